What follows belongs to an exercise in optimizing a design on an open flow for small area; a production flow would make more cautious choices.
In this exercise RTL edits were held to simulation tests only and were not proved equivalent to the original.
Order is by start time. A run may have started before the one above it ended, and the first run may already hold edits.
The series may have gaps, and a smaller design here may also do less where the tests do not look.
The clock cells of runs 4 to 12 come from the design's own scripts or RTL, not from TritonCTS.
The clock input has no modelled driver; a real chip could not lean on it and would need a root buffer or a full tree.

==> constraint.sdc <==
create_clock -name core_clock -period 10.0 [get_ports {clk}]
set_input_delay 2.0000 -clock core_clock [delete_from_list [all_inputs] [get_ports {clk}]]
set_output_delay 2.0000 -clock core_clock [all_outputs]
set_load 0.01 [all_outputs]
==> design.v <==
module button (
    input  logic clk,
    input  logic rst,
    input  logic b_i,
    output logic en_o
);
    logic[1:0] state, next_state;
    always_ff @(posedge clk or posedge rst) begin
        if(rst) begin
            state <= 0;
        end
        else begin
            state <= next_state;
        end
    end
    always_comb begin
        unique case (state)
            0:    if(b_i) next_state = 1;
                    else    next_state = 0;
            1:   if(!b_i)    next_state = 2;
                    else        next_state = 1;
            2:  next_state = 3;
            3:  next_state = 0;
        endcase
    end
    assign en_o = (state == 3);
endmodule
module clk_gen #(
    parameter logic[31:0] TIME_V = 32'd50_000
)
(
    input  logic clk,
    input  logic rst,
    output logic clk_o,
    output logic tick_o
);
    logic[31:0] clk_counter;
    logic       clk_reg;
    always_ff @(posedge clk or posedge rst) begin
        if(rst) begin
            clk_counter <= '0;
            clk_reg <= 1'b0;
        end
        else begin
            if(clk_counter != TIME_V)
                clk_counter <= clk_counter + 32'd1;
            else begin
                clk_reg <= !clk_reg;
                clk_counter <= '0;
            end
        end
    end
    assign clk_o = clk_reg;
    assign tick_o = (clk_counter == TIME_V) && !clk_reg;
endmodule
module counter (
    input  logic clk,
    input  logic rst,
    input  logic tick_i,
    input  logic en_i,
    output logic carry_o
);
    logic       carry_reg;
    logic[4:0]  time_reg;
    always_ff @(posedge clk or posedge rst) begin
        if(rst) begin
            carry_reg <= 1'b0;
            time_reg  <= 4'd0;
        end 
        else begin
            if(tick_i && en_i) begin
                if(time_reg < 4'd9) begin
                    time_reg  <= time_reg + 4'd1;
                    carry_reg <= 1'b0;
                end else begin
                    time_reg  <= 4'd0;
                    carry_reg <= 1'b1;
                end
            end
        end
    end
    assign carry_o = carry_reg;
endmodule
module debouncer ( 
    input  logic clk, 
    input  logic rst, 
    input  logic noisy,
    output logic clean 
);
    logic[19:0] count;
    logic       new_input;
    always_ff @(posedge clk)
    begin
        if (rst) begin 
            new_input <= noisy; 
            clean     <= noisy; 
            count     <= 20'd0;
        end
        else  
        begin 
            if (noisy != new_input) begin
                new_input <= noisy; 
                count <= 0;
            end
            else if (count == 20'd15)  
                clean <= new_input;
            else 
                count <= count + 20'd1;
        end
    end
endmodule
module display_counter (
    input logic       clk,
    input logic       rst,
    input logic       tick_i,
    input logic       carry_i,
    output logic[3:0] CSEG0_o,
    output logic[3:0] CSEG1_o,
    output logic[3:0] SEG0_o,
    output logic[3:0] SEG1_o,
    output logic[3:0] MIN0_o,
    output logic[3:0] MIN1_o,
    output logic[3:0] HOUR0_o,
    output logic[3:0] HOUR1_o
);
    logic[3:0] CSEG0, CSEG1, SEG0, SEG1, MIN0, MIN1, HOUR0, HOUR1;
    logic   en0, en1, en2, en3, en4, en5, en6, en7;
    assign  en0 = tick_i && carry_i;
    assign  en1 = (en0 && CSEG0 == 4'd9);
    assign  en2 = (en1 && CSEG1 == 4'd9);
    assign  en3 = (en2 && SEG0  == 4'd9);
    assign  en4 = (en3 && SEG1  == 4'd5);
    assign  en5 = (en4 && MIN0  == 4'd9);
    assign  en6 = (en5 && MIN1  == 4'd5);
    assign  en7 = (en6 && HOUR0    == 4'd9);
    always_ff @(posedge clk or posedge rst) begin
        if(rst) begin
            CSEG0       <= '0;
            CSEG1       <= '0;
            SEG0        <= '0;
            SEG1        <= '0;
            MIN0        <= '0;
            MIN1        <= '0;
            HOUR0       <= '0;
            HOUR1       <= '0;
        end
        else begin
            if(en0) begin
                if(CSEG0 == 4'd9)
                    CSEG0 <= '0;
                else
                    CSEG0 <= CSEG0 + 4'd1;
            end
            if(en1) begin
                if(CSEG1 == 4'd9)
                    CSEG1 <= '0;
                else
                    CSEG1 <= CSEG1 + 4'd1;
            end
            if(en2) begin
                if(SEG0 == 4'd9)
                    SEG0 <= '0;
                else
                    SEG0 <= SEG0 + 4'd1;
            end
            if(en3) begin
                if(SEG1 == 4'd5)
                    SEG1 <= '0;
                else
                    SEG1 <= SEG1 + 4'd1;
            end
            if(en4) begin
                if(MIN0 == 4'd9)
                    MIN0 <= '0;
                else
                    MIN0 <= MIN0 + 4'd1;
            end
            if(en5) begin
                if(MIN1 == 4'd5)
                    MIN1 <= '0;
                else
                    MIN1 <= MIN1 + 4'd1;
            end
            if(en6) begin
                if(HOUR0 == 4'd9)
                    HOUR0 <= '0;
                else
                    HOUR0 <= HOUR0 + 4'd1;
            end
            if(en7) begin
                if(HOUR1 == 4'd9)
                    HOUR1 <= '0;
                else
                    HOUR1 <= HOUR1 + 4'd1;
            end
        end
    end
    assign CSEG0_o      = CSEG0;
    assign CSEG1_o      = CSEG1;
    assign SEG0_o       = SEG0;
    assign SEG1_o       = SEG1;
    assign MIN0_o       = MIN0;
    assign MIN1_o       = MIN1;
    assign HOUR0_o      = HOUR0;
    assign HOUR1_o      = HOUR1;
endmodule
module display_manager (
    input  logic       clk,
    input  logic       tick_1,
    input  logic       tick_2,
    input  logic       rst,
    input  logic       update_i,
    input  logic[3:0]  CSEG0_i,
    input  logic[3:0]  CSEG1_i,
    input  logic[3:0]  SEG0_i,
    input  logic[3:0]  SEG1_i,
    input  logic[3:0]  MIN0_i,
    input  logic[3:0]  MIN1_i,
    input  logic[3:0]  HOUR0_i,
    input  logic[3:0]  HOUR1_i,
    output logic       display_en_o,
    output logic[3:0]  CSEG0_o,
    output logic[3:0]  CSEG1_o,
    output logic[3:0]  SEG0_o,
    output logic[3:0]  SEG1_o,
    output logic[3:0]  MIN0_o,
    output logic[3:0]  MIN1_o,
    output logic[3:0]  HOUR0_o,
    output logic[3:0]  HOUR1_o
);
    logic[3:0] CSEG0;
    logic[3:0] CSEG1;
    logic[3:0] SEG0;
    logic[3:0] SEG1;
    logic[3:0] MIN0;
    logic[3:0] MIN1;
    logic[3:0] HOUR0;
    logic[3:0] HOUR1;
    logic display_en;
    always_ff @(posedge clk or posedge rst) begin
        if(rst)
            display_en <= 1'b0;
        else if(tick_2)
            display_en <= !display_en; 
    end
    assign display_en_o = display_en;
    always_ff @(posedge clk or posedge rst) begin
        if(rst) begin
            CSEG0   <= '0;
            CSEG1   <= '0;
            SEG0    <= '0;
            SEG1    <= '0;
            MIN0    <= '0;
            MIN1    <= '0;
            HOUR0   <= '0;
            HOUR1   <= '0;            
        end
        else begin
            if(tick_1 && update_i) begin
                CSEG0   <= CSEG0_i;
                CSEG1   <= CSEG1_i;
                SEG0    <= SEG0_i;
                SEG1    <= SEG1_i;
                MIN0    <= MIN0_i;
                MIN1    <= MIN1_i;
                HOUR0   <= HOUR0_i;
                HOUR1   <= HOUR1_i; 
            end
        end
    end
    always_comb begin
        CSEG0_o      = CSEG0;
        CSEG1_o      = CSEG1;
        SEG0_o       = SEG0;
        SEG1_o       = SEG1;
        MIN0_o       = MIN0;
        MIN1_o       = MIN1;
        HOUR0_o      = HOUR0;
        HOUR1_o      = HOUR1;
    end
endmodule
module fsm (
    input  logic clk,
    input  logic rst,
    input  logic start_i,
    input  logic stop_i,
    input  logic split_i,
    output logic en_o,
    output logic update_o
);
    logic[1:0]  state, next_state;
    logic       start_b, stop_b, split_b;
    always_ff @(posedge clk or posedge rst) begin
        if(rst) begin
            state <= 0;
        end 
        else begin
            state <= next_state;
        end
    end    
    button START_B (
        .clk    (clk),
        .rst    (rst),
        .b_i    (start_i),
        .en_o   (start_b)
    ); 
    button STOP_B (
        .clk    (clk),
        .rst    (rst),
        .b_i    (stop_i),
        .en_o   (stop_b)
    ); 
    button SPLIT_B (
        .clk    (clk),
        .rst    (rst),
        .b_i    (split_i),
        .en_o   (split_b)
    ); 
    always_comb begin
        unique case (state)
            0:      if(start_b)      next_state = 1;
                         else             next_state = 0;
            1:      if(split_b)      next_state = 3;
                         else if(stop_b)  next_state = 2;
                         else             next_state = 1;
            3:      if(split_b)      next_state = 1;
                         else             next_state = 3;
            2:       if(start_b)      next_state = 1;
                         else             next_state = 2;
        endcase
    end
    assign en_o     = (state == 1 || state == 3);
    assign update_o = (state != 3);
endmodule 
module display (
    input clock,
    input reset,
    input [5:0] d1,
    input [5:0] d2,
    input [5:0] d3,
    input [5:0] d4,
    input [5:0] d5,
    input [5:0] d6,
    input [5:0] d7,
    input [5:0] d8,
    output [7:0] dec_cat,
    output [7:0] an
    );    
    reg [2:0] selected;
    always @(posedge clock, posedge reset) begin
        if(reset) begin
            selected <= 3'd0;
        end
        else begin
            if(timer1ms) begin
                selected <= selected + 3'd1;
            end
        end
    end
    reg [7:0] cathode;
    always @* begin
        case(selected)
            3'b000:  cathode = {segments[d1[4:1]], ~d1[0]};
            3'b001:  cathode = {segments[d2[4:1]], ~d2[0]};
            3'b010:  cathode = {segments[d3[4:1]], ~d3[0]};
            3'b011:  cathode = {segments[d4[4:1]], ~d4[0]};
            3'b100:  cathode = {segments[d5[4:1]], ~d5[0]};
            3'b101:  cathode = {segments[d6[4:1]], ~d6[0]};
            3'b110:  cathode = {segments[d7[4:1]], ~d7[0]};
            default: cathode = {segments[d8[4:1]], ~d8[0]};  
        endcase
    end
    reg [7:0] anode;
    always @* begin
        case(selected)
            3'b000:  anode = (d1[5] == 1'b1) ? 8'b0111_1111 : 8'b1111_1111; 
            3'b001:  anode = (d2[5] == 1'b1) ? 8'b1011_1111 : 8'b1111_1111;
            3'b010:  anode = (d3[5] == 1'b1) ? 8'b1101_1111 : 8'b1111_1111;
            3'b011:  anode = (d4[5] == 1'b1) ? 8'b1110_1111 : 8'b1111_1111;
            3'b100:  anode = (d5[5] == 1'b1) ? 8'b1111_0111 : 8'b1111_1111;
            3'b101:  anode = (d6[5] == 1'b1) ? 8'b1111_1011 : 8'b1111_1111;
            3'b110:  anode = (d7[5] == 1'b1) ? 8'b1111_1101 : 8'b1111_1111;
            default: anode = (d8[5] == 1'b1) ? 8'b1111_1110 : 8'b1111_1111;  
        endcase
    end
    wire [6:0] segments [15:0];
    assign segments[0] = 7'b1000000;
    assign segments[1] = 7'b1111001;
    assign segments[2] = 7'b0100100;
    assign segments[3] = 7'b0110000;
    assign segments[4] = 7'b0011001;
    assign segments[5] = 7'b0010010;
    assign segments[6] = 7'b0000010;
    assign segments[7] = 7'b1111000;
    assign segments[8] = 7'b0000000;
    assign segments[9] = 7'b0010000;
    assign segments[10] = 7'b0001000;
    assign segments[11] = 7'b0000011;
    assign segments[12] = 7'b1000110;
    assign segments[13] = 7'b0100001;
    assign segments[14] = 7'b0000110;
    assign segments[15] = 7'b0001110;
    reg timer1ms;
    reg [16:0] counter;
    always @(posedge clock, posedge reset) begin
        if(reset) begin
            timer1ms <=  1'b0;
            counter  <= 17'd0;
        end
        else begin
            if(counter == 17'd3) begin
                timer1ms <= 1'b1;
                counter <= 17'd0;
            end
            else begin
                timer1ms <= 1'b0;
                counter <= counter + 17'd1;
            end
        end
    end
    assign an = anode;
    assign dec_cat = cathode;
endmodule
module top (
    input  logic clk,
    input  logic rst,
    input  logic start_i,
    input  logic stop_i,
    input  logic split_i,
    output logic[7:0] dec_cat,
    output logic[7:0] an
);
    logic start_c, stop_c, split_c;
    logic en_timer, carry, update, display_en250ms, display_en;
    logic[3:0]  CSEG0, CSEG1, SEG0, SEG1, MIN0, MIN1, HOUR0, HOUR1;
    logic[3:0]  CSEG0_D, CSEG1_D, SEG0_D, SEG1_D, 
                MIN0_D, MIN1_D, HOUR0_D, HOUR1_D;
    logic   clk_100hz, clk_250ms, clk_split;
    logic   tick_100hz, tick_250ms;
    assign display_en = (update) ? 1'b1 : display_en250ms;
    debouncer DEB_START (
        .clk    (clk),
        .rst    (rst),
        .noisy  (start_i),
        .clean  (start_c)
    ); 
    debouncer DEB_STOP (
        .clk    (clk),
        .rst    (rst),
        .noisy  (stop_i),
        .clean  (stop_c)
    ); 
    debouncer DEB_SPLIT (
        .clk    (clk),
        .rst    (rst),
        .noisy  (split_i),
        .clean  (split_c)
    ); 
    fsm MAIN_FSM (
        .clk        (clk),
        .rst        (rst),
        .start_i    (start_c),
        .stop_i     (stop_c),
        .split_i    (split_c),
        .en_o       (en_timer),
        .update_o   (update)
    );
    clk_gen #(
        .TIME_V     (32'd0)
    ) CLOCK100HZ (
        .clk        (clk),
        .rst        (rst),
        .clk_o      (clk_100hz),
        .tick_o     (tick_100hz)
    );
    clk_gen #(
        .TIME_V     (32'd60)
    ) CLOCK250MS (
        .clk        (clk),
        .rst        (rst),
        .clk_o      (clk_250ms),
        .tick_o     (tick_250ms)
    );
    counter TIMER (
        .clk        (clk),
        .rst        (rst),
        .tick_i     (tick_100hz),
        .en_i       (en_timer),
        .carry_o    (carry)
    );
    display_counter DISPLAY_COUNTER (
        .clk            (clk),
        .rst            (rst),
        .tick_i         (tick_100hz),
        .carry_i        (carry),
        .CSEG0_o        (CSEG0),
        .CSEG1_o        (CSEG1),
        .SEG0_o         (SEG0),
        .SEG1_o         (SEG1),
        .MIN0_o         (MIN0),
        .MIN1_o         (MIN1),
        .HOUR0_o        (HOUR0),
        .HOUR1_o        (HOUR1) 
    );
    display_manager DISPLAY_MANAGER (
        .clk            (clk),
        .tick_1         (tick_100hz),
        .tick_2         (tick_250ms),
        .rst            (rst), 
        .update_i       (update),
        .CSEG0_i        (CSEG0),
        .CSEG1_i        (CSEG1),
        .SEG0_i         (SEG0),
        .SEG1_i         (SEG1),
        .MIN0_i         (MIN0),
        .MIN1_i         (MIN1),
        .HOUR0_i        (HOUR0),
        .HOUR1_i        (HOUR1),
        .display_en_o   (display_en250ms),
        .CSEG0_o        (CSEG0_D),
        .CSEG1_o        (CSEG1_D),
        .SEG0_o         (SEG0_D),
        .SEG1_o         (SEG1_D),
        .MIN0_o         (MIN0_D),
        .MIN1_o         (MIN1_D),
        .HOUR0_o        (HOUR0_D),
        .HOUR1_o        (HOUR1_D)         
    );
    display DISPLAY_7_SEG (
        .clock      (clk),
        .reset      (rst),
        .d1         ({display_en, HOUR1_D,  1'b0}),
        .d2         ({display_en, HOUR0_D,  display_en}),
        .d3         ({display_en, MIN1_D,   1'b0}),
        .d4         ({display_en, MIN0_D,   display_en}),
        .d5         ({display_en, SEG1_D,   1'b0}),
        .d6         ({display_en, SEG0_D,   display_en}),
        .d7         ({display_en, CSEG1_D,  1'b0}),
        .d8         ({display_en, CSEG0_D,  1'b0}),
        .dec_cat    (dec_cat),
        .an         (an)
    );
endmodule
==> config.mk <==
export PLATFORM = sky130hd
export DESIGN_NAME = top
export DESIGN_NICKNAME = top
export VERILOG_FILES = /design/flow/design.v
export SDC_FILE = /design/flow/constraint.sdc
export NUM_CORES = 4
export LEC_CHECK = 0
export CAP_MARGIN = 20
export CORE_MARGIN = 2
export CORE_UTILIZATION = 40
export SLEW_MARGIN = 20
==> run.sh <==
#!/bin/bash
# synth_recipe.tcl (not shown) runs the flow's synth.tcl, then flattens the netlist and writes it again
# the make line also repeats each setting of config.mk as NAME=value (left out here)
make -C /OpenROAD-flow-scripts/flow DESIGN_CONFIG=/design/flow/config.mk WORK_HOME=/design/flow/orfs CLKGATE_MAP_FILE= SYNTH_SCRIPT=/design/flow/synth_recipe.tcl finish
==> results of run 1 <==
[worst register-to-register path: cells and delay by family, from the launching register on]
kind,cells,cell delay (ns)
buffers and inverters,1,0.37
and+or+nand+nor,4,1.36
muxes,1,0.39
DFF,1,0.44
[path summary, 6_finish.rpt]
check,start,endpoint,slack [ns]
worst min register to register,CLOCK250MS.clk_reg$_DFFE_PP0N_,CLOCK250MS.clk_reg$_DFFE_PP0N_,0.46
worst max register to register,CLOCK100HZ.clk_counter[19]$_DFF_PP0_,DISPLAY_MANAGER.HOUR0[3]$_DFFE_PP0P_,7.32
worst min-delay path,CLOCK250MS.clk_reg$_DFFE_PP0N_,CLOCK250MS.clk_reg$_DFFE_PP0N_,0.46
max in group asynchronous,rst,CLOCK250MS.clk_counter[3]$_DFF_PP0_,6.41
worst max-delay path,DISPLAY_7_SEG.selected[2]$_DFFE_PP0P_,dec_cat[4],4.81
min in group asynchronous,rst,CLOCK250MS.clk_counter[13]$_DFF_PP0_,2.22
[logic make-up after synthesis]
group	count (synthesis)
buffers and inverters	101
xor gates and xnor gates	147
adders and majority gates	15
and+or+nand+nor	558
muxes	49
AOI/OAI and AO/OA	209
DFF	232
[routing by layer]
metal | GRT usage (%) | wire length, um
met4 | 4.52 | 656
met3 | 2.04 | 787
met5 | 0 | 0
met1 | 21.0 | 12000
met2 | 24.1 | 11100
[final cells by class]
| cell class | instances | share of cell area (%) |
|---|---|---|
| multi-input combinational | 978 | 47.3 |
| sequential | 232 | 40.1 |
| clock buffer | 40 | 5.66 |
| tap | 396 | 3.59 |
| timing repair buffer | 22 | 1.56 |
| inverter | 46 | 1.29 |
| clock inverter | 6 | 0.453 |
[placed cells by master (no fill, tap or decap), drive strengths merged, types with 5 or more instances in the layout]
| cell type | netlist | final |
|---|---|---|
| a21oi | 64 | 64 |
| o32ai | 7 | 7 |
| and4 | 15 | 15 |
| nor2 | 110 | 110 |
| inv | 45 | 47 |
| xnor2 | 92 | 92 |
| nand3 | 66 | 66 |
| a31oi | 12 | 12 |
| o21a | 5 | 5 |
| nor4 | 36 | 36 |
| edfxtp | 6 | 6 |
| nor3 | 27 | 27 |
| or4 | 10 | 10 |
| nand4b | 10 | 10 |
| clkdlybuf4s50 | 0 | 20 |
| clkbuf | 48 | 40 |
| and3 | 24 | 24 |
| a211oi | 12 | 12 |
| or3 | 16 | 16 |
| nand2b | 17 | 17 |
| mux2i | 5 | 5 |
| nor3b | 22 | 22 |
| nor2b | 23 | 23 |
| o22ai | 11 | 11 |
| ha | 14 | 14 |
| or3b | 6 | 6 |
| a22oi | 6 | 6 |
| mux2 | 44 | 44 |
| nand2 | 112 | 112 |
| o21ai | 56 | 56 |
| dfrtp | 166 | 166 |
| dfxtp | 60 | 60 |
| xor2 | 55 | 55 |
| nand4 | 43 | 43 |
[through the flow]
stage	hold WS, ns	instance area, um2	util (%)	cells	worst slack, ns
final	0.460	13800	45.0	1720	4.81
after global placement	0.447	13000	42.3	1674	5.24
after CTS	0.461	13800	45.0	1720	4.83
after floorplan	0.433	12500	-	1311	2.32
after detailed placement	0.449	13000	42.3	1674	5.21
after global routing	0.473	13800	45.0	1720	4.69
==> results.cfg, run 1 <==
[global_routing]
grt_pass1_vias = 8668
gr-total-overflow = 0
track_usage_pct = 15.0
grt_start_max_net_pins = 111
antenna_found_initial = 0
grt_pass1_wl_um = 42200

[synthesis]
synthMostInstantiatedCell = dfrtp_1
synth_compound_area_share_pct = 10.4
synthDistinctLibCells = 76
synth_cells = 1311
synth-adder-area-share_pct = 1.48
yosysTopAreaCell = dfrtp_1
synth_top_family_by_area = simple AND/OR/NAND/NOR gates
avgSynthCellArea_um2 = 9.53
synth_mux_area_share_pct = 4.37
synthXorXnorAreaFrac_pct = 10.3
yosys-top-cells-count = 166 x dfrtp_1, 112 x nand2_1, 110 x nor2_1
ys.flop_type = dfrtp_1
yosysWarnings = 9
netlist.area_leader.share_pct = 33.3
syn_nets = 1330
synth_edf_count = 6
ys_top_cells_by_area = dfrtp_1 33%, dfxtp_1 9.6%, xnor2_1 6.5%
synth_simple_gate_area_share_pct = 25.7
async_flop_share_pct = 71.6
netlist_area_um2 = 12500
yosysSeqAreaShare_pct = 44.3
ys_ff_latch = 232

[worst_setup_path]
end_kind = primary output
path_buf_inv = 2
critPathTopFamily = simple AND/OR/NAND/NOR gates
path_max_fanout = 11
reg2reg_depth = 6
crit_required_ns = 8.00
crit_type = register to primary output
slowest_delay_ns = 0.64
startpoint_type = register
cp_slowest_cell = or4_1
crit_chain = inv_1, ha_1, or4_1, a211oi_1, a2111oi_0, nand4_1, clkdlybuf4s50_1
path_depth = 7
cp_data_arrival_time_ns = 3.19

[hold_path]
hold_class = register to register
holdPathStages = 1

[die]
rows = 64
die_h_um = 181
ioPinCount = 21
die_x_um = 181
dieArea_um2 = 32700
coreArea_um2 = 30700
initial_utilization_pct = 40.7

[final_layout]
regArea_um2 = 5540
area_growth_pct = 10.5
n_antenna_cell = 0
fill_cells = 2912
fin_nets = 1324
reg_top3 = CLOCK100HZ.clk_counter (32), CLOCK250MS.clk_counter (32)
drive_gt1_share_pct = 6.95
multiInputGateArea_um2 = 6540

[clocking]
cts_setup_buffers = 0
clk_pin_slew_worst_paths_ns = 0.06
clk_latency_ns = 0.52
cts_tree = built
cts-root-buf = clkbuf_16
cts_made_buffers = 25
cts_htree_levels = 1
cts_hold_buf = 0
clockBufferDepth = 3
ctsResizeCount = 0
cts_sinks = 232

[sta]
maxSlewHeadroom_pct = 35.7
finClkSkew_ns = 0.0109
slew_violations = 0
clock.fmax_mhz = 193
setup_tns_ns = 0
finalCriticalPeriod_ns = 5.19
fin_crit_sh_pct = 51.9
hold_viol = 0
worstMarginPinSlew_ns = 0.964
setup_viol = 0
rsz0062_at_grt = no

[drt]
vias = 9298
drt_drc_violations_left = 0
wl_per_cell_um = 14.3
routed_via_density = 5.41
dr.pass1.iters = 4
drt_iter0_drc = 552
wirelength_um = 24600
ant_nets = 0

[job]
maxCapViolCount = 0

[placed_design]
hpwl_um = 17000
routabilityCongestion = 0.882
numPortBuffers = 20

[run_status]
outcome = finished clean
Power of run 1 is not shown: the default activity estimate is doubtful for this run.
==> run 2: changes to the inputs <==
==> design.v (replaced) <==
module top (
    input  logic clk,
    input  logic rst,
    input  logic start_i,
    input  logic stop_i,
    input  logic split_i,
    output logic[7:0] dec_cat,
    output logic[7:0] an
);
    logic [2:0] noisy;
    logic [2:0] smp, clean;
    logic [3:0] cnt [3];
    assign noisy = {split_i, stop_i, start_i};
    genvar g;
    generate
        for (g = 0; g < 3; g++) begin : deb
            always_ff @(posedge clk) begin
                if (rst) begin
                    smp[g]   <= noisy[g];
                    clean[g] <= noisy[g];
                    cnt[g]   <= 4'd0;
                end else if (noisy[g] != smp[g]) begin
                    smp[g] <= noisy[g];
                    cnt[g] <= 4'd0;
                end else if (cnt[g] == 4'd15)
                    clean[g] <= smp[g];
                else
                    cnt[g] <= cnt[g] + 4'd1;
            end
        end
    endgenerate
    logic [1:0] bst [3];
    logic [2:0] press;
    generate
        for (g = 0; g < 3; g++) begin : btn
            always_ff @(posedge clk or posedge rst) begin
                if (rst)
                    bst[g] <= 2'd0;
                else case (bst[g])
                    2'd0:    if (clean[g])  bst[g] <= 2'd1;
                    2'd1:    if (!clean[g]) bst[g] <= 2'd2;
                    default: bst[g] <= bst[g] + 2'd1;
                endcase
            end
            assign press[g] = (bst[g] == 2'd3);
        end
    endgenerate
    logic run, split;
    always_ff @(posedge clk or posedge rst) begin
        if (rst) begin
            run   <= 1'b0;
            split <= 1'b0;
        end else if (!run) begin
            if (press[0]) run <= 1'b1;
        end else if (split) begin
            if (press[2]) split <= 1'b0;
        end else if (press[2])
            split <= 1'b1;
        else if (press[1])
            run <= 1'b0;
    end
    logic [1:0] ph;
    logic       scan_go;
    logic [5:0] c61;
    logic       blink;
    logic       tick;
    assign tick = !ph[0];
    always_ff @(posedge clk or posedge rst) begin
        if (rst) begin
            ph      <= 2'd0;
            scan_go <= 1'b0;
            c61     <= 6'd0;
            blink   <= 1'b0;
        end else begin
            ph      <= ph + 2'd1;
            scan_go <= (ph == 2'd3);
            c61     <= (c61 == 6'd60) ? 6'd0 : c61 + 6'd1;
            if (c61 == 6'd60 && !ph[0])
                blink <= !blink;
        end
    end
    logic [3:0] pre;
    logic       carry;
    always_ff @(posedge clk or posedge rst) begin
        if (rst) begin
            pre   <= 4'd0;
            carry <= 1'b0;
        end else if (tick && run) begin
            if (pre == 4'd9) begin
                pre   <= 4'd0;
                carry <= 1'b1;
            end else begin
                pre   <= pre + 4'd1;
                carry <= 1'b0;
            end
        end
    end
    logic [3:0] cs0, cs1, s0, m0, h0, h1;
    logic [2:0] s1, m1;
    logic e0, e1, e2, e3, e4, e5, e6, e7;
    assign e0 = tick && carry;
    assign e1 = e0 && (cs0 == 4'd9);
    assign e2 = e1 && (cs1 == 4'd9);
    assign e3 = e2 && (s0  == 4'd9);
    assign e4 = e3 && (s1  == 3'd5);
    assign e5 = e4 && (m0  == 4'd9);
    assign e6 = e5 && (m1  == 3'd5);
    assign e7 = e6 && (h0  == 4'd9);
    always_ff @(posedge clk or posedge rst) begin
        if (rst) begin
            cs0 <= '0; cs1 <= '0; s0 <= '0; s1 <= '0;
            m0  <= '0; m1  <= '0; h0 <= '0; h1 <= '0;
        end else begin
            if (e0) cs0 <= (cs0 == 4'd9) ? 4'd0 : cs0 + 4'd1;
            if (e1) cs1 <= (cs1 == 4'd9) ? 4'd0 : cs1 + 4'd1;
            if (e2) s0  <= (s0  == 4'd9) ? 4'd0 : s0  + 4'd1;
            if (e3) s1  <= (s1  == 3'd5) ? 3'd0 : s1  + 3'd1;
            if (e4) m0  <= (m0  == 4'd9) ? 4'd0 : m0  + 4'd1;
            if (e5) m1  <= (m1  == 3'd5) ? 3'd0 : m1  + 3'd1;
            if (e6) h0  <= (h0  == 4'd9) ? 4'd0 : h0  + 4'd1;
            if (e7) h1  <= (h1  == 4'd9) ? 4'd0 : h1  + 4'd1;
        end
    end
    logic [3:0] dcs0, dcs1, ds0, dm0, dh0, dh1;
    logic [2:0] ds1, dm1;
    always_ff @(posedge clk or posedge rst) begin
        if (rst) begin
            dcs0 <= '0; dcs1 <= '0; ds0 <= '0; ds1 <= '0;
            dm0  <= '0; dm1  <= '0; dh0 <= '0; dh1 <= '0;
        end else if (tick && !split) begin
            dcs0 <= cs0; dcs1 <= cs1; ds0 <= s0; ds1 <= s1;
            dm0  <= m0;  dm1  <= m1;  dh0 <= h0; dh1 <= h1;
        end
    end
    logic [2:0] sel;
    always_ff @(posedge clk or posedge rst) begin
        if (rst)
            sel <= 3'd0;
        else if (scan_go)
            sel <= sel + 3'd1;
    end
    logic       lit;
    logic [3:0] digit;
    logic [6:0] seg;
    assign lit = !split || blink;
    always_comb begin
        case (sel)
            3'd0:    digit = dh1;
            3'd1:    digit = dh0;
            3'd2:    digit = {1'b0, dm1};
            3'd3:    digit = dm0;
            3'd4:    digit = {1'b0, ds1};
            3'd5:    digit = ds0;
            3'd6:    digit = dcs1;
            default: digit = dcs0;
        endcase
    end
    always_comb begin
        case (digit)
            4'd0:    seg = 7'b1000000;
            4'd1:    seg = 7'b1111001;
            4'd2:    seg = 7'b0100100;
            4'd3:    seg = 7'b0110000;
            4'd4:    seg = 7'b0011001;
            4'd5:    seg = 7'b0010010;
            4'd6:    seg = 7'b0000010;
            4'd7:    seg = 7'b1111000;
            4'd8:    seg = 7'b0000000;
            4'd9:    seg = 7'b0010000;
            default: seg = 7'bxxxxxxx;
        endcase
    end
    assign dec_cat = {seg, !(lit && sel[0] && sel != 3'd7)};
    assign an      = lit ? ~(8'b1000_0000 >> sel) : 8'hFF;
endmodule
==> run 2 against run 1 <==
Compared with the run above: maximum frequency down 8.3%; largest cell class is now sequential cells; non-clock buffer count stayed put; highest routed layer unchanged; still clean; clock skew decreased by 0.0016 ns; first-iteration DRC count shrank 66%.
==> results.cfg, run 2 <==
[die]
coreArea_um2 = 12500
die_x_um = 116
ioPinCount = 21
dieArea_um2 = 13600
initial_utilization_pct = 40.6
rows = 41
die_h_um = 116

[synthesis]
ys_ff_latch = 104
yosysWarnings = 3
synth_simple_gate_area_share_pct = 15.9
netlist_area_um2 = 5050
ys_top_cells_by_area = dfrtp_1 43%, mux2_2 8.0%, ha_1 6.2%
synth_top_family_by_area = simple AND/OR/NAND/NOR gates
ys.flop_type = dfrtp_1
yosys-top-cells-count = 86 x dfrtp_1, 41 x nand2_1, 36 x mux2_2
synthMostInstantiatedCell = dfrtp_1
synth_cells = 465
synth-adder-area-share_pct = 6.19
avgSynthCellArea_um2 = 10.9
synthDistinctLibCells = 52
yosysSeqAreaShare_pct = 50.9
synth_mux_area_share_pct = 10.2
async_flop_share_pct = 82.7
netlist.area_leader.share_pct = 42.6
synth_compound_area_share_pct = 8.81
yosysTopAreaCell = dfrtp_1
syn_nets = 495
synth_edf_count = 6
synthXorXnorAreaFrac_pct = 4.85

[clocking]
cts_hold_buf = 0
cts_tree = built
cts_htree_levels = 3
cts_setup_buffers = 0
cts_sinks = 104
cts_made_buffers = 9
clockBufferDepth = 2
cts-root-buf = clkbuf_16
ctsResizeCount = 0
clk_latency_ns = 0.35
clk_pin_slew_worst_paths_ns = 0.07

[sta]
clock.fmax_mhz = 177
setup_tns_ns = 0
finClkSkew_ns = 0.00924
rsz0062_at_grt = no
slew_violations = 0
worstMarginPinSlew_ns = 0.792
fin_crit_sh_pct = 56.6
maxSlewHeadroom_pct = 47.1
setup_viol = 0
hold_viol = 0
finalCriticalPeriod_ns = 5.66

[placed_design]
routabilityCongestion = 0.825
numPortBuffers = 20
hpwl_um = 6900

[final_layout]
largest_reg_flops = 12
area_growth_pct = 12.9
final_common_cell = dfrtp_1
multiInputGateArea_um2 = 2320
regArea_um2 = 2570
reg_top3 = cnt (12), bst (6), c61 (6)
fin_nets = 516
fill_cells = 1194
drive_gt1_share_pct = 12.4
regMostFlops = cnt
n_antenna_cell = 0
final_cell_mix = 86 x dfrtp_1, 41 x nand2_1, 36 x mux2_2

[worst_setup_path]
cp_data_arrival_time_ns = 3.66
crit_type = register to primary output
r2r_start = ph[0]$_DFF_PP0_
crit_required_ns = 8.00
startpoint_type = register
path_max_fanout = 19
end_kind = primary output
crit_start = sel[2]$_DFFE_PP0P_

[drt]
drt_iter0_drc = 185
vias = 3292
ant_nets = 0
routed_via_density = 4.97
wirelength_um = 9540
drt_drc_violations_left = 0
dr.pass1.iters = 4
wl_per_cell_um = 14.4

[global_routing]
grt_pass1_wl_um = 16000
antenna_found_initial = 0
grt_pass1_vias = 3220
grt_start_max_net_pins = 49
track_usage_pct = 15.5
gr-total-overflow = 0

[run_status]
outcome = finished clean

[hold_path]
hp-start = c61[5]$_DFF_PP0_
hold_class = register to register

[job]
maxCapViolCount = 0
## run 2: changes by cell type in the layout (fill, tap and decap cells not counted), sizes merged, moves of 35 or more
cell   delta
nand2    -71
xnor2    -77
dfrtp    -80
xor2     -42
nor2     -75
a21oi    -58
nand3    -46
nand4    -39
nor4     -35
dfxtp    -48
## run 2: path summary, 6_finish.rpt
check	cells after the start	end	slack, ns
min in group asynchronous	2	split$_DFFE_PP0P_	2.23
hold / removal	1	c61[5]$_DFF_PP0_	0.48
hold reg to reg	1	c61[5]$_DFF_PP0_	0.48
setup reg to reg	5	h1[3]$_DFFE_PP0P_	7.55
setup / recovery	8	dec_cat[6]	4.34
max in group asynchronous	3	dh0[0]$_DFFE_PP0P_	6.72
## run 2: through the flow
| stage | cell area, um2 | hold WS (ns) | setup WS, ns | util (%) | instances |
|---|---|---|---|---|---|
| 4_1_cts | 5710 | 0.485 | 4.34 | 45.8 | 663 |
| 6_report | 5710 | 0.481 | 4.34 | 45.8 | 663 |
| 2_1_floorplan | 5050 | 0.433 | 5.30 | - | 465 |
| 3_3_place_gp | 5420 | 0.454 | 4.89 | 43.5 | 647 |
| 5_1_grt | 5710 | 0.504 | 4.08 | 45.8 | 663 |
| 3_5_place_dp | 5420 | 0.469 | 4.73 | 43.5 | 647 |
## run 2: critical path, stage by stage, from the launching register on
cell and delay (ns):
dfrtp_1 0.75, inv_1 0.15, ha_1 0.30, or4_4 0.56, a31oi_1 0.37, inv_1 0.12, ha_1 0.23, a211oi_1 0.23
clkdlybuf4s50_1 0.59
## run 2: cells by family after synthesis
group / Yosys count
AOI/OAI and AO/OA: 68
muxes: 47
buffers and inverters: 37
DFF: 104
adders and majority gates: 25
xor gates and xnor gates: 28
and+or+nand+nor: 156
## run 2: cell type report
cell class,count,share of cell area [%]
flip-flops and latches,104,45.1
inverters,25,1.67
well taps,172,3.77
repair buffers,22,3.77
multi-input cells,324,40.7
clock inverters,5,0.702
clock buffers,11,4.25
## run 2: per-layer routing
| layer | vias up | track usage [%] | part of all wire, % |
|---|---|---|---|
| met5 | - | 0 | 0 |
| met4 | 0 | 3.57 | 0.89 |
| met3 | 5 | 5.09 | 2.8 |
| met2 | 28 | 27.9 | 54 |
| met1 | 1594 | 17.9 | 42 |
| li1 | 1665 | - | - |
Power of run 2 is not shown: the default activity estimate is doubtful for this run.
==> run 3: changes to the inputs <==
--- a/design.v
+++ b/design.v
@@ -16,11 +16,11 @@
         for (g = 0; g < 3; g++) begin : deb
+            always_ff @(posedge clk)
+                smp[g] <= noisy[g];
             always_ff @(posedge clk) begin
                 if (rst) begin
-                    smp[g]   <= noisy[g];
                     clean[g] <= noisy[g];
                     cnt[g]   <= 4'd0;
-                end else if (noisy[g] != smp[g]) begin
-                    smp[g] <= noisy[g];
+                end else if (noisy[g] != smp[g])
                     cnt[g] <= 4'd0;
-                end else if (cnt[g] == 4'd15)
+                else if (&cnt[g])
                     clean[g] <= smp[g];
@@ -64,5 +64,8 @@
     logic [5:0] c61;
+    logic [1:0] k4;
     logic       blink;
     logic       tick;
-    assign tick = !ph[0];
+    assign tick  = !ph[0];
+    assign k4    = ph - c61[1:0];
+    assign blink = k4[1] ^ k4[0];
     always_ff @(posedge clk or posedge rst) begin
@@ -72,3 +75,2 @@
             c61     <= 6'd0;
-            blink   <= 1'b0;
         end else begin
@@ -77,4 +79,2 @@
             c61     <= (c61 == 6'd60) ? 6'd0 : c61 + 6'd1;
-            if (c61 == 6'd60 && !ph[0])
-                blink <= !blink;
         end
@@ -83,15 +83,8 @@
     logic       carry;
+    assign carry = pre[3] & pre[1];
     always_ff @(posedge clk or posedge rst) begin
-        if (rst) begin
-            pre   <= 4'd0;
-            carry <= 1'b0;
-        end else if (tick && run) begin
-            if (pre == 4'd9) begin
-                pre   <= 4'd0;
-                carry <= 1'b1;
-            end else begin
-                pre   <= pre + 4'd1;
-                carry <= 1'b0;
-            end
-        end
+        if (rst)
+            pre <= 4'd0;
+        else if (tick && run)
+            pre <= carry ? 4'd1 : pre + 4'd1;
     end
@@ -100,10 +93,21 @@
     logic e0, e1, e2, e3, e4, e5, e6, e7;
+    function automatic logic [3:0] inc10(input logic [3:0] d);
+        inc10[0] = !d[0];
+        inc10[1] = (d[1] ^ d[0]) & !d[3];
+        inc10[2] = d[2] ^ (d[1] & d[0]);
+        inc10[3] = d[3] ? !d[0] : (d[2] & d[1] & d[0]);
+    endfunction
+    function automatic logic [2:0] inc6(input logic [2:0] d);
+        inc6[0] = !d[0];
+        inc6[1] = (d[1] ^ d[0]) & !d[2];
+        inc6[2] = d[2] ? !d[0] : (d[1] & d[0]);
+    endfunction
     assign e0 = tick && carry;
-    assign e1 = e0 && (cs0 == 4'd9);
-    assign e2 = e1 && (cs1 == 4'd9);
-    assign e3 = e2 && (s0  == 4'd9);
-    assign e4 = e3 && (s1  == 3'd5);
-    assign e5 = e4 && (m0  == 4'd9);
-    assign e6 = e5 && (m1  == 3'd5);
-    assign e7 = e6 && (h0  == 4'd9);
+    assign e1 = e0 && cs0[3] && cs0[0];
+    assign e2 = e1 && cs1[3] && cs1[0];
+    assign e3 = e2 && s0[3]  && s0[0];
+    assign e4 = e3 && s1[2]  && s1[0];
+    assign e5 = e4 && m0[3]  && m0[0];
+    assign e6 = e5 && m1[2]  && m1[0];
+    assign e7 = e6 && h0[3]  && h0[0];
     always_ff @(posedge clk or posedge rst) begin
@@ -113,10 +117,10 @@
         end else begin
-            if (e0) cs0 <= (cs0 == 4'd9) ? 4'd0 : cs0 + 4'd1;
-            if (e1) cs1 <= (cs1 == 4'd9) ? 4'd0 : cs1 + 4'd1;
-            if (e2) s0  <= (s0  == 4'd9) ? 4'd0 : s0  + 4'd1;
-            if (e3) s1  <= (s1  == 3'd5) ? 3'd0 : s1  + 3'd1;
-            if (e4) m0  <= (m0  == 4'd9) ? 4'd0 : m0  + 4'd1;
-            if (e5) m1  <= (m1  == 3'd5) ? 3'd0 : m1  + 3'd1;
-            if (e6) h0  <= (h0  == 4'd9) ? 4'd0 : h0  + 4'd1;
-            if (e7) h1  <= (h1  == 4'd9) ? 4'd0 : h1  + 4'd1;
+            if (e0) cs0 <= inc10(cs0);
+            if (e1) cs1 <= inc10(cs1);
+            if (e2) s0  <= inc10(s0);
+            if (e3) s1  <= inc6(s1);
+            if (e4) m0  <= inc10(m0);
+            if (e5) m1  <= inc6(m1);
+            if (e6) h0  <= inc10(h0);
+            if (e7) h1  <= inc10(h1);
         end
@@ -126,8 +130,11 @@
     always_ff @(posedge clk or posedge rst) begin
-        if (rst) begin
-            dcs0 <= '0; dcs1 <= '0; ds0 <= '0; ds1 <= '0;
-            dm0  <= '0; dm1  <= '0; dh0 <= '0; dh1 <= '0;
-        end else if (tick && !split) begin
+        if (rst)
+            dh1 <= '0;
+        else if (tick && !split)
+            dh1 <= h1;
+    end
+    always_ff @(posedge clk) begin
+        if (tick && !split) begin
             dcs0 <= cs0; dcs1 <= cs1; ds0 <= s0; ds1 <= s1;
-            dm0  <= m0;  dm1  <= m1;  dh0 <= h0; dh1 <= h1;
+            dm0  <= m0;  dm1  <= m1;  dh0 <= h0;
         end
@@ -157,17 +164,11 @@
     end
-    always_comb begin
-        case (digit)
-            4'd0:    seg = 7'b1000000;
-            4'd1:    seg = 7'b1111001;
-            4'd2:    seg = 7'b0100100;
-            4'd3:    seg = 7'b0110000;
-            4'd4:    seg = 7'b0011001;
-            4'd5:    seg = 7'b0010010;
-            4'd6:    seg = 7'b0000010;
-            4'd7:    seg = 7'b1111000;
-            4'd8:    seg = 7'b0000000;
-            4'd9:    seg = 7'b0010000;
-            default: seg = 7'bxxxxxxx;
-        endcase
-    end
+    logic A, B, C, D;
+    assign {A, B, C, D} = digit;
+    assign seg = ~{A | (B ^ C) | (C & !D),
+                   A | (!C & !D) | (B & !C) | (B & !D),
+                   (!B & !D) | (C & !D),
+                   A | (!B & !D) | (!B & C) | (C & !D) | (B & !C & D),
+                   B | !C | D,
+                   !B | !(C ^ D),
+                   A | C | !(B ^ D)};
     assign dec_cat = {seg, !(lit && sel[0] && sel != 3'd7)};
==> flow/run.sh (new file) <==
#!/bin/bash
# Own layout flow: the standard ORFS flow (standard.sh) with these changes:
#  - synthesis: the standard script, but the combinational logic is mapped by
#    the best of several area-oriented ABC scripts (flow/synth.tcl), and no
#    half/full adder cells are extracted (ABC maps that logic too);
#  - every port still gets a buffer, but the smallest one (buf_1);
#  - clock tree: no dummy loads, small clock buffers.
# make's full output goes to flow.log in the work folder; ORFS keeps each
# step's own log under orfs/logs/.
set -euo pipefail
cd "$(dirname "$0")/.."
bash standard.sh \
  SYNTH_SCRIPT="$PWD/flow/synth.tcl" \
  ADDER_MAP_FILE= \
  "BUFFER_PORTS_ARGS=-buffer_cell sky130_fd_sc_hd__buf_1" \
  "CTS_ARGS=-sink_clustering_enable -repair_clock_nets -dont_use_dummy_load -sink_clustering_size 20 -sink_clustering_max_diameter 60 -buf_list sky130_fd_sc_hd__clkbuf_4 -root_buf sky130_fd_sc_hd__clkbuf_4 -tree_buf sky130_fd_sc_hd__clkbuf_4" \
  "POST_CTS_TCL=$PWD/flow/post_cts.tcl" \
  finish > flow.log 2>&1
==> flow/abc1.script (new file) <==
&get -n
&st
&synch2
&nf -R 1000
&put
mfs2
strash
dch -f
amap
mfs2
strash
&get -n
&st
&dch -f
&nf -R 1000
&put
topo
==> flow/abc2.script (new file) <==
&get -n
&st
&synch2
&nf -R 1000
&put
mfs2
strash
&get -n
&st
&synch2
&nf -R 1000
&put
mfs2
strash
&get -n
&st
&dch -f
&nf -R 1000
&put
topo
==> flow/abc3.script (new file) <==
&get -n
&st
&synch2
&nf -R 1000
&put
mfs2
strash
&get -n
&st
&dch -f
&nf -R 1000
&put
topo
==> flow/abc4.script (new file) <==
strash
dc2
dch -f
amap
mfs2
strash
dch -f
amap
topo
==> flow/abc5.script (new file) <==
strash
dc2
dch -f
map -a
mfs2
strash
dch -f
map -a
mfs2
strash
dch -f
map -a
topo
==> flow/post_cts.tcl (new file) <==
set margin_ns 0.110
set sizes {sky130_fd_sc_hd__clkbuf_2 sky130_fd_sc_hd__clkbuf_4 sky130_fd_sc_hd__clkbuf_8 sky130_fd_sc_hd__clkbuf_16}
if {[[ord::get_db_block] findInst clkbuf_0_clk] ne "NULL"} {
  replace_cell clkbuf_0_clk sky130_fd_sc_hd__clkbuf_8
}
for {set pass 0} {$pass < 3} {incr pass} {
  estimate_parasitics -placement
  set changed 0
  foreach inst [get_cells clkbuf_*] {
    set m [get_property $inst ref_name]
    set y [get_pins -of_objects $inst -filter "direction==output"]
    set s [expr {max([get_property $y slew_max_rise], [get_property $y slew_max_fall])}]
    puts "clock buffer [get_full_name $inst] $m slew $s"
    set i [lsearch -exact $sizes $m]
    if {$s > $margin_ns && $i >= 0 && $i < [llength $sizes] - 1} {
      replace_cell [get_full_name $inst] [lindex $sizes [expr {$i + 1}]]
      set changed 1
    }
  }
  if {!$changed} break
}
detailed_placement
check_placement -verbose
==> flow/synth.tcl (new file) <==
# The standard synthesis (synth_recipe.tcl, sourced unchanged below) with
# one change: its single ABC mapping run is replaced by runs of several
# area-oriented ABC scripts on the same design, keeping the smallest result.
# Registers are mapped before ABC runs, so they are the standard ones.
set flow_dir [file dirname [file normalize [info script]]]
set ::my_abc_scripts [lsort [glob -directory $flow_dir abc*.script]]

proc my_area {} {
  set libs {}
  foreach lib $::env(LIB_FILES) { lappend libs -liberty $lib }
  set s [tee -q -s result.string stat {*}$libs]
  if {[regexp {Chip area for module '\\top': ([0-9.]+)} $s -> a]} { return $a }
  if {[regexp {Chip area[^:]*: ([0-9.]+)} $s -> a]} { return $a }
  return 1e18
}

proc abc {args} {
  set i [lsearch -exact $args -script]
  design -save my_pre_abc
  set best ""
  set best_area 1e18
  foreach s $::my_abc_scripts {
    design -load my_pre_abc
    set a $args
    lset a [expr {$i + 1}] $s
    if {[catch {yosys abc {*}$a} err]} { puts "ABC script $s failed: $err"; continue }
    if {[catch {yosys check -assert} err]} { puts "ABC script $s left unmapped cells"; continue }
    set area [my_area]
    puts "ABC script [file tail $s]: area $area"
    if {$area < $best_area} {
      set best_area $area
      set best $s
      design -save my_best_abc
    }
  }
  puts "ABC script chosen: [file tail $best] (area $best_area)"
  design -load my_best_abc
}

source [file join [file dirname $flow_dir] synth_recipe.tcl]
==> standard.sh (new file) <==
#!/bin/bash
# synth_recipe.tcl (not shown) runs the flow's synth.tcl, then flattens the netlist and writes it again
# the make line also repeats each setting of config.mk as NAME=value (left out here)
make -C /OpenROAD-flow-scripts/flow DESIGN_CONFIG=/design/flow/config.mk WORK_HOME=/design/flow/orfs CLKGATE_MAP_FILE= SYNTH_SCRIPT=/design/flow/synth_recipe.tcl "${@:-finish}"
removed: run.sh
==> run 3 against run 2 <==
Compared with the run above: sequential share of layout area increased by 15 points; largest cell class unchanged; synthesized cell count decreased by 30%; critical path depth increased by 2; synthesized area decreased by 22%; core utilization decreased by 0.81 points; cell count decreased by 26%; routed wire length decreased by 32%; first-iteration DRC count decreased by 41%; setup slack improved by 0.96 ns; worst hold slack got worse by 0.0056 ns; register-to-register slack got worse by 0.89 ns.
==> results.cfg, run 3 <==
[run_status]
outcome = finished clean

[clocking]
clk_latency_ns = 0.32
cts_sinks = 102
clk_pin_slew_worst_paths_ns = 0.07
cts_tree = built

[die]
dieArea_um2 = 10700
ioPinCount = 21
initial_utilization_pct = 40.9
die_x_um = 104
rows = 36
die_h_um = 104
coreArea_um2 = 9680

[drt]
routed_via_density = 5.09
dr.pass1.iters = 4
wirelength_um = 6500
ant_nets = 0
wl_per_cell_um = 13.3
vias = 2492
drt_iter0_drc = 109
drt_drc_violations_left = 0

[synthesis]
synthMostInstantiatedCell = dfrtp_1
ys_ff_latch = 102
synthDistinctLibCells = 34
yosysWarnings = 3
netlist.area_leader.share_pct = 36.7
synth_cells = 326
yosys-top-cells-count = 58 x dfrtp_1, 34 x a21oi_1, 34 x nor2_1
synth_edf_count = 29
ys_top_cells_by_area = dfrtp_1 37%, edfxtp_1 22%, dfxtp_1 7.6%
netlist_area_um2 = 3960
yosysTopAreaCell = dfrtp_1
syn_nets = 331
async_flop_share_pct = 56.9
yosysSeqAreaShare_pct = 66.2
avgSynthCellArea_um2 = 12.1
ys.flop_type = dfrtp_1

[final_layout]
final_util_pct = 45.0
largest_reg_flops = 12
final_area_um2 = 4350
n_antenna_cell = 0
fin_nets = 364
final_cell_mix = 58 x dfrtp_1, 34 x a21oi_1, 33 x nor2_1
final_common_cell = dfrtp_1
drive_gt1_share_pct = 3.64
regMostFlops = cnt
fill_cells = 900
multiInputGateArea_um2 = 1320
regArea_um2 = 2620
reg_top3 = cnt (12), bst (6), c61 (6)
area_growth_pct = 9.95

[sta]
rsz0062_at_grt = no
hold_viol = 0
fin_crit_sh_pct = 47.1
worst_hold_slack_ns = 0.476
finalCriticalPeriod_ns = 4.71
clock.fmax_mhz = 212
maxSlewHeadroom_pct = 49.7
finClkSkew_ns = 0.0179
setup_viol = 0
worstMarginPinSlew_ns = 0.754
setup_tns_ns = 0
slew_violations = 0

[job]
maxCapViolCount = 0

[worst_setup_path]
crit_required_ns = 8.00
end_kind = primary output
cp_data_arrival_time_ns = 2.71
startpoint_type = register
path_max_fanout = 12
crit_type = register to primary output

[placed_design]
routabilityCongestion = 0.804
numPortBuffers = 20
hpwl_um = 4510
post_dp_cell_area_um2 = 4220

[hold_path]
hold_class = register to register

[global_routing]
grt_start_max_net_pins = 61
track_usage_pct = 13.3
grt_pass1_wl_um = 11400
antenna_found_initial = 0
grt_pass1_vias = 2460
gr-total-overflow = 0
## run 3: cell count changes after synthesis, sizes merged, moves of 12 or more
cell / before / now
a21oi: 6 / 34
and3: 1 / 13
dfrtp: 86 / 58
edfxtp: 6 / 29
ha: 25 / 0
inv: 25 / 0
mux2: 36 / 9
o21ai: 30 / 6
## run 3: layout make-up
class	instances	share of cell area (%)
inverter	5	0.431
tap	133	3.82
sequential	102	60.2
timing repair buffer	22	2.07
clock buffer	9	3.10
multi-input combinational	219	30.3
## run 3: cell families (layout without fill, tap and decap cells)
kind of cell    Yosys count  after routing  share of synthesized area [%]
xor+xnor                 29             29                           6.41
simple gates            113            113                           13.6
compound gates           68             68                           10.7
flops                   102            102                           66.2
buf+inv                   5             36                          0.474
mux                       9              9                           2.56
## run 3: stage by stage
step	worst slack, ns	cells
after global placement	5.77	481
after floorplan	5.82	326
after global routing	5.04	490
final	5.29	490
after detailed placement	5.64	481
## run 3: critical path, stage by stage, from the launching register on
cell     delay [ns]
dfrtp_1        0.53
and3b_1        0.28
a22o_1         0.24
a221o_1        0.26
a21oi_1        0.11
nand3_1        0.16
or2_0          0.26
nand2_1        0.12
nand3_1        0.10
nor3_1         0.15
buf_1          0.17
## run 3: path summary, 6_finish.rpt
path                       slack, ns  depth (start not counted)           endpoint               start
max                             5.29                         10         dec_cat[1]  sel[0]$_DFFE_PP0P_
min                             0.48                          0  dcs0[1]$_DFFE_PP_  cs0[1]$_DFFE_PP0N_
max reg2reg                     6.66                         11  h1[2]$_DFFE_PP0P_     ph[0]$_DFF_PP0_
min reg2reg                     0.48                          0  dcs0[1]$_DFFE_PP_  cs0[1]$_DFFE_PP0N_
max in group asynchronous       7.47                          3  h0[1]$_DFFE_PP0P_                 rst
min in group asynchronous       2.02                          3   c61[3]$_DFF_PP0_                 rst
## run 3: layer usage
layer | global-route usage [%] | up-vias | part of all wire (%)
met5 | 0 | - | 0
met4 | 6.08 | 0 | 1.8
met3 | 3.84 | 8 | 4.5
met2 | 20.3 | 48 | 45
met1 | 17.5 | 1202 | 49
li1 | - | 1234 | -
Power of run 3 is not shown: the default activity estimate is doubtful for this run.
==> run 4: changes to the inputs <==
--- a/design.v
+++ b/design.v
@@ -19,10 +19,7 @@
             always_ff @(posedge clk) begin
-                if (rst) begin
+                if (rst || (noisy[g] == smp[g] && &cnt[g]))
                     clean[g] <= noisy[g];
-                    cnt[g]   <= 4'd0;
-                end else if (noisy[g] != smp[g])
+                if (rst || noisy[g] != smp[g])
                     cnt[g] <= 4'd0;
-                else if (&cnt[g])
-                    clean[g] <= smp[g];
-                else
+                else if (!(&cnt[g]))
                     cnt[g] <= cnt[g] + 4'd1;
@@ -37,10 +34,9 @@
                 if (rst)
-                    bst[g] <= 2'd0;
-                else case (bst[g])
-                    2'd0:    if (clean[g])  bst[g] <= 2'd1;
-                    2'd1:    if (!clean[g]) bst[g] <= 2'd2;
-                    default: bst[g] <= bst[g] + 2'd1;
-                endcase
+                    bst[g] <= 2'b00;
+                else begin
+                    bst[g][0] <= !bst[g][1] && (bst[g][0] || clean[g]);
+                    bst[g][1] <= bst[g][0] && (bst[g][1] || !clean[g]);
+                end
             end
-            assign press[g] = (bst[g] == 2'd3);
+            assign press[g] = bst[g][1] && !bst[g][0];
         end
==> flow/abc6.script (new file) <==
strash
ifraig
scorr -c
dc2
&get -n
&st
&synch2
&nf -R 1000
&put
mfs2
strash
dch -f
amap
mfs2
strash
&get -n
&st
&dch -f
&nf -R 1000
&put
topo
==> flow/abc7.script (new file) <==
&get -n
&st
&synch2
&nf -R 2000 -E 100
&put
mfs2 -W 4 -M 5000
strash
dch -f
amap
mfs2 -W 4 -M 5000
strash
&get -n
&st
&dch -f
&nf -R 2000
&put
topo
==> flow/abc8.script (new file) <==
strash
dc2
dch -f
map -a
mfs2 -a
strash
dc2
dch -f
map -a
mfs2 -a
strash
dch -f
map -a
topo
==> flow/post_cts.tcl (replaced) <==
set margin_ns 0.100
set sizes {sky130_fd_sc_hd__clkbuf_4 sky130_fd_sc_hd__clkbuf_8 sky130_fd_sc_hd__clkbuf_16}

set block [ord::get_db_block]
set db [ord::get_db]
set clk_net [[$block findBTerm clk] getNet]

# the clock sinks: flop clock pins reached through the CTS buffers
proc clock_sinks {net} {
  set sinks {}
  set bufs {}
  foreach it [$net getITerms] {
    if {[$it isOutputSignal]} continue
    set inst [$it getInst]
    set m [[$inst getMaster] getName]
    if {[string match *clkbuf* $m] || [string match *clkinv* $m]} {
      lappend bufs $inst
      foreach ot [$inst getITerms] {
        if {[$ot isOutputSignal]} {
          lassign [clock_sinks [$ot getNet]] s b
          set sinks [concat $sinks $s]
          set bufs [concat $bufs $b]
        }
      }
    } else {
      lappend sinks $it
    }
  }
  return [list $sinks $bufs]
}
lassign [clock_sinks $clk_net] sinks bufs
puts "clock tree: [llength $sinks] sinks, [llength $bufs] CTS buffers"
foreach it $sinks {
  set inst [$it getInst]
  if {[string match *clkbuf* [[$inst getMaster] getName]]} { error "unexpected sink" }
}

# remove the CTS buffers and their nets
foreach b $bufs {
  foreach it [$b getITerms] {
    set n [$it getNet]
    if {$n ne "NULL" && [$n getName] ne [$clk_net getName] && [$it isOutputSignal]} {
      foreach s [$n getITerms] { $s disconnect }
      odb::dbNet_destroy $n
    }
  }
  odb::dbInst_destroy $b
}

# split the sinks into 4 equal clusters: halves by x, then each half by y
set pts {}
set idx 0
foreach it $sinks {
  set bb [[$it getInst] getBBox]
  lappend pts [list [expr {([$bb xMin] + [$bb xMax]) / 2.0}] [expr {([$bb yMin] + [$bb yMax]) / 2.0}] $idx]
  incr idx
}
proc halves {pts axis} {
  set s [lsort -real -index $axis $pts]
  set h [expr {[llength $s] / 2}]
  return [list [lrange $s 0 [expr {$h - 1}]] [lrange $s $h end]]
}
set groups {}
foreach half [halves $pts 0] {
  foreach q [halves $half 1] { lappend groups $q }
}
set nclusters [llength $groups]
set assign [lrepeat [llength $sinks] 0]
set cent {}
set k 0
foreach g $groups {
  set sx 0.0; set sy 0.0
  foreach p $g {
    lset assign [lindex $p 2] $k
    set sx [expr {$sx + [lindex $p 0]}]; set sy [expr {$sy + [lindex $p 1]}]
  }
  lappend cent [list [expr {$sx / [llength $g]}] [expr {$sy / [llength $g]}]]
  incr k
}

# one buffer per cluster, at the cluster's centre
set cbufs {}
for {set k 0} {$k < $nclusters} {incr k} {
  set master [$db findMaster [lindex $sizes 0]]
  set inst [odb::dbInst_create $block $master "clkbuf_l_$k"]
  set net [odb::dbNet_create $block "clknet_l_$k"]
  $net setSigType CLOCK
  [$inst findITerm A] connect $clk_net
  [$inst findITerm X] connect $net
  foreach it $sinks a $assign {
    if {$a == $k} { $it connect $net }
  }
  set c [lindex $cent $k]
  $inst setLocation [expr {int([lindex $c 0])}] [expr {int([lindex $c 1])}]
  $inst setPlacementStatus PLACED
  lappend cbufs $inst
}
detailed_placement

for {set pass 0} {$pass < 4} {incr pass} {
  estimate_parasitics -placement
  set changed 0
  foreach inst $cbufs {
    set name [$inst getName]
    set m [[$inst getMaster] getName]
    set y [get_pins $name/X]
    set s [expr {max([get_property $y slew_max_rise], [get_property $y slew_max_fall])}]
    puts "clock buffer $name $m slew $s"
    set i [lsearch -exact $sizes $m]
    if {$s > $margin_ns && $i < [llength $sizes] - 1} {
      replace_cell $name [lindex $sizes [expr {$i + 1}]]
      set changed 1
    }
  }
  if {!$changed} break
  detailed_placement
}
check_placement -verbose
==> run 4 against run 3 <==
Compared with the run above: sequential share of layout area grew 0.86 points; clock skew decreased by 0.010 ns; synthesized cell count rose by 0.61%; critical path depth decreased by 1; cell count fell by 0.61%; maximum frequency increased by 6.1%; first-iteration DRC count down 4.6%; routed wire length down 2.0%; setup slack gained 0.27 ns; flip-flop and latch count unchanged; worst hold slack worse by 0.044 ns; critical endpoint is now dec_cat[7]; highest routed layer unchanged.
==> results.cfg, run 4 <==
[sta]
finClkSkew_ns = 0.00783
slew_violations = 0
clock.fmax_mhz = 225
fin_crit_sh_pct = 44.4
worstMarginPinSlew_ns = 0.734
setup_viol = 0
setup_slack_ns = 5.56
maxSlewHeadroom_pct = 51.0
finalCriticalPeriod_ns = 4.44
setup_tns_ns = 0
rsz0062_at_grt = no
hold_viol = 0

[worst_setup_path]
crit_chain = nor3b_1, a22oi_1, nand4_1, a21o_1, clkinv_1, o21ai_0, nand2b_1, nor2_1, buf_1
cp_data_arrival_time_ns = 2.44
crit_required_ns = 8.00
reg2reg_to = h1[3]$_DFFE_PP0P_
reg2reg_depth = 10
path_max_fanout = 12
slowest_delay_ns = 0.56
startpoint_type = register
crit_start = sel[0]$_DFFE_PP0P_
end_kind = primary output
crit_type = register to primary output
r2r_start = ph[0]$_DFF_PP0_
cp_slowest_cell = dfrtp_1
r2r_setup_slack_ns = 6.66

[synthesis]
ys.flop_type = dfrtp_1
synthMostInstantiatedCell = dfrtp_1
ys_ff_latch = 102
synth_cells = 328
yosysSeqAreaShare_pct = 66.7
yosysWarnings = 3
synthDistinctLibCells = 36
synth_edf_count = 29
avgSynthCellArea_um2 = 12.0
yosysTopAreaCell = dfrtp_1
yosys-top-cells-count = 58 x dfrtp_1, 41 x nor2_1, 29 x a21oi_1, 29 x edfxtp_1, 23 x nand2_1
netlist_area_um2 = 3930
netlist.area_leader.share_pct = 36.9
async_flop_share_pct = 56.9
syn_nets = 333
ys_top_cells_by_area = dfrtp_1 37%, edfxtp_1 22%, dfxtp_1 7.6%

[final_layout]
reg_top3 = cnt (12), bst (6), c61 (6)
area_growth_pct = 9.13
largest_reg_flops = 12
final_cell_mix = 58 x dfrtp_1, 40 x nor2_1, 29 x a21oi_1, 29 x edfxtp_1, 23 x nand2_1
n_antenna_cell = 0
fill_cells = 926
regArea_um2 = 2620
regMostFlops = cnt
final_common_cell = dfrtp_1
drive_gt1_share_pct = 2.26
layoutNonFillerInstCount = 487
multiInputGateArea_um2 = 1280
fin_nets = 361
final_util_pct = 44.5

[hold_path]
hold_class = register to register
hp-start = bst[1][1]$_DFF_PP0_
holdPathStages = 1
min_to = bst[1][0]$_DFF_PP0_

[die]
dieArea_um2 = 10600
rows = 36
initial_utilization_pct = 40.8
die_x_um = 103
die_h_um = 103
coreArea_um2 = 9640
ioPinCount = 21

[job]
maxCapViolCount = 0

[run_status]
outcome = finished clean

[drt]
wl_per_cell_um = 13.1
wirelength_um = 6370
routed_via_density = 5.06
drt_drc_violations_left = 0
dr.pass1.iters = 5
vias = 2462
ant_nets = 0
drt_iter0_drc = 104

[global_routing]
grt_pass1_vias = 2313
antenna_found_initial = 0
gr-total-overflow = 0
grt_pass1_wl_um = 10700
grt_start_max_net_pins = 62
track_usage_pct = 13.0

[clocking]
clk_pin_slew_worst_paths_ns = 0.10
clk_latency_ns = 0.16
cts_sinks = 102

[placed_design]
hpwl_um = 4540
dp_cells = 483
place_ws_ns = 5.78
numPortBuffers = 20
routabilityCongestion = 0.866
[run 4: changes by cell type after synthesis, sizes merged, moves of 3 or more]
cell / change
a21boi: +3
a21oi: -5
a222oi: -3
a22oi: +5
clkinv: +5
mux2: -5
nand2: -8
nor2: +7
nor3: +4
[run 4: cell families (layout without fill, tap and decap cells)]
family,after synthesis,in the layout,synth area share (%)
flops,102,102,66.7
compound gates,68,68,10.9
buf+inv,10,36,0.954
simple gates,116,116,14.1
mux,4,4,1.14
xor+xnor,28,28,6.23
[run 4: final cells by class]
class | instances | share of cell area (%)
flip-flops and latches | 102 | 61.1
inverters | 10 | 0.874
repair buffers | 22 | 2.10
plain buffers | 4 | 2.33
multi-input cells | 216 | 29.7
well taps | 133 | 3.88
[run 4: how the worst max path moves through the flow]
| stage | to | slack [ns] | cells after the start |
|---|---|---|---|
| after floorplan | clean[0]$_DFFE_PP_ | 6.00 | 2 |
| after global placement | dec_cat[7] | 5.90 | 9 |
| after detailed placement | dec_cat[7] | 5.78 | 9 |
| after global routing | dec_cat[7] | 5.27 | 9 |
| final | dec_cat[7] | 5.56 | 9 |
[run 4: worst max-delay path, delay by kind of cell, from the launching register on]
| kind | cells | cell delay [ns] |
|---|---|---|
| buffers and inverters | 2 | 0.25 |
| AO/OA/AOI/OAI | 3 | 0.60 |
| flip-flops | 1 | 0.56 |
| AND/OR/NAND/NOR | 4 | 0.86 |
[run 4: metrics by stage]
stage               hold WS [ns]  cell area, um2
floorplan                  0.410            3930
global placement           0.416            4190
detailed placement         0.430            4190
global route               0.461            4290
finish                     0.432            4290
[run 4: routing by layer]
layer	vias up	GRT usage (%)	share of wire (%)	routed length, um
met1	1175	17.3	49	3120
met5	-	0	0	0
met3	7	3.43	3.5	222
met4	0	3.54	1.2	76
met2	46	21.3	46	2950
li1	1234	-	-	-
Power of run 4 is not shown: the default activity estimate is doubtful for this run.
==> run 5: changes to the inputs <==
--- a/design.v
+++ b/design.v
@@ -32,3 +32,3 @@
         for (g = 0; g < 3; g++) begin : btn
-            always_ff @(posedge clk or posedge rst) begin
+            always_ff @(posedge clk) begin
                 if (rst)
@@ -45,12 +45,13 @@
     always_ff @(posedge clk or posedge rst) begin
-        if (rst) begin
-            run   <= 1'b0;
+        if (rst)
             split <= 1'b0;
-        end else if (!run) begin
-            if (press[0]) run <= 1'b1;
-        end else if (split) begin
-            if (press[2]) split <= 1'b0;
-        end else if (press[2])
-            split <= 1'b1;
-        else if (press[1])
+        else if (run && press[2])
+            split <= !split;
+    end
+    always_ff @(posedge clk) begin
+        if (rst)
+            run <= 1'b0;
+        else if (!run)
+            run <= press[0];
+        else if (!split && !press[2] && press[1])
             run <= 1'b0;
@@ -66,3 +67,3 @@
     assign blink = k4[1] ^ k4[0];
-    always_ff @(posedge clk or posedge rst) begin
+    always_ff @(posedge clk) begin
         if (rst) begin
@@ -80,3 +81,3 @@
     assign carry = pre[3] & pre[1];
-    always_ff @(posedge clk or posedge rst) begin
+    always_ff @(posedge clk) begin
         if (rst)
@@ -132,3 +133,3 @@
     always_ff @(posedge clk) begin
-        if (tick && !split) begin
+        if (rst || (tick && !split)) begin
             dcs0 <= cs0; dcs1 <= cs1; ds0 <= s0; ds1 <= s1;
==> flow/abc10.script (new file) <==
strash
dc2
&get -n
&st
&dch -f
&nf -R 1000
&put
mfs2
strash
dc2
&get -n
&st
&dch -f
&nf -R 1000
&put
mfs2
strash
dc2
&get -n
&st
&dch -f
&nf -R 1000
&put
mfs2
strash
&get -n
&st
&synch2
&nf -R 1000
&put
topo
==> flow/abc11.script (new file) <==
strash
ifraig
&get -n
&st
&dch
&nf -R 500 -E 50
&put
mfs2
strash
dc2
&get -n
&st
&dch -f
&nf -R 1000
&put
mfs2
strash
dc2
&get -n
&st
&dch
&nf -R 500 -E 50
&put
topo
==> flow/abc9.script (new file) <==
strash
dc2
&get -n
&st
&synch2
&nf -R 1000
&put
mfs2
strash
dch -f
amap
mfs2
strash
&get -n
&st
&dch
&nf -R 500 -E 50
&put
topo
==> run 5 against run 4 <==
Compared with the run above: still clean; final area down 1.9%; core utilization grew 0.84 points; cell count decreased by 0.21%; clock skew barely moved; critical path type unchanged.
==> results.cfg, run 5 <==
[run_status]
outcome = finished clean

[synthesis]
synthDistinctLibCells = 35
yosysTopAreaCell = dfrtp_1
async_flop_share_pct = 37.3
yosys-top-cells-count = 38 x dfrtp_1, 38 x nor2_1, 35 x dfxtp_1
netlist.area_leader.share_pct = 24.7
ys_top_cells_by_area = dfrtp_1 25%, edfxtp_1 23%, dfxtp_1 18%
synth_cells = 331
synth_edf_count = 29
netlist_area_um2 = 3860
yosysWarnings = 3
ys_ff_latch = 102
ys.flop_type = dfrtp_1
syn_nets = 336
yosysSeqAreaShare_pct = 65.4
avgSynthCellArea_um2 = 11.7

[die]
die_x_um = 102
initial_utilization_pct = 41.5
coreArea_um2 = 9280
ioPinCount = 21
rows = 35
die_h_um = 102
dieArea_um2 = 10400

[final_layout]
fill_cells = 870
final_cell_mix = 38 x nor2_1, 38 x dfrtp_1, 35 x dfxtp_1
regMostFlops = cnt
drive_gt1_share_pct = 1.96
reg_top3 = cnt (12), bst (6), c61 (6)
area_growth_pct = 9.21
layoutNonFillerInstCount = 486
n_antenna_cell = 0
fin_nets = 364
largest_reg_flops = 12

[worst_setup_path]
reg2reg_to = h1[3]$_DFFE_PP0P_
crit_start = sel[0]$_DFFE_PP0P_
startpoint_type = register
crit_required_ns = 8.00
r2r_start = pre[1]$_SDFFE_PP0P_
reg2reg_depth = 12
cp_data_arrival_time_ns = 2.48
crit_type = register to primary output
r2r_setup_slack_ns = 6.33
path_max_fanout = 12
end_kind = primary output
setup.worst_path.end = dec_cat[7]

[placed_design]
dp_cells = 482
place_ws_ns = 5.75
numPortBuffers = 20
hpwl_um = 4530
routabilityCongestion = 0.840

[global_routing]
grt_pass1_wl_um = 10600
grt_start_max_net_pins = 50
gr-total-overflow = 0
antenna_found_initial = 0
track_usage_pct = 13.0
grt_pass1_vias = 2283

[drt]
vias = 2475
drt_iter0_drc = 111
routed_via_density = 5.09
wirelength_um = 6340
ant_nets = 0
wl_per_cell_um = 13.1
drt_drc_violations_left = 0
dr.pass1.iters = 4

[clocking]
clk_pin_slew_worst_paths_ns = 0.10
clk_latency_ns = 0.16
cts_sinks = 102

[sta]
worstMarginPinSlew_ns = 0.614
fin_crit_sh_pct = 44.8
rsz0062_at_grt = no
setup_slack_ns = 5.52
clock.fmax_mhz = 223
slew_violations = 0
hold_viol = 0
maxSlewHeadroom_pct = 58.7
worst_hold_slack_ns = 0.446
finalCriticalPeriod_ns = 4.48
finClkSkew_ns = 0.00743
setup_tns_ns = 0
setup_viol = 0

[hold_path]
holdPathStages = 1
hold_class = register to register

[job]
maxCapViolCount = 0
run 5: changes by cell type after synthesis, moves of 7 or more:
cell / change
dfxtp_1: +20
dfrtp_1: -20
a22oi_1: -7
xor2_1: -10
xnor2_1: +7
run 5: metrics by stage:
step,utilization (%),cell area [um2]
2_1_floorplan,-,3860
5_1_grt,45.4,4210
3_3_place_gp,44.3,4110
6_report,45.4,4210
3_5_place_dp,44.3,4110
run 5: routing by layer:
metal	global-route usage, %	wire [um]
met3	3.49	285
met4	3.69	103
met5	0	0
met1	17.6	3160
met2	20.6	2800
run 5: critical path: stages (launching register included):
cell and delay (ns):
dfrtp_1 0.54, nor3b_1 0.54, a22o_1 0.22, a221oi_1 0.05
and3_1 0.25, nor2_1 0.11, or2_0 0.18, o21ai_0 0.13
nor3_1 0.15, buf_1 0.17
run 5: layout make-up:
| cell class | instances | area (um2) | area share (%) |
|---|---|---|---|
| repair buffers | 22 | 90.1 | 2.14 |
| inverters | 8 | 30.0 | 0.713 |
| flip-flops and latches | 102 | 2520 | 59.9 |
| plain buffers | 4 | 100 | 2.38 |
| well taps | 129 | 161 | 3.83 |
| multi-input cells | 221 | 1310 | 31.1 |
run 5: how the worst min path moves through the flow:
stage	end	slack [ns]	from
2_1_floorplan	bst[1][0]$_SDFF_PP0_	0.41	bst[1][1]$_SDFF_PP0_
3_3_place_gp	bst[1][0]$_SDFF_PP0_	0.42	bst[1][1]$_SDFF_PP0_
3_5_place_dp	bst[1][0]$_SDFF_PP0_	0.43	bst[1][1]$_SDFF_PP0_
5_1_grt	bst[2][0]$_SDFF_PP0_	0.47	bst[2][1]$_SDFF_PP0_
6_report	bst[1][0]$_SDFF_PP0_	0.45	bst[1][1]$_SDFF_PP0_
run 5: logic make-up (layout without fill, tap and decap cells):
logic type	Yosys count	in the layout	synth area share (%)
flops	102	102	65.4
compound gates	69	69	11.7
xor+xnor	25	25	5.68
simple gates	123	123	15.3
mux	4	4	1.17
buf+inv	8	34	0.778
Power of run 5 is not shown: the default activity estimate is doubtful for this run.
==> run 6: changes to the inputs <==
--- a/flow/post_cts.tcl
+++ b/flow/post_cts.tcl
@@ -1,2 +1,2 @@
-set margin_ns 0.100
+set margin_ns 0.115
 set sizes {sky130_fd_sc_hd__clkbuf_4 sky130_fd_sc_hd__clkbuf_8 sky130_fd_sc_hd__clkbuf_16}
@@ -49,3 +49,3 @@
 
-# split the sinks into 4 equal clusters: halves by x, then each half by y
+# split the sinks into 3 equal strips by x
 set pts {}
@@ -57,10 +57,7 @@
 }
-proc halves {pts axis} {
-  set s [lsort -real -index $axis $pts]
-  set h [expr {[llength $s] / 2}]
-  return [list [lrange $s 0 [expr {$h - 1}]] [lrange $s $h end]]
-}
 set groups {}
-foreach half [halves $pts 0] {
-  foreach q [halves $half 1] { lappend groups $q }
+set s [lsort -real -index 0 $pts]
+set n [llength $s]
+for {set k 0} {$k < 3} {incr k} {
+  lappend groups [lrange $s [expr {$k * $n / 3}] [expr {($k + 1) * $n / 3 - 1}]]
 }
==> run 6 against run 5 <==
Compared with the run above: maximum frequency decreased by 0.64%; via count decreased by 0.48%; global-route usage decreased by 0.38 points; synthesized cell count unchanged; die area unchanged; core utilization decreased by 0.27 points; synthesized area unchanged; sequential share of layout area increased by 0.36 points; final area decreased by 0.59%; critical path type unchanged; largest cell class unchanged; highest routed layer unchanged.
==> results.cfg, run 6 <==
[synthesis]
synth_cells = 331
yosysTopAreaCell = dfrtp_1
synth-adder-area-share_pct = 0
yosys-top-cells-count = 38 x dfrtp_1, 38 x nor2_1, 35 x dfxtp_1
synth_compound_area_share_pct = 11.7
syn_nets = 336
synth_top_family_by_area = simple AND/OR/NAND/NOR gates
async_flop_share_pct = 37.3
netlist.area_leader.share_pct = 24.7
synthDistinctLibCells = 35
synthXorXnorAreaFrac_pct = 5.68
ys_ff_latch = 102
synth_simple_gate_area_share_pct = 15.3
yosysWarnings = 3
ys.flop_type = dfrtp_1
synth_edf_count = 29
netlist_area_um2 = 3860
avgSynthCellArea_um2 = 11.7
yosysSeqAreaShare_pct = 65.4
synth_mux_area_share_pct = 1.17
ys_top_cells_by_area = dfrtp_1 25%, edfxtp_1 23%, dfxtp_1 18%

[worst_setup_path]
crit_chain = nor3b_1, a22o_1, a221oi_1, and3_1, nor2_1, or2_0, o21ai_0, nor3_1, buf_1
reg2reg_depth = 11
crit_required_ns = 8.00
path_depth = 9
r2r_setup_slack_ns = 6.34
end_kind = primary output
path_max_fanout = 12
path_buf_inv = 1
cp_slowest_cell = dfrtp_1
slowest_delay_ns = 0.56
cp_data_arrival_time_ns = 2.51
startpoint_type = register
crit_type = register to primary output
critPathTopFamily = simple AND/OR/NAND/NOR gates

[final_layout]
final_area_um2 = 4190
reg_top3 = cnt (12), bst (6), c61 (6)
largest_reg_flops = 12
n_antenna_cell = 0
regMostFlops = cnt
drive_gt1_share_pct = 1.69
area_growth_pct = 8.56
final_cell_mix = 38 x nor2_1, 38 x dfrtp_1, 35 x dfxtp_1
fin_nets = 363

[global_routing]
track_usage_pct = 12.6
antenna_found_initial = 0
gr-total-overflow = 0
grt_pass1_wl_um = 10500
grt_start_max_net_pins = 50
grt_pass1_vias = 2251

[die]
ioPinCount = 21
dieArea_um2 = 10400
initial_utilization_pct = 41.5
coreArea_um2 = 9280
die_x_um = 102
die_h_um = 102
rows = 35

[drt]
dr.pass1.iters = 6
drt_drc_violations_left = 0
drt_iter0_drc = 164
wl_per_cell_um = 12.9
wirelength_um = 6260
routed_via_density = 5.08
ant_nets = 0
vias = 2463

[sta]
finClkSkew_ns = 0.00809
clock.fmax_mhz = 222
setup_slack_ns = 5.49
maxSlewHeadroom_pct = 57.2
rsz0062_at_grt = no
fin_crit_sh_pct = 45.1
finalCriticalPeriod_ns = 4.51
worst_hold_slack_ns = 0.443
setup_viol = 0
hold_viol = 0
slew_violations = 0
setup_tns_ns = 0
worstMarginPinSlew_ns = 0.638

[run_status]
outcome = finished clean

[hold_path]
holdPathStages = 1
hold_class = register to register

[placed_design]
place_ws_ns = 5.75
post_dp_cell_area_um2 = 4110
numPortBuffers = 20
hpwl_um = 4530
routabilityCongestion = 0.840

[job]
maxCapViolCount = 0

[clocking]
clk_latency_ns = 0.18
clk_pin_slew_worst_paths_ns = 0.12
cts_sinks = 102
[run 6: cell count changes in the layout (fill, tap and decap cells not counted), sizes merged]
cell,change
clkbuf,-1
[run 6: area by class of cell]
cell class / instances / area (um2)
buffer: 3 / 75.1
fill: 871 / 5100
sequential: 102 / 2520
tap: 129 / 161
inverter: 8 / 30.0
multi-input combinational: 221 / 1310
timing repair buffer: 22 / 90.1
[run 6: path summary, 6_finish.rpt]
path / startpoint / end
max: sel[0]$_DFFE_PP0P_ / dec_cat[7]
min: bst[1][1]$_SDFF_PP0_ / bst[1][0]$_SDFF_PP0_
max reg2reg: ph[0]$_SDFF_PP0_ / h1[3]$_DFFE_PP0P_
min reg2reg: bst[1][1]$_SDFF_PP0_ / bst[1][0]$_SDFF_PP0_
max in group asynchronous: rst / m0[0]$_DFFE_PP0N_
min in group asynchronous: rst / h1[1]$_DFFE_PP0P_
[run 6: through the flow]
stage / utilization, % / instances
6_report: 45.1 / 485
3_3_place_gp: 44.3 / 482
2_1_floorplan: - / 331
5_1_grt: 45.1 / 485
3_5_place_dp: 44.3 / 482
[run 6: routing by layer]
metal / global-route usage, % / vias up / wire, um
met4: 2.97 / 0 / 107
met5: 0 / - / 0
met1: 17.2 / 1153 / 3050
li1: - / 1249 / -
met3: 2.87 / 11 / 284
met2: 20.6 / 50 / 2820
[run 6: worst reg2reg max path: stages (launching register included)]
cell,delay (ns)
dfxtp_1,0.41
nor2_1,0.24
and3_1,0.36
nand3_1,0.22
nor3_1,0.36
and3_1,0.29
and2_0,0.38
and3_1,0.28
and2_0,0.34
and3_1,0.38
a41oi_1,0.16
a31oi_1,0.17
[run 6: logic make-up (layout without fill, tap and decap cells)]
kind of cell	Yosys count	count (layout)
buffers and inverters	8	33
AO/OA/AOI/OAI	69	69
multiplexers	4	4
AND/OR/NAND/NOR	123	123
XOR/XNOR	25	25
flip-flops	102	102
Power of run 6 is not shown: the default activity estimate is doubtful for this run.
==> run 7: changes to the inputs <==
--- a/design.v
+++ b/design.v
@@ -32,3 +32,3 @@
         for (g = 0; g < 3; g++) begin : btn
-            always_ff @(posedge clk) begin
+            always_ff @(posedge clk or posedge rst) begin
                 if (rst)
@@ -45,13 +45,12 @@
     always_ff @(posedge clk or posedge rst) begin
-        if (rst)
+        if (rst) begin
+            run   <= 1'b0;
             split <= 1'b0;
-        else if (run && press[2])
-            split <= !split;
-    end
-    always_ff @(posedge clk) begin
-        if (rst)
-            run <= 1'b0;
-        else if (!run)
-            run <= press[0];
-        else if (!split && !press[2] && press[1])
+        end else if (!run) begin
+            if (press[0]) run <= 1'b1;
+        end else if (split) begin
+            if (press[2]) split <= 1'b0;
+        end else if (press[2])
+            split <= 1'b1;
+        else if (press[1])
             run <= 1'b0;
@@ -67,3 +66,3 @@
     assign blink = k4[1] ^ k4[0];
-    always_ff @(posedge clk) begin
+    always_ff @(posedge clk or posedge rst) begin
         if (rst) begin
@@ -81,3 +80,3 @@
     assign carry = pre[3] & pre[1];
-    always_ff @(posedge clk) begin
+    always_ff @(posedge clk or posedge rst) begin
         if (rst)
@@ -127,11 +126,8 @@
     always_ff @(posedge clk or posedge rst) begin
-        if (rst)
-            dh1 <= '0;
-        else if (tick && !split)
-            dh1 <= h1;
-    end
-    always_ff @(posedge clk) begin
-        if (rst || (tick && !split)) begin
+        if (rst) begin
+            dcs0 <= '0; dcs1 <= '0; ds0 <= '0; ds1 <= '0;
+            dm0  <= '0; dm1  <= '0; dh0 <= '0; dh1 <= '0;
+        end else if (tick && !split) begin
             dcs0 <= cs0; dcs1 <= cs1; ds0 <= s0; ds1 <= s1;
-            dm0  <= m0;  dm1  <= m1;  dh0 <= h0;
+            dm0  <= m0;  dm1  <= m1;  dh0 <= h0; dh1 <= h1;
         end
--- a/flow/post_cts.tcl
+++ b/flow/post_cts.tcl
@@ -1,2 +1,2 @@
-set margin_ns 0.115
+set margin_ns 0.100
 set sizes {sky130_fd_sc_hd__clkbuf_4 sky130_fd_sc_hd__clkbuf_8 sky130_fd_sc_hd__clkbuf_16}
@@ -49,3 +49,3 @@
 
-# split the sinks into 3 equal strips by x
+# split the sinks into 4 equal clusters: halves by x, then each half by y
 set pts {}
@@ -57,7 +57,10 @@
 }
+proc halves {pts axis} {
+  set s [lsort -real -index $axis $pts]
+  set h [expr {[llength $s] / 2}]
+  return [list [lrange $s 0 [expr {$h - 1}]] [lrange $s $h end]]
+}
 set groups {}
-set s [lsort -real -index 0 $pts]
-set n [llength $s]
-for {set k 0} {$k < 3} {incr k} {
-  lappend groups [lrange $s [expr {$k * $n / 3}] [expr {($k + 1) * $n / 3 - 1}]]
+foreach half [halves $pts 0] {
+  foreach q [halves $half 1] { lappend groups $q }
 }
==> run 7 against run 6 <==
Compared with the run above: still clean on timing, DRC and antenna; die area increased by 5.8%; core utilization barely moved; worst hold slack lost 0.0094 ns; setup slack worse by 0.068 ns; routed wire length up 16%; global-route usage increased by 1.2 points; maximum frequency is 1.5% lower; final area rose by 6.2%.
==> results.cfg, run 7 <==
[run_status]
outcome = finished clean

[sta]
maxSlewHeadroom_pct = 51.1
slew_violations = 0
finClkSkew_ns = 0.00981
rsz0062_at_grt = no
fin_crit_sh_pct = 45.8
worstMarginPinSlew_ns = 0.734
finalCriticalPeriod_ns = 4.58
setup_tns_ns = 0
setup_viol = 0
clock.fmax_mhz = 219
hold_viol = 0

[synthesis]
synth_edf_count = 3
yosys-top-cells-count = 84 x dfrtp_1, 36 x nor2_1, 31 x a21oi_1
ys_top_cells_by_area = dfrtp_1 51%, mux2_1 7.4%, dfxtp_1 7.3%
yosysTopAreaCell = dfrtp_1
synthMostInstantiatedCell = dfrtp_1
yosysWarnings = 3
ys.flop_type = dfrtp_1
ys_ff_latch = 102
async_flop_share_pct = 82.4
netlist.area_leader.share_pct = 51.4
synthDistinctLibCells = 37
synth_cells = 353
yosysSeqAreaShare_pct = 61.0
netlist_area_um2 = 4090
avgSynthCellArea_um2 = 11.6
syn_nets = 358

[clocking]
clk_pin_slew_worst_paths_ns = 0.10
cts_sinks = 102
clk_latency_ns = 0.16

[final_layout]
reg_top3 = cnt (12), bst (6), c61 (6)
fin_nets = 386
regMostFlops = cnt
drive_gt1_share_pct = 2.11
n_antenna_cell = 0
fill_cells = 940
final_common_cell = dfrtp_1
area_growth_pct = 8.81
largest_reg_flops = 12
final_cell_mix = 84 x dfrtp_1, 35 x nor2_1, 31 x a21oi_1

[drt]
drt_iter0_drc = 131
routed_via_density = 5.18
wl_per_cell_um = 14.1
ant_nets = 0
drt_drc_violations_left = 0
wirelength_um = 7240
vias = 2652
dr.pass1.iters = 5

[global_routing]
gr-total-overflow = 0
grt_start_max_net_pins = 59
track_usage_pct = 13.8
grt_pass1_vias = 2530
grt_pass1_wl_um = 12300
antenna_found_initial = 0

[hold_path]
min_to = bst[0][0]$_DFF_PP0_
hold_class = register to register
hp-start = bst[0][1]$_DFF_PP0_
holdPathStages = 1

[worst_setup_path]
path_buf_inv = 1
startpoint_type = register
slowest_delay_ns = 0.56
r2r_setup_slack_ns = 5.92
cp_data_arrival_time_ns = 2.58
cp_slowest_cell = nor3b_1
critPathTopFamily = simple AND/OR/NAND/NOR gates
r2r_start = ph[0]$_DFF_PP0_
reg2reg_depth = 13
crit_chain = nor3b_1, a222oi_1, nand2_1, and3b_1, and2_0, o21a_1, nor3_1, buf_1
crit_type = register to primary output
reg2reg_to = h1[2]$_DFFE_PP0P_
crit_required_ns = 8.00
path_max_fanout = 12
end_kind = primary output

[die]
dieArea_um2 = 11000
die_h_um = 105
ioPinCount = 21
die_x_um = 105
coreArea_um2 = 9860
initial_utilization_pct = 41.5
rows = 36

[placed_design]
numPortBuffers = 20
routabilityCongestion = 0.801
hpwl_um = 5130

[job]
maxCapViolCount = 0
run 7: cell types whose count changed in the layout (fill, tap and decap cells not counted), moves of 6 or more:
cell      change
mux2_1       +23
a21oi_1       +6
dfxtp_1      -20
dfrtp_1      +46
edfxtp_1     -26
run 7: kinds of logic after synthesis:
kind of cell | count (synthesis) | synth area share, %
AO/OA/AOI/OAI | 71 | 11.2
XOR/XNOR | 27 | 5.78
buffers and inverters | 11 | 1.01
flip-flops | 102 | 61.0
multiplexers | 27 | 7.44
AND/OR/NAND/NOR | 115 | 13.6
run 7: cell type report:
type / count / area, um2 / share of cell area [%]
repair buffers: 22 / 90.1 / 2.02
well taps: 133 / 166 / 3.74
flip-flops and latches: 102 / 2490 / 56.0
plain buffers: 4 / 100 / 2.25
multi-input cells: 240 / 1560 / 35.0
inverters: 11 / 42.5 / 0.956
run 7: worst max path at each step:
stage / start / endpoint / cells past startpoint
detailed placement: sel[0]$_DFFE_PP0P_ / dec_cat[1] / 8
global placement: sel[0]$_DFFE_PP0P_ / dec_cat[1] / 8
floorplan: rst / cnt[0][2]$_SDFFE_PP0N_ / 3
global route: sel[0]$_DFFE_PP0P_ / dec_cat[1] / 8
finish: sel[0]$_DFFE_PP0P_ / dec_cat[1] / 8
run 7: through the flow:
step / utilization (%) / hold slack (ns) / instance area, um2 / worst slack (ns) / cells
2_1_floorplan: - / 0.410 / 4090 / 5.20 / 353
3_3_place_gp: 44.1 / 0.414 / 4350 / 5.82 / 508
3_5_place_dp: 44.1 / 0.424 / 4350 / 5.70 / 508
5_1_grt: 45.1 / 0.456 / 4450 / 5.27 / 512
6_report: 45.1 / 0.434 / 4450 / 5.42 / 512
run 7: per-layer routing:
layer	routed length [um]	part of all wire [%]	GRT usage, %	vias to the layer above
li1	-	-	-	1322
met1	3590	50	18.9	1291
met2	3370	47	22.4	34
met3	207	2.9	3.24	5
met4	75	1.0	3.14	0
met5	0	0	0	-
Power of run 7 is not shown: the default activity estimate is doubtful for this run.
==> run 8: changes to the inputs <==
--- a/design.v
+++ b/design.v
@@ -32,3 +32,3 @@
         for (g = 0; g < 3; g++) begin : btn
-            always_ff @(posedge clk or posedge rst) begin
+            always_ff @(posedge clk) begin
                 if (rst)
@@ -45,12 +45,13 @@
     always_ff @(posedge clk or posedge rst) begin
-        if (rst) begin
-            run   <= 1'b0;
+        if (rst)
             split <= 1'b0;
-        end else if (!run) begin
-            if (press[0]) run <= 1'b1;
-        end else if (split) begin
-            if (press[2]) split <= 1'b0;
-        end else if (press[2])
-            split <= 1'b1;
-        else if (press[1])
+        else if (run && press[2])
+            split <= !split;
+    end
+    always_ff @(posedge clk) begin
+        if (rst)
+            run <= 1'b0;
+        else if (!run)
+            run <= press[0];
+        else if (!split && !press[2] && press[1])
             run <= 1'b0;
@@ -66,3 +67,3 @@
     assign blink = k4[1] ^ k4[0];
-    always_ff @(posedge clk or posedge rst) begin
+    always_ff @(posedge clk) begin
         if (rst) begin
@@ -80,3 +81,3 @@
     assign carry = pre[3] & pre[1];
-    always_ff @(posedge clk or posedge rst) begin
+    always_ff @(posedge clk) begin
         if (rst)
@@ -126,8 +127,11 @@
     always_ff @(posedge clk or posedge rst) begin
-        if (rst) begin
-            dcs0 <= '0; dcs1 <= '0; ds0 <= '0; ds1 <= '0;
-            dm0  <= '0; dm1  <= '0; dh0 <= '0; dh1 <= '0;
-        end else if (tick && !split) begin
+        if (rst)
+            dh1 <= '0;
+        else if (tick && !split)
+            dh1 <= h1;
+    end
+    always_ff @(posedge clk) begin
+        if (rst || (tick && !split)) begin
             dcs0 <= cs0; dcs1 <= cs1; ds0 <= s0; ds1 <= s1;
-            dm0  <= m0;  dm1  <= m1;  dh0 <= h0; dh1 <= h1;
+            dm0  <= m0;  dm1  <= m1;  dh0 <= h0;
         end
==> flow/abc12.script (new file) <==
&get -n
&st
&deepsyn -I 4 -T 60
&nf -R 1000
&put
mfs2
strash
&get -n
&st
&dch -f
&nf -R 1000
&put
topo
==> flow/abc13.script (new file) <==
&get -n
&st
&deepsyn -I 2 -T 30
&nf -R 1000
&put
mfs2
strash
&get -n
&st
&dch -f
&nf -R 1000
&put
topo
--- a/flow/post_cts.tcl
+++ b/flow/post_cts.tcl
@@ -1,2 +1,2 @@
-set margin_ns 0.100
+set margin_ns 0.115
 set sizes {sky130_fd_sc_hd__clkbuf_4 sky130_fd_sc_hd__clkbuf_8 sky130_fd_sc_hd__clkbuf_16}
@@ -49,3 +49,3 @@
 
-# split the sinks into 4 equal clusters: halves by x, then each half by y
+# split the sinks into 3 equal strips by x
 set pts {}
@@ -57,10 +57,7 @@
 }
-proc halves {pts axis} {
-  set s [lsort -real -index $axis $pts]
-  set h [expr {[llength $s] / 2}]
-  return [list [lrange $s 0 [expr {$h - 1}]] [lrange $s $h end]]
-}
 set groups {}
-foreach half [halves $pts 0] {
-  foreach q [halves $half 1] { lappend groups $q }
+set s [lsort -real -index 0 $pts]
+set n [llength $s]
+for {set k 0} {$k < 3} {incr k} {
+  lappend groups [lrange $s [expr {$k * $n / 3}] [expr {($k + 1) * $n / 3 - 1}]]
 }
==> run 8 against run 7 <==
Compared with the run above: sequential share of layout area increased by 4.2 points; still clean on timing, DRC and antenna; first-iteration DRC count decreased by 3.8%; worst hold slack improved by 0.0033 ns; routed wire length decreased by 8.5%; highest routed layer unchanged; critical path depth increased by 2; final area decreased by 5.9%; flip-flop and latch count unchanged; global-route usage decreased by 0.12 points; clock skew about the same; maximum frequency increased by 3.1%; synthesized cell count decreased by 2.0%; die area decreased by 5.5%; largest cell class unchanged.
==> results.cfg, run 8 <==
[run_status]
outcome = finished clean

[synthesis]
yosys-top-cells-count = 54 x nor2_1, 38 x dfrtp_1, 35 x dfxtp_1
yosysWarnings = 3
synthDistinctLibCells = 30
netlist.area_leader.share_pct = 24.7
synthXorXnorAreaFrac_pct = 5.45
ys.flop_type = dfrtp_1
synthMostInstantiatedCell = nor2_1
synth_simple_gate_area_share_pct = 16.1
async_flop_share_pct = 37.3
ys_top_cells_by_area = dfrtp_1 25%, edfxtp_1 23%, dfxtp_1 18%
ys_ff_latch = 102
synth-adder-area-share_pct = 0
syn_nets = 351
synth_top_family_by_area = simple AND/OR/NAND/NOR gates
synth_compound_area_share_pct = 11.3
synth_cells = 346
synth_mux_area_share_pct = 1.17
netlist_area_um2 = 3860
yosysTopAreaCell = dfrtp_1
avgSynthCellArea_um2 = 11.1
synth_edf_count = 29
yosysSeqAreaShare_pct = 65.4

[final_layout]
final_cell_mix = 54 x nor2_1, 38 x dfrtp_1, 35 x dfxtp_1
layoutNonFillerInstCount = 500
final_common_cell = nor2_1
reg_top3 = cnt (12), bst (6), c61 (6)
n_antenna_cell = 0
area_growth_pct = 8.57
largest_reg_flops = 12
regMostFlops = cnt
fin_nets = 378
drive_gt1_share_pct = 1.62

[die]
ioPinCount = 21
initial_utilization_pct = 41.5
coreArea_um2 = 9280
dieArea_um2 = 10400
rows = 35
die_x_um = 102
die_h_um = 102

[hold_path]
holdPathStages = 1
min_to = bst[2][0]$_SDFF_PP0_
hp-start = bst[2][1]$_SDFF_PP0_
hold_class = register to register

[sta]
fin_crit_sh_pct = 44.4
finalCriticalPeriod_ns = 4.44
rsz0062_at_grt = no
setup_tns_ns = 0
worst_hold_slack_ns = 0.437
hold_viol = 0
worstMarginPinSlew_ns = 0.579
clock.fmax_mhz = 225
slew_violations = 0
finClkSkew_ns = 0.00988
setup_slack_ns = 5.56
maxSlewHeadroom_pct = 61.4
setup_viol = 0

[clocking]
clk_pin_slew_worst_paths_ns = 0.12
cts_sinks = 102
clk_latency_ns = 0.18

[drt]
routed_via_density = 5.00
wl_per_cell_um = 13.3
dr.pass1.iters = 4
vias = 2500
wirelength_um = 6630
drt_iter0_drc = 126
ant_nets = 0
drt_drc_violations_left = 0

[placed_design]
dp_cells = 497
routabilityCongestion = 0.818
place_ws_ns = 5.85
hpwl_um = 4740
numPortBuffers = 20

[global_routing]
grtUsageMet3_pct = 2.39
grt_pass1_vias = 2421
grt-busiest-layer = met2
met1_usage_pct = 18.1
gr-usage-met2_pct = 23.4
gr-total-overflow = 0
grt_start_max_net_pins = 48
antenna_found_initial = 0
grt_pass1_wl_um = 11300
track_usage_pct = 13.7

[worst_setup_path]
r2r_setup_slack_ns = 7.07
crit_required_ns = 8.00
cp_data_arrival_time_ns = 2.44
crit_type = register to primary output
end_kind = primary output
reg2reg_to = h1[3]$_DFFE_PP0P_
path_max_fanout = 10
reg2reg_depth = 10
r2r_start = ph[0]$_SDFF_PP0_
startpoint_type = register

[job]
maxCapViolCount = 0
-- run 8: cell count changes after synthesis, moves of 6 or more --
cell	delta
and3_1	+10
dfrtp_1	-46
dfxtp_1	+20
edfxtp_1	+26
mux2_1	-23
nor2_1	+18
o21ai_0	+10
o22ai_1	+6
-- run 8: metal layers --
layer  part of all wire [%]  vias up
met5                      0        -
met4                    2.0        0
met3                    3.6        9
met2                     46       49
met1                     49     1165
li1                       -     1277
-- run 8: area by class of cell --
class,count,area [um2]
repair buffers,22,90.1
inverters,6,22.5
well taps,129,161
multi-input cells,238,1320
flip-flops and latches,102,2520
fillers,888,5100
plain buffers,3,75.1
-- run 8: worst max path at each step --
stage	start	to
2_1_floorplan	rst	dcs0[0]$_DFFE_PP_
3_3_place_gp	sel[1]$_DFFE_PP0P_	dec_cat[7]
3_5_place_dp	sel[1]$_DFFE_PP0P_	dec_cat[7]
5_1_grt	sel[1]$_DFFE_PP0P_	dec_cat[7]
6_report	sel[1]$_DFFE_PP0P_	dec_cat[7]
-- run 8: kinds of logic (layout without fill, tap and decap cells) --
logic type,Yosys count,in the layout
muxes,4,4
DFF,102,102
and+or+nand+nor,137,137
AOI/OAI and AO/OA,73,73
buffers and inverters,6,31
xor gates and xnor gates,24,24
-- run 8: through the flow --
step | utilization [%] | instance area, um2
after global routing | 45.1 | 4190
after detailed placement | 44.3 | 4110
after global placement | 44.3 | 4110
after floorplan | - | 3860
final | 45.1 | 4190
-- run 8: worst max-delay path, stage by stage, from the launching register on --
cell and delay, ns:
dfrtp_1 0.49, or2_0 0.32, o22ai_1 0.16, nor3_1 0.06, o21ai_0 0.10, o21ai_0 0.21
or2_0 0.30, xor2_1 0.22, nor2_1 0.08, nor3_1 0.14, buf_1 0.17
Power of run 8 is not shown: the default activity estimate is doubtful for this run.
==> run 9: changes to the inputs <==
--- a/design.v
+++ b/design.v
@@ -109,3 +109,3 @@
     assign e7 = e6 && h0[3]  && h0[0];
-    always_ff @(posedge clk or posedge rst) begin
+    always_ff @(posedge clk) begin
         if (rst) begin
@@ -133,3 +133,3 @@
     always_ff @(posedge clk) begin
-        if (rst || (tick && !split)) begin
+        if (tick && !split) begin
             dcs0 <= cs0; dcs1 <= cs1; ds0 <= s0; ds1 <= s1;
==> flow/abc14.script (new file) <==
strash
ifraig
&get -n
&st
&dch
&nf -R 500 -E 50
&put
strash
&get -n
&st
&dch -f
&nf -R 1000
&put
mfs2
strash
&get -n
&st
&dch -f
&nf -R 1000
&put
topo
==> flow/abc15.script (new file) <==
strash
dc2
dch -f
amap
strash
dch
map -a -B 0
strash
&get -n
&st
&dch
&nf -R 500 -E 50
&put
topo
==> run 9 against run 8 <==
Compared with the run above: flip-flop and latch count unchanged; critical path depth decreased by 1; core utilization decreased by 1.0 points.
==> results.cfg, run 9 <==
[global_routing]
antenna_found_initial = 0
grt_pass1_vias = 2308
gr-usage-met2_pct = 21.4
met1_usage_pct = 17.6
grt_pass1_wl_um = 10700
track_usage_pct = 13.0
grt-busiest-layer = met2
grt_start_max_net_pins = 37
grtUsageMet3_pct = 1.94
gr-total-overflow = 0

[synthesis]
synth_compound_area_share_pct = 14.7
synthDistinctLibCells = 34
avgSynthCellArea_um2 = 10.8
netlist_area_um2 = 3730
yosysTopAreaCell = dfxtp_1
netlist.area_leader.share_pct = 34.9
yosysSeqAreaShare_pct = 63.7
synthXorXnorAreaFrac_pct = 3.29
ys_top_cells_by_area = dfxtp_1 35%, edfxtp_1 23%, dfrtp_1 5.4%
yosysWarnings = 3
synth_cells = 345
synth_top_family_by_area = simple AND/OR/NAND/NOR gates
ys_ff_latch = 102
synth_mux_area_share_pct = 1.21
yosys-top-cells-count = 65 x dfxtp_1, 39 x a21oi_1, 33 x nor2_1
synthMostInstantiatedCell = dfxtp_1
synth-adder-area-share_pct = 0
synth_simple_gate_area_share_pct = 16.4
async_flop_share_pct = 7.84
syn_nets = 350
synth_edf_count = 29
ys.flop_type = dfxtp_1

[sta]
rsz0062_at_grt = no
slew_violations = 0
worst_hold_slack_ns = 0.446
hold_viol = 0
finClkSkew_ns = 0.00888
setup_viol = 0
finalCriticalPeriod_ns = 4.53
setup_slack_ns = 5.47
setup_tns_ns = 0
clock.fmax_mhz = 221
maxSlewHeadroom_pct = 46.5
fin_crit_sh_pct = 45.3
worstMarginPinSlew_ns = 0.798

[drt]
vias = 2569
drt_iter0_drc = 151
drt_drc_violations_left = 0
ant_nets = 0
dr.pass1.iters = 5
wl_per_cell_um = 13.2
routed_via_density = 5.34
wirelength_um = 6360

[die]
die_h_um = 101
initial_utilization_pct = 40.7
rows = 35
ioPinCount = 21
dieArea_um2 = 10100
coreArea_um2 = 9150
die_x_um = 101

[worst_setup_path]
critPathTopFamily = simple AND/OR/NAND/NOR gates
cp_slowest_cell = dfrtp_1
end_kind = primary output
startpoint_type = register
slowest_delay_ns = 0.53
path_max_fanout = 11
crit_chain = nor2b_1, a222oi_1, and3_1, a21oi_1, or2_0, nand2_1, o21ai_0, nor3_1, buf_1
crit_required_ns = 8.00
cp_data_arrival_time_ns = 2.53
path_buf_inv = 1
crit_type = register to primary output

[final_layout]
area_growth_pct = 8.23
layoutNonFillerInstCount = 481
regMostFlops = cnt
n_antenna_cell = 0
fin_nets = 377
drive_gt1_share_pct = 1.62
largest_reg_flops = 12
final_common_cell = dfxtp_1
reg_top3 = cnt (12), bst (6), c61 (6)
final_cell_mix = 65 x dfxtp_1, 39 x a21oi_1, 32 x nor2_1

[placed_design]
hpwl_um = 4470
numPortBuffers = 20
place_ws_ns = 5.72
dp_cells = 478
routabilityCongestion = 0.838

[job]
maxCapViolCount = 0

[clocking]
clk_latency_ns = 0.18
clk_pin_slew_worst_paths_ns = 0.12
cts_sinks = 102

[run_status]
outcome = finished clean

[hold_path]
hold_class = register to register
==> run 9: cell count changes after synthesis, moves of 9 or more <==
cell     delta
nor2_1     -21
nor3_1     +11
a21oi_1    +10
dfxtp_1    +30
xor2_1      -9
dfrtp_1    -30
==> run 9: cells by family (layout without fill, tap and decap cells) <==
logic type,count (synthesis),count (layout)
xor+xnor,14,14
buf+inv,7,32
flops,102,102
mux,4,4
compound gates,90,90
simple gates,128,128
==> run 9: cell type report <==
class                   count  area, um2
repair buffers             22       90.1
multi-input cells         236       1330
flip-flops and latches    102       2370
inverters                   7       26.3
well taps                 111        139
plain buffers               3       75.1
fillers                   853       5120
==> run 9: metrics by stage <==
| step | instance area (um2) | utilization (%) |
|---|---|---|
| floorplan | 3730 | - |
| global placement | 3960 | 43.2 |
| global route | 4030 | 44.1 |
| finish | 4030 | 44.1 |
| detailed placement | 3960 | 43.2 |
==> run 9: metal layers <==
metal,wire [um],share of wire (%)
met2,2830,45
met3,219,3.4
met1,3160,50
met5,0,0
met4,145,2.3
==> run 9: final timing paths <==
kind | cells past startpoint | startpoint | slack, ns | end
max | 9 | sel[1]$_DFFE_PP0P_ | 5.47 | dec_cat[7]
max in group asynchronous | 3 | rst | 7.47 | sel[2]$_DFFE_PP0P_
min in group asynchronous | 3 | rst | 2.15 | dh1[2]$_DFFE_PP0P_
min | 1 | bst[2][1]$_SDFF_PP0_ | 0.45 | bst[2][0]$_SDFF_PP0_
max reg2reg | 13 | pre[1]$_SDFFE_PP0P_ | 6.03 | h1[3]$_SDFFE_PP0P_
min reg2reg | 1 | bst[2][1]$_SDFF_PP0_ | 0.45 | bst[2][0]$_SDFF_PP0_
==> run 9: worst register-to-register path, stage by stage (launching register included) <==
cell and delay (ns):
dfxtp_1 0.37, nand2_1 0.08, nor2_1 0.30, and3_1 0.34, and3_1 0.27, and2_0 0.31
and3_1 0.34, and3_1 0.34, and3_1 0.26, and2_0 0.39, and3_1 0.35, and3_1 0.24
a21oi_1 0.08, a311oi_1 0.23
Power of run 9 is not shown: the default activity estimate is doubtful for this run.
==> run 10: changes to the inputs <==
--- a/design.v
+++ b/design.v
@@ -75,3 +75,3 @@
             scan_go <= (ph == 2'd3);
-            c61     <= (c61 == 6'd60) ? 6'd0 : c61 + 6'd1;
+            c61     <= (&c61[5:2]) ? 6'd0 : c61 + 6'd1;
         end
==> run 10 against run 9 <==
Compared with the run above: routed wire length rose by 0.96%; via count fell by 0.27%; core utilization barely moved; cell count fell by 1.5%; setup slack got worse by 0.022 ns; largest cell class unchanged.
==> results.cfg, run 10 <==
[run_status]
outcome = finished clean

[placed_design]
routabilityCongestion = 0.838
post_dp_cell_area_um2 = 3920
hpwl_um = 4500
numPortBuffers = 20

[global_routing]
gr-total-overflow = 0
grt-busiest-layer = met2
met1_usage_pct = 18.3
antenna_found_initial = 0
track_usage_pct = 13.2
grtUsageMet3_pct = 2.44
grt_start_max_net_pins = 38
grt_pass1_wl_um = 10800
grt_pass1_vias = 2250
gr-usage-met2_pct = 21.5

[sta]
slew_violations = 0
setup_viol = 0
clock.fmax_mhz = 220
rsz0062_at_grt = no
fin_crit_sh_pct = 45.5
hold_viol = 0
worstMarginPinSlew_ns = 0.788
finClkSkew_ns = 0.00734
finalCriticalPeriod_ns = 4.55
setup_tns_ns = 0
maxSlewHeadroom_pct = 47.1

[synthesis]
yosys-top-cells-count = 65 x dfxtp_1, 40 x a21oi_1, 37 x nor2_1
netlist_area_um2 = 3680
yosysWarnings = 3
synth_cells = 338
syn_nets = 343
async_flop_share_pct = 7.84
synthDistinctLibCells = 31
ys_ff_latch = 102
netlist.area_leader.share_pct = 35.3
avgSynthCellArea_um2 = 10.9
ys.flop_type = dfxtp_1
synth_top_family_by_area = simple AND/OR/NAND/NOR gates
synth_edf_count = 29
synth_simple_gate_area_share_pct = 15.9
synth_compound_area_share_pct = 15.2
synth-adder-area-share_pct = 0
ys_top_cells_by_area = dfxtp_1 35%, edfxtp_1 24%, a21oi_1 5.4%
yosysSeqAreaShare_pct = 64.4
synth_mux_area_share_pct = 1.49
yosysTopAreaCell = dfxtp_1
synthMostInstantiatedCell = dfxtp_1
synthXorXnorAreaFrac_pct = 2.62

[final_layout]
multiInputGateArea_um2 = 1300
regArea_um2 = 2370
final_util_pct = 44.0
drive_gt1_share_pct = 1.65
fill_cells = 854
final_common_cell = dfxtp_1
regMostFlops = cnt
reg_top3 = cnt (12), bst (6), c61 (6)
area_growth_pct = 8.32
final_area_um2 = 3990
fin_nets = 370
largest_reg_flops = 12
final_cell_mix = 65 x dfxtp_1, 40 x a21oi_1, 36 x nor2_1
n_antenna_cell = 0

[drt]
drt_drc_violations_left = 0
routed_via_density = 5.41
wl_per_cell_um = 13.5
vias = 2562
dr.pass1.iters = 6
ant_nets = 0
wirelength_um = 6420
drt_iter0_drc = 146

[worst_setup_path]
setup.worst_path.end = dec_cat[6]
end_kind = primary output
crit_required_ns = 8.00
reg2reg_depth = 13
reg2reg_to = h1[3]$_SDFFE_PP0P_
r2r_setup_slack_ns = 6.07
r2r_start = pre[1]$_SDFFE_PP0P_
path_max_fanout = 9
crit_type = register to primary output
cp_data_arrival_time_ns = 2.55
startpoint_type = register
crit_start = sel[1]$_DFFE_PP0P_

[die]
die_h_um = 100
coreArea_um2 = 9060
ioPinCount = 21
dieArea_um2 = 9990
die_x_um = 100
initial_utilization_pct = 40.6
rows = 35

[job]
maxCapViolCount = 0

[clocking]
clk_pin_slew_worst_paths_ns = 0.12
clk_latency_ns = 0.18
cts_sinks = 102

[hold_path]
hold_class = register to register
[run 10: changes by cell type after synthesis, sizes merged, moves of 3 or more]
cell,delta
and3,-3
clkinv,-3
nand2,-4
nor2,+4
o21ai,+3
xnor2,-3
[run 10: worst min-delay path by stage]
| stage | end | slack, ns | cells past startpoint | start |
|---|---|---|---|---|
| floorplan | bst[2][0]$_SDFF_PP0_ | 0.41 | 1 | bst[2][1]$_SDFF_PP0_ |
| global placement | bst[2][0]$_SDFF_PP0_ | 0.42 | 1 | bst[2][1]$_SDFF_PP0_ |
| detailed placement | bst[2][0]$_SDFF_PP0_ | 0.43 | 1 | bst[2][1]$_SDFF_PP0_ |
| global route | bst[2][0]$_SDFF_PP0_ | 0.47 | 1 | bst[2][1]$_SDFF_PP0_ |
| finish | bst[1][0]$_SDFF_PP0_ | 0.45 | 1 | bst[1][1]$_SDFF_PP0_ |
[run 10: layout make-up]
cell class                      instances  share of cell area (%)
Buffer                                  3                    1.88
Inverter                                4                   0.376
Multi-Input combinational cell        232                    32.5
Sequential cell                       102                    59.5
Tap cell                              111                    3.48
Timing Repair Buffer                   22                    2.26
[run 10: critical path: stages, from the launching register on]
cell      delay (ns)
dfrtp_1         0.45
nor2b_1         0.53
a222oi_1        0.21
and3_1          0.23
a21oi_1         0.23
or2_0           0.22
nor2b_1         0.19
nor2_1          0.06
nor2_1          0.09
buf_1           0.16
[run 10: layer usage]
metal  up-vias  wire length, um
met1      1203             3140
met4         0              110
met5         -                0
met3         7              259
met2        57             2910
li1       1295                -
[run 10: cell families (layout without fill, tap and decap cells)]
| family | after synthesis | count (layout) |
|---|---|---|
| flip-flops | 102 | 102 |
| AO/OA/AOI/OAI | 92 | 92 |
| buffers and inverters | 4 | 29 |
| AND/OR/NAND/NOR | 124 | 124 |
| multiplexers | 5 | 5 |
| XOR/XNOR | 11 | 11 |
[run 10: through the flow]
| stage | setup slack (ns) | hold WS, ns | instances |
|---|---|---|---|
| final | 5.45 | 0.448 | 474 |
| after global routing | 5.08 | 0.475 | 474 |
| after detailed placement | 5.69 | 0.433 | 471 |
| after global placement | 5.83 | 0.417 | 471 |
| after floorplan | 6.08 | 0.406 | 338 |
Power of run 10 is not shown: the default activity estimate is doubtful for this run.
==> run 11: changes to the inputs <==
--- a/design.v
+++ b/design.v
@@ -149,14 +149,8 @@
     assign lit = !split || blink;
-    always_comb begin
-        case (sel)
-            3'd0:    digit = dh1;
-            3'd1:    digit = dh0;
-            3'd2:    digit = {1'b0, dm1};
-            3'd3:    digit = dm0;
-            3'd4:    digit = {1'b0, ds1};
-            3'd5:    digit = ds0;
-            3'd6:    digit = dcs1;
-            default: digit = dcs0;
-        endcase
-    end
+    logic [7:0] oh;
+    assign oh = 8'b1000_0000 >> sel;
+    assign digit = ({4{oh[7]}} & dh1)         | ({4{oh[6]}} & dh0) |
+                   ({4{oh[5]}} & {1'b0, dm1}) | ({4{oh[4]}} & dm0) |
+                   ({4{oh[3]}} & {1'b0, ds1}) | ({4{oh[2]}} & ds0) |
+                   ({4{oh[1]}} & dcs1)        | ({4{oh[0]}} & dcs0);
     logic A, B, C, D;
@@ -170,4 +164,4 @@
                    A | C | !(B ^ D)};
-    assign dec_cat = {seg, !(lit && sel[0] && sel != 3'd7)};
-    assign an      = lit ? ~(8'b1000_0000 >> sel) : 8'hFF;
+    assign dec_cat = {seg, !(lit && (oh[6] || oh[4] || oh[2]))};
+    assign an      = ~({8{lit}} & oh);
 endmodule
==> run 11 against run 10 <==
Compared with the run above: still clean; maximum frequency fell by 2.8%; critical path depth fell by 1; global-route usage rose by 0.23 points; flip-flop and latch count did not move; first-iteration DRC count rose by 18%; core utilization fell by 0.12 points; via count fell by 2.3%; highest routed layer unchanged.
==> results.cfg, run 11 <==
[worst_setup_path]
slowest_delay_ns = 0.51
crit_required_ns = 8.00
path_buf_inv = 1
critPathTopFamily = simple AND/OR/NAND/NOR gates
crit_type = register to primary output
end_kind = primary output
path_max_fanout = 9
cp_data_arrival_time_ns = 2.68
startpoint_type = register
cp_slowest_cell = nor2b_1
crit_chain = nor2b_1, a222oi_1, and3_1, a21oi_1, nor2b_1, a21oi_1, a211oi_1, buf_1

[placed_design]
hpwl_um = 4530
numPortBuffers = 20
place_ws_ns = 5.56
post_dp_cell_area_um2 = 3920
routabilityCongestion = 0.809

[synthesis]
netlist_area_um2 = 3690
ys_top_cells_by_area = dfxtp_1 35%, edfxtp_1 24%, a21oi_1 5.4%
syn_nets = 343
synth-adder-area-share_pct = 0
synth_compound_area_share_pct = 14.8
yosysSeqAreaShare_pct = 64.2
synthXorXnorAreaFrac_pct = 3.08
yosysWarnings = 3
netlist.area_leader.share_pct = 35.2
avgSynthCellArea_um2 = 10.9
async_flop_share_pct = 7.84
yosys-top-cells-count = 65 x dfxtp_1, 40 x a21oi_1, 37 x nor2_1
ys.flop_type = dfxtp_1
synth_top_family_by_area = simple AND/OR/NAND/NOR gates
synth_cells = 338
synth_mux_area_share_pct = 1.49
ys_ff_latch = 102
synthDistinctLibCells = 34
yosysTopAreaCell = dfxtp_1
synth_simple_gate_area_share_pct = 15.8
synthMostInstantiatedCell = dfxtp_1
synth_edf_count = 29

[drt]
vias = 2503
drt_iter0_drc = 172
drt_drc_violations_left = 0
wirelength_um = 6360
ant_nets = 0
dr.pass1.iters = 4
wl_per_cell_um = 13.4
routed_via_density = 5.28

[sta]
finalCriticalPeriod_ns = 4.68
worstMarginPinSlew_ns = 0.785
fin_crit_sh_pct = 46.8
maxSlewHeadroom_pct = 47.3
setup_slack_ns = 5.32
setup_viol = 0
rsz0062_at_grt = no
hold_viol = 0
clock.fmax_mhz = 214
finClkSkew_ns = 0.00811
setup_tns_ns = 0
slew_violations = 0

[final_layout]
final_cell_mix = 65 x dfxtp_1, 40 x a21oi_1, 36 x nor2_1
final_area_um2 = 4000
drive_gt1_share_pct = 1.65
regMostFlops = cnt
fin_nets = 370
final_util_pct = 43.9
fill_cells = 876
area_growth_pct = 8.30
final_common_cell = dfxtp_1
reg_top3 = cnt (12), bst (6), c61 (6)
n_antenna_cell = 0
largest_reg_flops = 12

[die]
die_h_um = 100
ioPinCount = 21
rows = 35
initial_utilization_pct = 40.5
coreArea_um2 = 9110
die_x_um = 100
dieArea_um2 = 10000

[clocking]
clk_latency_ns = 0.18
clk_pin_slew_worst_paths_ns = 0.12
cts_sinks = 102

[global_routing]
grt_pass1_vias = 2241
gr-total-overflow = 0
grt_pass1_wl_um = 11000
grt_start_max_net_pins = 39
track_usage_pct = 13.5
antenna_found_initial = 0

[job]
maxCapViolCount = 0

[hold_path]
hold_class = register to register

[run_status]
outcome = finished clean
-- run 11: changes by cell type after synthesis, moves of 3 or more --
cell,previous run,this run
nand2_1,24,28
o21ai_0,21,16
nor3_1,22,18
xnor2_1,7,10
-- run 11: final cells by class --
| cell class | count | area (um2) | area share, % |
|---|---|---|---|
| plain buffers | 3 | 75.1 | 1.88 |
| multi-input cells | 231 | 1300 | 32.6 |
| repair buffers | 22 | 90.1 | 2.25 |
| flip-flops and latches | 102 | 2370 | 59.3 |
| inverters | 5 | 18.8 | 0.469 |
| well taps | 111 | 139 | 3.47 |
-- run 11: through the flow --
stage	cells	hold WS (ns)
2_1_floorplan	338	0.406
3_3_place_gp	471	0.413
3_5_place_dp	471	0.431
5_1_grt	474	0.481
6_report	474	0.451
-- run 11: kinds of logic after synthesis --
| group | after synthesis |
|---|---|
| multiplexers | 5 |
| XOR/XNOR | 13 |
| AND/OR/NAND/NOR | 124 |
| buffers and inverters | 5 |
| AO/OA/AOI/OAI | 89 |
| flip-flops | 102 |
-- run 11: worst paths after layout --
check | start | slack, ns | endpoint | cells after the start
worst min-delay path | bst[2][1]$_SDFF_PP0_ | 0.45 | bst[2][0]$_SDFF_PP0_ | 1
min in group asynchronous | rst | 2.16 | sel[1]$_DFFE_PP0P_ | 3
max in group asynchronous | rst | 7.47 | dh1[3]$_DFFE_PP0P_ | 3
worst max-delay path | sel[1]$_DFFE_PP0P_ | 5.32 | dec_cat[7] | 8
worst max register to register | ph[0]$_SDFF_PP0_ | 6.14 | h1[3]$_SDFFE_PP0P_ | 12
worst min register to register | bst[2][1]$_SDFF_PP0_ | 0.45 | bst[2][0]$_SDFF_PP0_ | 1
-- run 11: layer usage --
| metal | up-vias | GRT usage [%] | routed length [um] |
|---|---|---|---|
| met2 | 32 | 21.6 | 2980 |
| met1 | 1175 | 19.6 | 3130 |
| met3 | 5 | 2.30 | 195 |
| met4 | 0 | 2.21 | 45 |
| met5 | - | 0 | 0 |
| li1 | 1291 | - | - |
-- run 11: worst register-to-register path, cell delays in order, from the launching register on --
cell	delay (ns)
dfxtp_1	0.41
nor2_1	0.33
and3_1	0.33
and3_1	0.28
and2_0	0.27
and3_1	0.33
and3_1	0.34
and3_1	0.25
and2_0	0.35
and3_1	0.34
and3_1	0.25
a21oi_1	0.08
a311oi_1	0.22
Power of run 11 is not shown: the default activity estimate is doubtful for this run.
==> run 12: changes to the inputs <==
--- a/design.v
+++ b/design.v
@@ -149,8 +149,14 @@
     assign lit = !split || blink;
-    logic [7:0] oh;
-    assign oh = 8'b1000_0000 >> sel;
-    assign digit = ({4{oh[7]}} & dh1)         | ({4{oh[6]}} & dh0) |
-                   ({4{oh[5]}} & {1'b0, dm1}) | ({4{oh[4]}} & dm0) |
-                   ({4{oh[3]}} & {1'b0, ds1}) | ({4{oh[2]}} & ds0) |
-                   ({4{oh[1]}} & dcs1)        | ({4{oh[0]}} & dcs0);
+    always_comb begin
+        case (sel)
+            3'd0:    digit = dh1;
+            3'd1:    digit = dh0;
+            3'd2:    digit = {1'b0, dm1};
+            3'd3:    digit = dm0;
+            3'd4:    digit = {1'b0, ds1};
+            3'd5:    digit = ds0;
+            3'd6:    digit = dcs1;
+            default: digit = dcs0;
+        endcase
+    end
     logic A, B, C, D;
@@ -164,4 +170,4 @@
                    A | C | !(B ^ D)};
-    assign dec_cat = {seg, !(lit && (oh[6] || oh[4] || oh[2]))};
-    assign an      = ~({8{lit}} & oh);
+    assign dec_cat = {seg, !(lit && sel[0] && sel != 3'd7)};
+    assign an      = lit ? ~(8'b1000_0000 >> sel) : 8'hFF;
 endmodule
--- a/flow/run.sh
+++ b/flow/run.sh
@@ -6,3 +6,5 @@
 #  - every port still gets a buffer, but the smallest one (buf_1);
-#  - clock tree: no dummy loads, small clock buffers.
+#  - clock tree: ORFS's CTS runs (no dummy loads), then flow/post_cts.tcl
+#    replaces its tree by 3 clock buffers, each driving one third of the
+#    flops (split by x), all driven straight from the clock port.
 # make's full output goes to flow.log in the work folder; ORFS keeps each
==> run 12 against run 11 <==
Compared with the run above: still clean; synthesized cell count did not move; register-to-register slack worse by 0.07 ns; cell count stayed put; via count up 2.4%; global-route usage is 0.23 points lower; first-iteration DRC count down 15%; routed wire length rose by 0.96%; worst hold slack worse by 0.0023 ns; sequential share of layout area grew 0.13 points; die area down 0.23%; synthesized area shrank 0.24%; flip-flop and latch count did not move; largest cell class unchanged; highest routed layer unchanged.
==> results.cfg, run 12 <==
[drt]
vias = 2562
routed_via_density = 5.41
dr.pass1.iters = 6
drt_iter0_drc = 146
drt_drc_violations_left = 0
ant_nets = 0
wl_per_cell_um = 13.5
wirelength_um = 6420

[hold_path]
hold_class = register to register

[worst_setup_path]
crit_type = register to primary output
cp_data_arrival_time_ns = 2.55
crit_chain = nor2b_1, a222oi_1, and3_1, a21oi_1, or2_0, nor2b_1, nor2_1, nor2_1, buf_1
path_max_fanout = 9
slowest_delay_ns = 0.53
cp_slowest_cell = nor2b_1
critPathTopFamily = simple AND/OR/NAND/NOR gates
startpoint_type = register
crit_required_ns = 8.00
path_buf_inv = 1
end_kind = primary output

[final_layout]
final_util_pct = 44.0
final_cell_mix = 65 x dfxtp_1, 40 x a21oi_1, 36 x nor2_1
layoutNonFillerInstCount = 474
n_antenna_cell = 0
fin_nets = 370
largest_reg_flops = 12
regMostFlops = cnt
reg_top3 = cnt (12), bst (6), c61 (6)
area_growth_pct = 8.32
drive_gt1_share_pct = 1.65
final_common_cell = dfxtp_1

[sta]
maxSlewHeadroom_pct = 47.1
setup_viol = 0
fin_crit_sh_pct = 45.5
setup_slack_ns = 5.45
rsz0062_at_grt = no
slew_violations = 0
setup_tns_ns = 0
finClkSkew_ns = 0.00734
clock.fmax_mhz = 220
finalCriticalPeriod_ns = 4.55
hold_viol = 0
worstMarginPinSlew_ns = 0.788

[synthesis]
yosysWarnings = 3
netlist_area_um2 = 3680
netlist.area_leader.share_pct = 35.3
synthMostInstantiatedCell = dfxtp_1
ys.flop_type = dfxtp_1
synth_edf_count = 29
ys_ff_latch = 102
avgSynthCellArea_um2 = 10.9
syn_nets = 343
yosysSeqAreaShare_pct = 64.4
synthDistinctLibCells = 31
yosysTopAreaCell = dfxtp_1
synth_cells = 338
async_flop_share_pct = 7.84
ys_top_cells_by_area = dfxtp_1 35%, edfxtp_1 24%, a21oi_1 5.4%
yosys-top-cells-count = 65 x dfxtp_1, 40 x a21oi_1, 37 x nor2_1

[clocking]
clk_pin_slew_worst_paths_ns = 0.12
cts_sinks = 102
clk_latency_ns = 0.18

[die]
dieArea_um2 = 9990
die_h_um = 100
initial_utilization_pct = 40.6
coreArea_um2 = 9060
die_x_um = 100
rows = 35
ioPinCount = 21

[placed_design]
place_ws_ns = 5.69
numPortBuffers = 20
routabilityCongestion = 0.838
hpwl_um = 4500
dp_cells = 471

[global_routing]
grt_pass1_vias = 2250
grt_start_max_net_pins = 38
antenna_found_initial = 0
track_usage_pct = 13.2
grt_pass1_wl_um = 10800
gr-total-overflow = 0

[job]
maxCapViolCount = 0

[run_status]
outcome = finished clean
## run 12: cell types whose count changed in the layout (fill, tap and decap cells not counted), sizes merged, moves of 2 or more
cell    delta
nand3      +2
nand4      -2
xnor2      -3
nor2b      +2
nor3       +4
nand2      -4
o21a       -2
o21ai      +5
nand2b     -2
## run 12: layer usage
metal | share of wire (%) | up-vias | global-route usage [%]
li1 | - | 1295 | -
met1 | 49 | 1203 | 18.3
met2 | 45 | 57 | 21.5
met3 | 4.0 | 7 | 2.44
met4 | 1.7 | 0 | 3.48
met5 | 0 | - | 0
## run 12: path summary, 6_finish.rpt
check                                           from                   end  slack (ns)  cells past startpoint
worst max-delay path              sel[1]$_DFFE_PP0P_            dec_cat[6]        5.45                      9
worst max register to register   pre[1]$_SDFFE_PP0P_    h1[3]$_SDFFE_PP0P_        6.07                     13
min in group asynchronous                        rst     split$_DFFE_PP0P_        2.14                      3
worst min register to register  bst[1][1]$_SDFF_PP0_  bst[1][0]$_SDFF_PP0_        0.45                      1
max in group asynchronous                        rst    sel[0]$_DFFE_PP0P_        7.48                      3
worst min-delay path            bst[1][1]$_SDFF_PP0_  bst[1][0]$_SDFF_PP0_        0.45                      1
## run 12: metrics by stage
step                      hold slack (ns)  instance area (um2)
after floorplan                     0.406                 3680
after global placement              0.417                 3920
after detailed placement            0.433                 3920
after global routing                0.475                 3990
final                               0.448                 3990
## run 12: cell type report
class	instances	area, um2
sequential	102	2370
multi-input combinational	232	1300
fill	854	5070
inverter	4	15.0
tap	111	139
buffer	3	75.1
timing repair buffer	22	90.1
## run 12: cell families (layout without fill, tap and decap cells)
group,count (synthesis),in the layout,share of synthesized area [%]
buffers and inverters,4,29,0.407
and+or+nand+nor,124,124,15.9
DFF,102,102,64.4
muxes,5,5,1.49
xor gates and xnor gates,11,11,2.62
AOI/OAI and AO/OA,92,92,15.2
Power of run 12 is not shown: the default activity estimate is doubtful for this run.

## static timing again, ports no longer ideal
The results above use ideal ports. As a check the final layouts listed here were re-extracted and re-timed, cells and wires unchanged. Step 1 sets driving cells, clkbuf_16 on the clock port and buf_2 on the other inputs (assumed; they add their load-dependent delay and slew). Step 2, shift: input delay + t, output delay - t, t = (earliest + latest rising clock arrival at the registers) / 2. This alone moves slack from input paths to output paths. a / b / c = ideal / step 1 / step 2; a / b = the first two.
run | t (ns) | setup WS [ns] | worst hold slack (ns)
run 1 | 0.558 | 4.808 / 4.764 / 5.322 | 0.460 / 0.460 / 0.460
run 2 | 0.388 | 4.336 / 4.298 / 4.686 | 0.481 / 0.481 / 0.481
run 3 | 0.348 | 5.293 / 5.255 / 5.603 | 0.476 / 0.476 / 0.476
run 4 | 0.229 | 5.565 / 5.491 / 5.720 | 0.432 / 0.432 / 0.432
run 5 | 0.231 | 5.520 / 5.445 / 5.676 | 0.446 / 0.446 / 0.446
run 6 | 0.232 | 5.491 / 5.432 / 5.664 | 0.443 / 0.443 / 0.443
run 7 | 0.235 | 5.424 / 5.343 / 5.578 | 0.434 / 0.434 / 0.434
run 8 | 0.233 | 5.563 / 5.504 / 5.737 | 0.437 / 0.437 / 0.437
run 9 | 0.233 | 5.471 / 5.411 / 5.644 | 0.446 / 0.446 / 0.446
run 10 | 0.233 | 5.449 / 5.389 / 5.623 | 0.448 / 0.448 / 0.448
run 11 | 0.235 | 5.318 / 5.258 / 5.493 | 0.451 / 0.451 / 0.451
run 12 | 0.233 | 5.449 / 5.389 / 5.623 | 0.448 / 0.448 / 0.448
After both steps every run listed still meets setup and hold.
